Background: an optimization exercise with open tools, aiming at a short achievable clock period and few clock cycles. Do not read the settings as production practice.
Where RTL was checked, it was by simulation tests only, not by an equivalence proof against the original.
The runs stand in the order in which they began. Some may have run side by side, so a run need not build on the results above it, and the first need not be the original design.
Some runs may be left out. An edit can pass the tests and still lose a function that they never use.
Function not checked in run 2: the RTL went through the layout flow alone.
Power is estimated from default activity; no workload was simulated.

===== config.mk =====
export PLATFORM = sky130hd
export DESIGN_NAME = cmu
export DESIGN_NICKNAME = cmu
export VERILOG_FILES = /design/flow/design.v
export SDC_FILE = /design/flow/constraint.sdc
export NUM_CORES = 4
export LEC_CHECK = 0
export CAP_MARGIN = 20
export CORE_MARGIN = 2
export CORE_UTILIZATION = 40
export PLACE_DENSITY = 0.6
export SETUP_SLACK_MARGIN = 1.0
export SLEW_MARGIN = 20

===== design.v =====
localparam 
    ADDR_BITS = 32,
    WORD_BYTES = 4,
    WORD_BYTES_WIDTH = 2,    
    WORD_BITS = (WORD_BYTES * 8),
    ELEMENT_WORDS = 4,
    ELEMENT_WORDS_WIDTH = 2,    
    BLOCK_WIDTH = (ELEMENT_WORDS_WIDTH + WORD_BYTES_WIDTH),    
    ELEMENT_NUM = 32,
    WAYS = 2,
    ELEMENT_INDEX_WIDTH = 5,    
    SET_INDEX_WIDTH = 4,    
    TAG_BITS = (ADDR_BITS - SET_INDEX_WIDTH - BLOCK_WIDTH);   
module cache (
	input wire clk,   
	input wire rst,   
	input wire [31:0] addr,   
    input wire load,     
	input wire replace,   
	input wire store,   
	input wire invalid,   
    input wire [2:0] u_b_h_w,  
	input wire [31:0] din,   
	output hit,   
	output [31:0] dout,   
	output valid,   
	output dirty,   
	output [23:0] tag   
	);
     localparam 
    ADDR_BITS = 32,
    WORD_BYTES = 4,
    WORD_BYTES_WIDTH = 2,    
    WORD_BITS = (WORD_BYTES * 8),
    ELEMENT_WORDS = 4,
    ELEMENT_WORDS_WIDTH = 2,    
    BLOCK_WIDTH = (ELEMENT_WORDS_WIDTH + WORD_BYTES_WIDTH),    
    ELEMENT_NUM = 32,
    WAYS = 2,
    ELEMENT_INDEX_WIDTH = 5,    
    SET_INDEX_WIDTH = 4,    
    TAG_BITS = (ADDR_BITS - SET_INDEX_WIDTH - BLOCK_WIDTH);   
 	wire [31:0] word1, word2;
    wire [15:0] half_word1, half_word2;
    wire [7:0]  byte1, byte2;
    wire recent1, recent2, valid1, valid2, dirty1, dirty2;
    wire [TAG_BITS-1:0] tag1, tag2;
    wire hit1, hit2;
    reg [ELEMENT_NUM-1:0] inner_recent;
    reg [ELEMENT_NUM-1:0] inner_valid;
    reg [ELEMENT_NUM-1:0] inner_dirty;
    reg [TAG_BITS-1:0] inner_tag [0:ELEMENT_NUM-1];
    reg [31:0] inner_data [0:ELEMENT_NUM*ELEMENT_WORDS-1];
    wire [TAG_BITS-1:0] addr_tag;
    wire [SET_INDEX_WIDTH-1:0] addr_index;      
    wire [ELEMENT_INDEX_WIDTH-1:0] addr_element1; 
    wire [ELEMENT_INDEX_WIDTH-1:0] addr_element2;      
    wire [ELEMENT_INDEX_WIDTH+ELEMENT_WORDS_WIDTH-1:0] addr_word1;
    wire [ELEMENT_INDEX_WIDTH+ELEMENT_WORDS_WIDTH-1:0] addr_word2;  
    assign addr_tag = addr[31:8];   
    assign addr_index = addr[7:4];  
    assign addr_element1 = {addr_index, 1'b0};   
    assign addr_element2 = {addr_index, 1'b1};   
    assign addr_word1 = {addr_element1, addr[ELEMENT_WORDS_WIDTH+WORD_BYTES_WIDTH-1:WORD_BYTES_WIDTH]};
    assign addr_word2 = {addr_element2, addr[ELEMENT_WORDS_WIDTH+WORD_BYTES_WIDTH-1:WORD_BYTES_WIDTH]};            
    assign word1 = inner_data[addr_word1];
    assign word2 = inner_data[addr_word2];                 
    assign half_word1 = addr[1] ? word1[31:16] : word1[15:0];
    assign half_word2 = addr[1] ? word2[31:16] : word2[15:0];  
    assign byte1 = addr[1] ?
                    addr[0] ? word1[31:24] : word1[23:16] :
                    addr[0] ? word1[15:8] :  word1[7:0]   ;
    assign byte2 = addr[1] ?
                    addr[0] ? word2[31:24] : word2[23:16] :
                    addr[0] ? word2[15:8] :  word2[7:0]   ;
    assign recent1 = inner_recent[addr_element1];
    assign recent2 = inner_recent[addr_element2];               
    assign valid1 = inner_valid[addr_element1];
    assign valid2 = inner_valid[addr_element2];                
    assign dirty1 = inner_dirty[addr_element1];
    assign dirty2 = inner_dirty[addr_element2];                
    assign tag1 = inner_tag[addr_element1];
    assign tag2 = inner_tag[addr_element2];                  
    assign hit1 = valid1 & (tag1 == addr_tag);
    assign hit2 = valid2 & (tag2 == addr_tag);                  
    assign valid = hit1 ? valid1 : hit2 ? valid2 : recent1 ? valid2 : recent2 ? valid1 : 0;                   
    assign dirty = hit1 ? dirty1 : hit2 ? dirty2 : recent1 ? dirty2 : recent2 ? dirty1 : 0;                   
    assign hit = valid && (hit1 || hit2);        
    assign tag = hit1 ? tag1 : hit2 ? tag2 : recent1 ? tag2 : tag1;      
    assign dout = (load && hit1) ? 
    (u_b_h_w[1] ? word1 : 
        (u_b_h_w[0] ? 
            {u_b_h_w[2] ? 16'b0 : {16{half_word1[15]}}, half_word1} :
            {u_b_h_w[2] ? 24'b0 : {24{byte1[7]}}, byte1})) :
    (load && hit2) ? 
    (u_b_h_w[1] ? word2 :
        (u_b_h_w[0] ? 
            {u_b_h_w[2] ? 16'b0 : {16{half_word2[15]}}, half_word2} :
            {u_b_h_w[2] ? 24'b0 : {24{byte2[7]}}, byte2})) : 
    (!load) ? inner_data[ recent1 ? addr_word2 : addr_word1 ]
        : 32'b0;
    always @ (posedge clk) begin
        if (rst) begin
            inner_recent <= {ELEMENT_NUM{1'b0}};
            inner_valid <= {ELEMENT_NUM{1'b0}};
            inner_dirty <= {ELEMENT_NUM{1'b0}};
        end
        else if (load) begin
            if (hit1) begin
                inner_recent[addr_element1] <= 1'b1;
                inner_recent[addr_element2] <= 1'b0;
            end
            else if (hit2) begin
                inner_recent[addr_element1] <= 1'b0;
                inner_recent[addr_element2] <= 1'b1;
            end
        end
        else if (store) begin
            if (hit1) begin
                inner_data[addr_word1] <= 
                    u_b_h_w[1] ?         
                        din
                    :
                        u_b_h_w[0] ?     
                            addr[1] ?        
                                {din[15:0], word1[15:0]} 
                            :
                                {word1[31:16], din[15:0]} 
                        :    
                            addr[1] ?
                                addr[0] ?
                                    {din[7:0], word1[23:0]}    
                                :
                                    {word1[31:24], din[7:0], word1[15:0]}  
                            :
                                addr[0] ?
                                    {word1[31:16], din[7:0], word1[7:0]}    
                                :
                                    {word1[31:8], din[7:0]}  
                ;
                inner_dirty[addr_element1] <= 1'b1;
                inner_recent[addr_element1] <= 1'b1;
                inner_recent[addr_element2] <= 1'b0;
            end
            else if (hit2) begin
                inner_data[addr_word2] <=
                    u_b_h_w[1] ?         
                        din
                    :
                        u_b_h_w[0] ?     
                            addr[1] ?        
                                {din[15:0], word2[15:0]} 
                            :
                                {word2[31:16], din[15:0]} 
                        :    
                            addr[1] ?
                                addr[0] ?
                                    {din[7:0], word2[23:0]}    
                                :
                                    {word2[31:24], din[7:0], word2[15:0]}  
                            :
                                addr[0] ?
                                    {word2[31:16], din[7:0], word2[7:0]}    
                                :
                                    {word2[31:8], din[7:0]}  
                ;
                inner_dirty[addr_element2] <= 1'b1;  
                inner_recent[addr_element1] <= 1'b0;
                inner_recent[addr_element2] <= 1'b1;  
            end 
        end
        else if (replace) begin
            if (hit1) begin
                inner_data[addr_word1] <= din;
                inner_valid[addr_element1] <= 1'b1;
                inner_dirty[addr_element1] <= 1'b0;
                inner_tag[addr_element1] <= addr_tag;
                inner_recent[addr_element1] <= 1'b1;
                inner_recent[addr_element2] <= 1'b0;
            end
            else if (hit2) begin
                inner_data[addr_word2] <= din;
                inner_valid[addr_element2] <= 1'b1;
                inner_dirty[addr_element2] <= 1'b0;
                inner_tag[addr_element2] <= addr_tag;
                inner_recent[addr_element1] <= 1'b0;
                inner_recent[addr_element2] <= 1'b1;
            end
            else if (recent1) begin   
                inner_data[addr_word2] <= din;
                inner_valid[addr_element2] <= 1'b1;
                inner_dirty[addr_element2] <= 1'b0;
                inner_tag[addr_element2] <= addr_tag;
                inner_recent[addr_element1] <= 1'b0;
                inner_recent[addr_element2] <= 1'b1;
            end else begin
                inner_data[addr_word1] <= din;
                inner_valid[addr_element1] <= 1'b1;
                inner_dirty[addr_element1] <= 1'b0;
                inner_tag[addr_element1] <= addr_tag;
                inner_recent[addr_element1] <= 1'b1;
                inner_recent[addr_element2] <= 1'b0;
            end
        end
        else if (invalid) begin
            inner_recent[addr_element1] <= 1'b0;
            inner_recent[addr_element2] <= 1'b0;
            inner_valid[addr_element1] <= 1'b0;
            inner_valid[addr_element2] <= 1'b0;
            inner_dirty[addr_element1] <= 1'b0;
            inner_dirty[addr_element2] <= 1'b0;
        end
    end
endmodule
module cmu (
		input clk,
		input rst,
		input [31:0] addr_rw,
		input en_r,
		input en_w,
        input [2:0] u_b_h_w,
		input [31:0] data_w,
		output [31:0] data_r,
		output stall,
		output reg mem_cs_o,
		output reg mem_we_o,
		output reg [31:0] mem_addr_o,
		input [31:0] mem_data_i,
		output [31:0] mem_data_o,
		input mem_ack_i
	);
     localparam 
    ADDR_BITS = 32,
    WORD_BYTES = 4,
    WORD_BYTES_WIDTH = 2,    
    WORD_BITS = (WORD_BYTES * 8),
    ELEMENT_WORDS = 4,
    ELEMENT_WORDS_WIDTH = 2,    
    BLOCK_WIDTH = (ELEMENT_WORDS_WIDTH + WORD_BYTES_WIDTH),    
    ELEMENT_NUM = 32,
    WAYS = 2,
    ELEMENT_INDEX_WIDTH = 5,    
    SET_INDEX_WIDTH = 4,    
    TAG_BITS = (ADDR_BITS - SET_INDEX_WIDTH - BLOCK_WIDTH);   
    reg [ADDR_BITS-1:0] cache_addr;
    reg cache_load;
    reg cache_replace;
    reg cache_store;
    reg [2:0] cache_u_b_h_w;
    reg [WORD_BITS-1:0] cache_din;
    wire cache_hit;
    wire [WORD_BITS-1:0] cache_dout;
    wire cache_valid;
    wire cache_dirty;
    wire [TAG_BITS-1:0] cache_tag;
    cache CACHE (
        .clk(clk),
        .rst(rst),
        .addr(cache_addr),
        .load(cache_load),
        .replace(cache_replace),
        .store(cache_store),
        .invalid(1'b0),
        .u_b_h_w(cache_u_b_h_w),
        .din(cache_din),
        .hit(cache_hit),
        .dout(cache_dout),
        .valid(cache_valid),
        .dirty(cache_dirty),
        .tag(cache_tag)
    );
    localparam
        S_IDLE = 0,
        S_BACK = 2,
        S_FILL = 3,
        S_WAIT = 4;
    reg [2:0]state;
    reg [2:0]next_state;
    reg [ELEMENT_WORDS_WIDTH-1:0]word_count;
    reg [ELEMENT_WORDS_WIDTH-1:0]next_word_count;
    always @ (posedge clk) begin
        if (rst) begin
            state <= S_IDLE;
            word_count <= 2'b00;
        end
        else begin
            state <= next_state;
            word_count <= next_word_count;
        end
    end
    always @ (*) begin
        case (state)
            S_IDLE: begin
                if (en_r || en_w) begin
                    if (cache_hit)
                        next_state = S_IDLE;
                    else if (cache_valid && cache_dirty)
                        next_state = S_BACK;
                    else
                        next_state = S_FILL;
                end
                else begin
                    next_state = S_IDLE;
                end
                next_word_count = 2'b00;
            end
            S_BACK: begin
                if (mem_ack_i && word_count == {ELEMENT_WORDS_WIDTH{1'b1}})     
                    next_state = S_FILL;
                else
                    next_state = S_BACK;
                if (mem_ack_i)
                    next_word_count = word_count + 2'b01;
                else
                    next_word_count = word_count;
            end
            S_FILL: begin
                if (mem_ack_i && word_count == {ELEMENT_WORDS_WIDTH{1'b1}})
                    next_state = S_WAIT;
                else
                    next_state = S_FILL;
                if (mem_ack_i)
                    next_word_count = word_count + 2'b01;
                else
                    next_word_count = word_count;
            end
            S_WAIT: begin
                next_state = S_IDLE;
                next_word_count = 2'b00;
            end
            default: begin
                next_state = S_IDLE;
                next_word_count = 2'b00;
            end
        endcase
    end
    always @ (*) begin
        case(state)
            S_IDLE, S_WAIT: begin
                cache_addr = addr_rw;
                cache_load = en_r;
                cache_store = en_w;
                cache_replace = 1'b0;
                cache_u_b_h_w = u_b_h_w;
                cache_din = data_w;
            end
            S_BACK: begin
                cache_addr = {addr_rw[ADDR_BITS-1:BLOCK_WIDTH], word_count, {ELEMENT_WORDS_WIDTH{1'b0}}};  
                cache_load = 1'b0;
                cache_store = 1'b0;
                cache_replace = 1'b0;
                cache_u_b_h_w = 3'b010;
                cache_din = 32'b0;
            end
            S_FILL: begin
                cache_addr = {addr_rw[ADDR_BITS-1:BLOCK_WIDTH], word_count, {ELEMENT_WORDS_WIDTH{1'b0}}};
                cache_load = 1'b0;
                cache_store = 1'b0;
                cache_replace = mem_ack_i;
                cache_u_b_h_w = 3'b010;
                cache_din = mem_data_i;
            end
            default: begin
                cache_addr = addr_rw;
                cache_load = en_r;
                cache_store = en_w;
                cache_replace = 1'b0;
                cache_u_b_h_w = u_b_h_w;
                cache_din = data_w;
            end
        endcase
    end
    assign data_r = cache_dout;
    always @ (*) begin
        case (state)
            S_IDLE, S_WAIT: begin
                mem_cs_o = 1'b0;
                mem_we_o = 1'b0;
                mem_addr_o = 32'b0;
            end
            S_BACK: begin
                mem_cs_o = 1'b1;
                mem_we_o = 1'b1;
                mem_addr_o = {cache_tag, addr_rw[ADDR_BITS-TAG_BITS-1:BLOCK_WIDTH], word_count, {ELEMENT_WORDS_WIDTH{1'b0}}};  
            end
            S_FILL: begin
                mem_cs_o = 1'b1;
                mem_we_o = 1'b0;
                mem_addr_o = {addr_rw[ADDR_BITS-1:BLOCK_WIDTH], word_count, {ELEMENT_WORDS_WIDTH{1'b0}}};  
            end
            default: begin
                mem_cs_o = 1'b0;
                mem_we_o = 1'b0;
                mem_addr_o = 32'b0;
            end
        endcase
    end
    assign mem_data_o = cache_dout;
    assign stall = (next_state != S_IDLE);
endmodule

===== run.sh =====
#!/bin/bash
# synth_recipe.tcl (not shown) runs the flow's synth.tcl, then flattens the netlist and writes it again
# the make line also repeats each setting of config.mk as NAME=value (left out here)
make -C /OpenROAD-flow-scripts/flow DESIGN_CONFIG=/design/flow/config.mk WORK_HOME=/design/flow/orfs CLKGATE_MAP_FILE= SYNTH_SCRIPT=/design/flow/synth_recipe.tcl finish

===== constraint.sdc =====
create_clock -name core_clock -period 15.0 [get_ports {clk}]
set_input_delay 3.0000 -clock core_clock [delete_from_list [all_inputs] [get_ports {clk}]]
set_output_delay 3.0000 -clock core_clock [all_outputs]
set_load 0.01 [all_outputs]

==> results of run 1 <==
cell usage in the layout (no fill, tap or decap), drive strengths merged, types with 92 or more instances in the layout:
cell type,instances
a22oi,136
a21oi,293
dfxtp,101
mux4,1248
nand2,765
nor2,355
o21ai,170
clkbuf,639
nand3,175
edfxtp,4864
mux2i,736
o22ai,104
clkinv,238
a31oi,92
clkdlybuf4s50,193
buf,570
sequential cells by signal (all words and copies together) (netlist names), named ones only:
register           count
CACHE.inner_data    4096
CACHE.inner_dirty     32
CACHE.inner_tag      768
CACHE.inner_valid     32
state                  3
word_count             2
how the worst max path moves through the flow:
| stage | endpoint | slack (ps) | depth (start not counted) |
|---|---|---|---|
| 5_1_grt | mem_data_o[9] | 1220 | 15 |
| 6_report | data_r[6] | 1300 | 15 |
| 2_1_floorplan | CACHE.inner_data[0][14] | 2060 | 19 |
| 3_5_place_dp | data_r[6] | 1680 | 15 |
| 4_1_cts | data_r[6] | 1660 | 15 |
| 3_3_place_gp | mem_data_o[9] | 1010 | 14 |
stage by stage:
| stage | power, W | area, sq um | hold slack, ps |
|---|---|---|---|
| floorplan | 0.0182 | 204000 | 421 |
| global placement | 0.0202 | 217000 | 430 |
| finish | 0.0330 | 235000 | 449 |
| CTS | 0.0329 | 234000 | 450 |
| detailed placement | 0.0203 | 217000 | 437 |
| global route | 0.0336 | 235000 | 461 |
cell type report:
type / instances / area, sq um / area share [%]
well taps: 6732 / 8420 / 3.59
clock inverters: 299 / 3190 / 1.36
inverters: 45 / 191 / 0.0816
diodes: 44 / 110 / 0.0469
flip-flops and latches: 4965 / 148000 / 63.1
multi-input cells: 4935 / 54100 / 23.1
repair buffers: 765 / 6850 / 2.92
clock buffers: 638 / 13700 / 5.83
worst max-delay path: stages:
cell and delay [ps]:
sky130_fd_sc_hd__clkdlybuf4s50_1 500, sky130_fd_sc_hd__a21oi_4 550, sky130_fd_sc_hd__buf_16 250, sky130_fd_sc_hd__buf_12 220, sky130_fd_sc_hd__buf_4 270, sky130_fd_sc_hd__buf_12 510
sky130_fd_sc_hd__buf_4 490, sky130_fd_sc_hd__mux4_2 680, sky130_fd_sc_hd__mux4_2 670, sky130_fd_sc_hd__o221ai_1 780, sky130_fd_sc_hd__a21oi_1 140, sky130_fd_sc_hd__a221o_1 400
sky130_fd_sc_hd__a21oi_1 1130, sky130_fd_sc_hd__buf_4 290, sky130_fd_sc_hd__clkdlybuf4s50_1 540
layer usage:
metal / vias to the layer above / global-route usage, %
met1: 63900 / 41.3
met4: 38 / 17.1
li1: 45300 / -
met2: 8437 / 45.0
met3: 1455 / 9.21
met5: - / 0
logic make-up (layout without fill, tap and decap cells):
group | Yosys count | in the layout | synth area share, %
flip-flops | 4965 | 4965 | 72.7
AO/OA/AOI/OAI | 1225 | 1225 | 4.04
multiplexers | 2057 | 2057 | 17.8
adder cells (fa/ha/maj) | 7 | 7 | 0.0430
AND/OR/NAND/NOR | 1608 | 1608 | 3.45
buffers and inverters | 766 | 1747 | 1.85
other | 1 | 46 | 0.00184
XOR/XNOR | 36 | 36 | 0.155
report_power, final:
group | switching (W) | internal (W) | leakage [nW] | total, W
Sequential | 0.00000907 | 0.0158 | 44.6 | 0.0158
Combinational | 0.00321 | 0.00120 | 22.6 | 0.00440
Clock | 0.00567 | 0.00713 | 8.14 | 0.0128
Total | 0.00889 | 0.0241 | 75.4 | 0.0330
==> notes.md, run 1 <==
Critical path
The launch instance of the worst register-to-register path is state[1]. The data arrival at the endpoint of the critical path is between 10,000 and 15,000 ps. The worst path required time is 12,000 ps. The minimum setup slack among reg-to-reg paths is 6790 ps. The most critical setup path has its startpoint at addr_rw[2]. Measured in cells, the most critical reg-to-reg path has a length of 14. The largest fanout on the critical path is between 80 and 90.

STA classifies the critical path endpoint as a primary output. The endpoint identified for the worst register-to-register timing path is CACHE.inner_data[127][18]. The startpoint class of the critical path is a primary input. The critical path is of the primary input to primary output type.

Clock network
The number of CTS-inserted buffers is ~530. The CTS sink count is 4,965. Once the clock tree was built, the setup fixing pass inserted 0 buffers. The count of cells resized by post-cts repair is 0.

The number of hold buffers added after CTS was 0. The level count of the clock H-tree is 6. The TritonCTS clock tree is done.

The clock latency of the later-clocked register in the worst-skew pair is 1130 ps. Clock-pin slew was measured on the worst setup and hold paths at 60 ps. The cell sitting at the root of the clock tree is a sky130_fd_sc_hd__clkbuf_16. No sink is reached through more buffers than the 4 on the longest clock path.

Logic synthesis
sky130_fd_sc_hd__edfxtp_1 is the most common cell in the netlist. The synthesized area per cell is 19.1 sq um. The prevailing post-synth register cell is sky130_fd_sc_hd__edfxtp_1.

Of all cell types, the one taking the most synthesized area is sky130_fd_sc_hd__edfxtp_1. The share of the Yosys chip area taken by registers is 72.7%. The synthesized design contains 4,965 register bits. The unique cell type count in the Yosys netlist is 87. The combined area of all synthesized cells is 0.204 sq mm.

By area the synthesized netlist is led by sky130_fd_sc_hd__edfxtp_1, sky130_fd_sc_hd__mux4_2, sky130_fd_sc_hd__mux2i_1. Summed over its instances, the top area cell type makes up 71.7% of the synthesized netlist area. The count of yosys warnings during synthesis is 2. The share of flip-flops with an asynchronous set or reset after synthesis is 0%.

After synthesis, the most frequently instantiated cells are sky130_fd_sc_hd__edfxtp_1, sky130_fd_sc_hd__mux4_2, sky130_fd_sc_hd__nand2_1. Counting flops with a built-in enable in the synthesized netlist gives about 4,900. After technology mapping, the gate count stands at roughly 11,000.

Floorplanning
The count of pins on the block boundary is 203. After floorplanning, the core was divided into 262 placement rows. The starting density of the core is 40.1%. The width of the chip is 718 microns. The overall die height is 718 microns.

The die outline area is 0.515 sq mm. The core region is 0.508 sq mm.

Global routing
The maximum number of pins on one net before global-route repair is 105. The first global-routing pass estimated ~1,100,000 microns of wire. The number of global-route vias before repair is 113,000.

The total track usage is between 30% and 40%. The total global routing overflow is 0. The number of antenna violations at the first check in global routing came to 106.

Drt
The total via count in the routed design is around 120k. The routed design has 810,000 microns of wire. Dividing the detail-routed wire length by the instance count gives 44.0 microns.

The met3 wirelength from detailed routing is 98,400 microns. The count of nets left with antenna violations after detail routing is 0. For this run, the detailed router's first-pass iteration total came to 6. The topmost layer with routed signal wires is met5. In the final routing, the length of wire on met1 measures 305,000 microns. Dividing the detail-routed via count by the number of cells gives 6.46.

The routed wire length on met2 is 352,000 microns. The detailed router's first-iteration violation count is around 20,000. After detailed routing, the number of remaining DRC violations is 0.

Placed design
Input and output buffers added on the ports amount to 200. Prior to clock tree synthesis, the placed netlist has a worst setup slack of roughly 1700 ps. The placed wire-length estimate is 532,000 microns. At the end of routability-driven placement, the weighted congestion stood at 1.05. Once placement completed, the tool counted placed cells totaling 17,400.

Min path
The sink of the worst hold path is CACHE.inner_valid[13]. Counting instances, the worst hold path has a depth of 1. The worst hold path belongs to the class flop to flop. The worst hold path begins at CACHE.inner_valid[13].

STA
Setup repair after global routing left no endpoint under its margin. Setup slack on the critical path of the routed design comes to 1300 ps. The post-route minimum period is 13,700 ps. The sum of negative setup slack is 0 ps. The final count of hold timing violations is 0.

The number of slew-limit violations in the final report is 0. In this run the tightest slew margin relative to its limit is 4.07%. Of the available clock period, the critical path in the final layout requires 91.3%. For the pin with the worst max-slew slack, the measured transition is around 1400 ps. Based on the critical path, the design can be clocked at up to 73.0 MHz. The final setup violation count is 0. The clock arrives with ~100 ps of skew.

Flow run
Max-cap violations in this run came to 0.

Run status
The run finished with no timing, DRC or antenna violations.

Final layout
Compared with the post-synthesis result, the final layout area differs by 15.1%. Of the cells placed in the final design, the portion with a size suffix greater than 1 is 25.3%. The final layout contains 11,400 nets. The count of non-filler cells in the finished layout is 18,400. The count of filler cells inserted in the layout is around 42,000. For this run, the share of the core covered by cells in the final layout is 46.2%.

Power and ir drop
The standby leakage power is 75.4 nW. The peak supply drop is 114 uV. The ratio of total power to cell area is 140 mW/mm^2.
Testbench counts, summed over its fixed seeds: cycles 122,279.
==> run 2, diff against run 1 <==
==> design.v (replaced) <==
localparam 
    ADDR_BITS = 32,
    WORD_BYTES = 4,
    WORD_BYTES_WIDTH = 2,    
    WORD_BITS = (WORD_BYTES * 8),
    ELEMENT_WORDS = 4,
    ELEMENT_WORDS_WIDTH = 2,    
    BLOCK_WIDTH = (ELEMENT_WORDS_WIDTH + WORD_BYTES_WIDTH),    
    ELEMENT_NUM = 32,
    WAYS = 2,
    ELEMENT_INDEX_WIDTH = 5,    
    SET_INDEX_WIDTH = 4,    
    TAG_BITS = (ADDR_BITS - SET_INDEX_WIDTH - BLOCK_WIDTH);   
module mux_tree #(
    parameter W = 32,
    parameter S = 4
) (
    input  wire [W*(1<<S)-1:0] d,
    input  wire [S-1:0]        s,
    output wire [W-1:0]        y
);
    localparam N = 1 << S;
    wire [2*N*W-1:0] t;
    genvar n;
    generate
        for (n = N; n < 2*N; n = n + 1) begin : leaf
            assign t[n*W +: W] = d[(n-N)*W +: W];
        end
        for (n = 1; n < N; n = n + 1) begin : node
            localparam integer D = (n >= 64) ? 6 : (n >= 32) ? 5 : (n >= 16) ? 4 :
                                   (n >= 8) ? 3 : (n >= 4) ? 2 : (n >= 2) ? 1 : 0;
            assign t[n*W +: W] = s[S-1-D] ? t[(2*n+1)*W +: W] : t[2*n*W +: W];
        end
    endgenerate
    assign t[W-1:0] = {W{1'b0}};
    assign y = t[W +: W];
endmodule
module cmu (
        input clk,
        input rst,
        input [31:0] addr_rw,
        input en_r,
        input en_w,
        input [2:0] u_b_h_w,
        input [31:0] data_w,
        output [31:0] data_r,
        output stall,
        output mem_cs_o,
        output mem_we_o,
        output [31:0] mem_addr_o,
        input [31:0] mem_data_i,
        output [31:0] mem_data_o,
        input mem_ack_i
    );
     localparam 
    ADDR_BITS = 32,
    WORD_BYTES = 4,
    WORD_BYTES_WIDTH = 2,    
    WORD_BITS = (WORD_BYTES * 8),
    ELEMENT_WORDS = 4,
    ELEMENT_WORDS_WIDTH = 2,    
    BLOCK_WIDTH = (ELEMENT_WORDS_WIDTH + WORD_BYTES_WIDTH),    
    ELEMENT_NUM = 32,
    WAYS = 2,
    ELEMENT_INDEX_WIDTH = 5,    
    SET_INDEX_WIDTH = 4,    
    TAG_BITS = (ADDR_BITS - SET_INDEX_WIDTH - BLOCK_WIDTH);   
    function [31:0] load_ext(input [31:0] wd, input [1:0] bo, input [2:0] m);
        reg [15:0] h;
        reg [7:0] b;
        begin
            h = bo[1] ? wd[31:16] : wd[15:0];
            b = bo[1] ? (bo[0] ? wd[31:24] : wd[23:16]) : (bo[0] ? wd[15:8] : wd[7:0]);
            if (m[1]) load_ext = wd;
            else if (m[0]) load_ext = {m[2] ? 16'b0 : {16{h[15]}}, h};
            else load_ext = {m[2] ? 24'b0 : {24{b[7]}}, b};
        end
    endfunction
    function [3:0] store_be(input [1:0] bo, input [2:0] m);
        begin
            if (m[1]) store_be = 4'b1111;
            else if (m[0]) store_be = bo[1] ? 4'b1100 : 4'b0011;
            else store_be = 4'b0001 << bo;
        end
    endfunction
    function [31:0] store_lanes(input [31:0] d, input [2:0] m);
        begin
            if (m[1]) store_lanes = d;
            else if (m[0]) store_lanes = {d[15:0], d[15:0]};
            else store_lanes = {4{d[7:0]}};
        end
    endfunction
    reg [4095:0] dat;
    reg [383:0] tag0, tag1;
    reg [15:0] v0, v1, d0, d1;
    reg [15:0] r0;               
    reg s_idle, s_rd, s_wb, s_fill, s_fin;
    reg stall_q;
    reg cs_q, we_q;
    reg [29:0] maddr_q;
    reg [31:0] mdata_q;
    reg [31:0] data_r_q;
    reg [1:0] cnt;
    reg [31:0] addr_q;
    reg [2:0] ubhw_q;
    reg [31:0] din_q;
    reg st_q;                    
    reg way_q;                   
    reg miss_q;
    reg [23:0] vtag_q;           
    reg [27:0] last_line;        
    reg last_way;
    reg last_valid;
    reg [127:0] lb;              
    wire req = en_r | en_w;
    wire [3:0] set_i = addr_rw[7:4];
    wire [23:0] tag_i = addr_rw[31:8];
    wire fast = last_valid & (addr_rw[31:4] == last_line);
    wire [383:0] vt_all;
    wire [511:0] vw0_all;
    wire [15:0] vd_all;
    wire [15:0] m0, m1;
    genvar gs;
    generate
        for (gs = 0; gs < 16; gs = gs + 1) begin : per_set
            assign vt_all[gs*24 +: 24] = r0[gs] ? tag1[gs*24 +: 24] : tag0[gs*24 +: 24];
            assign vw0_all[gs*32 +: 32] = r0[gs] ? dat[(gs*2+1)*128 +: 32] : dat[(gs*2)*128 +: 32];
            assign vd_all[gs] = r0[gs] ? (v1[gs] & d1[gs]) : (v0[gs] & d0[gs]);
            assign m0[gs] = v0[gs] & (tag0[gs*24 +: 24] == tag_i);
            assign m1[gs] = v1[gs] & (tag1[gs*24 +: 24] == tag_i);
        end
    endgenerate
    wire hit0_i = m0[set_i];
    wire hit1_i = m1[set_i];
    wire hit_i = hit0_i | hit1_i;
    wire vic_i = r0[set_i];
    wire vd_i = vd_all[set_i];
    wire [23:0] vt_i;
    wire [31:0] vw0_i;
    mux_tree #(.W(24), .S(4)) MVT (.d(vt_all), .s(set_i), .y(vt_i));
    mux_tree #(.W(32), .S(4)) MVW (.d(vw0_all), .s(set_i), .y(vw0_i));
    wire [31:0] lb_word = lb[addr_rw[3:2]*32 +: 32];
    wire [3:0] set_q = addr_q[7:4];
    wire [23:0] tag_q = addr_q[31:8];
    wire [1:0] word_q = addr_q[3:2];
    wire [255:0] setline;
    mux_tree #(.W(256), .S(4)) MD (.d(dat), .s(set_q), .y(setline));
    wire [127:0] line_w = way_q ? setline[255:128] : setline[127:0];
    wire [1:0] cnt_nx = cnt + 2'd1;
    wire [31:0] wb_next = line_w[cnt_nx*32 +: 32];
    wire [31:0] wb_cur = line_w[cnt*32 +: 32];
    wire [31:0] lbw_q = lb[word_q*32 +: 32];
    wire [1:0] cnt_eff = mem_ack_i ? cnt_nx : cnt;
    wire wb_on = s_wb & ~(mem_ack_i & (cnt == 2'd3));
    wire [3:0] be_q = store_be(addr_q[1:0], ubhw_q);
    wire [31:0] sd_q = store_lanes(din_q, ubhw_q);
    wire fill_end = s_fill & mem_ack_i & (cnt == 2'd3);
    wire start = s_idle & req;
    wire nx_idle = (s_idle & ~req) | s_fin;
    wire nx_rd = start & ~fast & hit_i;
    wire nx_wb = (start & ~fast & ~hit_i & vd_i) | wb_on;
    wire nx_fill = (start & ~fast & ~hit_i & ~vd_i) | (s_wb & ~wb_on) | (s_fill & ~fill_end);
    wire nx_fin = (start & fast) | s_rd | fill_end;
    always @(posedge clk) begin
        if (rst) begin
            s_idle <= 1'b1;
            s_rd <= 1'b0;
            s_wb <= 1'b0;
            s_fill <= 1'b0;
            s_fin <= 1'b0;
            stall_q <= 1'b1;
            cs_q <= 1'b0;
        end else begin
            s_idle <= nx_idle;
            s_rd <= nx_rd;
            s_wb <= nx_wb;
            s_fill <= nx_fill;
            s_fin <= nx_fin;
            stall_q <= ~nx_fin;
            cs_q <= nx_wb | nx_fill;
        end
    end
    always @(posedge clk) begin
        if (rst) begin
            last_valid <= 1'b0;
            v0 <= 16'b0;
            v1 <= 16'b0;
            d0 <= 16'b0;
            d1 <= 16'b0;
            r0 <= 16'b0;
        end else if (s_fin) begin
            last_valid <= 1'b1;
            if (way_q) begin
                v1[set_q] <= 1'b1;
                d1[set_q] <= st_q | (d1[set_q] & ~miss_q);
            end else begin
                v0[set_q] <= 1'b1;
                d0[set_q] <= st_q | (d0[set_q] & ~miss_q);
            end
            r0[set_q] <= ~way_q;
        end
    end
    always @(posedge clk) begin
        if (s_idle) begin
            addr_q <= addr_rw;
            ubhw_q <= u_b_h_w;
            din_q <= data_w;
            st_q <= en_w;
            cnt <= 2'd0;
            miss_q <= ~(fast | hit_i);
            way_q <= fast ? last_way : hit_i ? hit1_i : vic_i;
            vtag_q <= vt_i;
        end
        if (s_rd) begin
            lb <= line_w;
        end
        if (s_wb & mem_ack_i) cnt <= cnt_nx;
        if (s_fill) begin
            lb[cnt*32 +: 32] <= mem_data_i;
            if (mem_ack_i) cnt <= cnt_nx;
        end
        if (s_fin) begin
            last_line <= addr_q[31:4];
            last_way <= way_q;
            if (st_q) begin
                if (be_q[0]) lb[word_q*32 + 0 +: 8] <= sd_q[7:0];
                if (be_q[1]) lb[word_q*32 + 8 +: 8] <= sd_q[15:8];
                if (be_q[2]) lb[word_q*32 + 16 +: 8] <= sd_q[23:16];
                if (be_q[3]) lb[word_q*32 + 24 +: 8] <= sd_q[31:24];
            end
            if (miss_q) begin
                if (way_q) tag1[set_q*24 +: 24] <= tag_q;
                else tag0[set_q*24 +: 24] <= tag_q;
            end
        end
    end
    wire [6:0] row_q = {set_q, way_q, s_fill ? cnt : word_q};
    wire st_we = s_fin & st_q;
    wire [31:0] wdat = s_fill ? mem_data_i : sd_q;
    integer i, b;
    always @(posedge clk) begin
        for (i = 0; i < 128; i = i + 1)
            for (b = 0; b < 4; b = b + 1)
                if ((row_q == i) & (s_fill | (st_we & be_q[b])))
                    dat[i*32 + b*8 +: 8] <= wdat[b*8 +: 8];
    end
    always @(posedge clk) begin
        if (s_idle) begin
            we_q <= vd_i;
            maddr_q <= vd_i ? {vt_i, set_i, 2'd0} : {tag_i, set_i, 2'd0};
            mdata_q <= vw0_i;
            data_r_q <= load_ext(lb_word, addr_rw[1:0], u_b_h_w);
        end else begin
            we_q <= wb_on;
            maddr_q <= {wb_on ? vtag_q : tag_q, set_q, cnt_eff};
            mdata_q <= mem_ack_i ? wb_next : wb_cur;
            if (s_rd)
                data_r_q <= load_ext(line_w[word_q*32 +: 32], addr_q[1:0], ubhw_q);
            else if (cnt == word_q)
                data_r_q <= load_ext(mem_data_i, addr_q[1:0], ubhw_q);
            else
                data_r_q <= load_ext(lbw_q, addr_q[1:0], ubhw_q);
        end
    end
    assign data_r = data_r_q;
    assign stall = stall_q;
    assign mem_cs_o = cs_q;
    assign mem_we_o = we_q;
    assign mem_addr_o = {maddr_q, 2'b00};
    assign mem_data_o = mdata_q;
endmodule
==> flow/run.sh (new file) <==
#!/bin/bash
set -euo pipefail
cd "$(dirname "$0")/.."
MARGIN=$(cat flow/margin.txt)
bash standard.sh "SETUP_SLACK_MARGIN=${MARGIN}" finish > flow_make.log 2>&1
==> flow/margin.txt (new file) <==
10
==> standard.sh (new file) <==
#!/bin/bash
# synth_recipe.tcl (not shown) runs the flow's synth.tcl, then flattens the netlist and writes it again
# the make line also repeats each setting of config.mk as NAME=value (left out here)
make -C /OpenROAD-flow-scripts/flow DESIGN_CONFIG=/design/flow/config.mk WORK_HOME=/design/flow/orfs CLKGATE_MAP_FILE= SYNTH_SCRIPT=/design/flow/synth_recipe.tcl "${@:-finish}"
--- a/config.mk
+++ b/config.mk
@@ -6,8 +6,9 @@
 export NUM_CORES = 4
 export LEC_CHECK = 0
+export ABC_CLOCK_PERIOD_IN_PS = 4000
 export CAP_MARGIN = 20
 export CORE_MARGIN = 2
-export CORE_UTILIZATION = 40
-export PLACE_DENSITY = 0.6
-export SETUP_SLACK_MARGIN = 1.0
+export CORE_UTILIZATION = 50
+export PLACE_DENSITY = 0.65
+export SETUP_SLACK_MARGIN = 5
 export SLEW_MARGIN = 20
removed: run.sh
==> run 2 against run 1 <==
  * Still clean
  * Core utilization increased by 11 points
  * Critical path depth is 1 higher
  * Clock-buffer cell count is 67 higher
  * Die area decreased by 5.0%
  * Clock skew grew 15 ps
  * First-iteration DRC count up 41%
  * Design area up 17%
  * Via count up 33%
  * Combinational power up 16%
  * Sequential share of layout area down 6.4 points
  * Register-to-register slack improved by 3100 ps
  * Critical endpoint is now tag1[173]
  * Largest power group unchanged
==> notes.md, run 2 <==
Logic synthesis
The combined area of all synthesized cells is 0.242 sq mm (was 0.204 sq mm). The most frequent cell after synthesis is sky130_fd_sc_hd__edfxtp_1 (unchanged). The unique cell type count in the Yosys netlist is 92 (was 87). The area fraction of the dominant cell type after synthesis came to 61.9% (was 71.7%).

The synthesized area per cell is 15.9 sq um (was 19.1 sq um). The post-synthesis cell type with the largest combined area is sky130_fd_sc_hd__edfxtp_1 (unchanged). The number of instances in the synthesized netlist is 15,200 (was 10,700).

The prevailing post-synth register cell is sky130_fd_sc_hd__edfxtp_1 (unchanged). Leading post-synthesis cells by cell area: sky130_fd_sc_hd__edfxtp_1, sky130_fd_sc_hd__mux4_2, sky130_fd_sc_hd__mux2i_1 (unchanged). The register bit count reported by yosys was 5,300 (was 4,965). The portion of the post-synthesis area used by sequential elements is 64.5% (was 72.7%).

The share of flip-flops with an asynchronous set or reset after synthesis is 0% (unchanged). The count of flip-flops with a built-in enable after synthesis is 4,987 (was 4,864). Commonest cells in the netlist: sky130_fd_sc_hd__edfxtp_1, sky130_fd_sc_hd__mux4_2, sky130_fd_sc_hd__mux2i_1 (was sky130_fd_sc_hd__edfxtp_1, sky130_fd_sc_hd__mux4_2, sky130_fd_sc_hd__nand2_1). The count of yosys warnings during synthesis is 1 (was 2).

Run status
Outcome: finished clean (unchanged).

Clock network
The CTS sink count is 5,300 (was 4,965). The clock input transition at the sequential cells of the worst setup and hold paths is 70 ps (was 60 ps). The clock latency of the later-clocked register in the worst-skew pair is 1150 ps (was 1130 ps). The number of CTS-inserted buffers is 557 (was 531). The TritonCTS clock tree is done (unchanged). The maximum clock insertion buffer count is 4 (unchanged).

The level count of the clock H-tree is 6 (unchanged). The cell chosen for the clock root is sky130_fd_sc_hd__clkbuf_16 (unchanged).

STA
The final clock period utilization by the worst path is 34.3% (was 91.3%). Setup repair after global routing missed its margin: true (was false). The post-route minimum period is 5150 ps (was 13,700 ps).

The clock skew is 118 ps (was 102 ps). The achievable clock frequency came to 194 MHz (was 73.0 MHz). The normalized max-slew margin was 11.6% (was 4.07%). The sum of negative setup slack was 0 ps (unchanged).

The final count of hold timing violations came to 0 (unchanged). The least setup slack across all paths after layout is 9850 ps (was 1300 ps). The final setup violation count was 0 (unchanged). The pin slew with the least headroom to its limit is 1330 ps (was 1440 ps). The number of slew-limit violations in the final report is 0 (unchanged).

Global routing
The total track usage came to 36.4% (was 30.8%). The number of antenna violations at the first check in global routing is 157 (was 106). The number of global-route vias before repair came to 149,000 (was 113,000).

The global-route wire length before repair is 1,240,000 microns (was 1,060,000 microns). The maximum number of pins on one net before global-route repair is 155 (was 105). The total global routing overflow is 0 (unchanged).

Floorplanning
The starting density of the core is 50.2% (was 40.1%). The placement row count is 255 (was 262). The die outline area was 0.490 sq mm (was 0.515 sq mm). The overall die height is 700 microns (was 718 microns).

The width of the chip is 700 microns (was 718 microns). The area of the placeable core is 0.482 sq mm (was 0.508 sq mm). The count of pins on the block boundary is 203 (unchanged).

Placed design
The number of cells in the design after placement was 21,400 (was 17,400). The placed wire-length estimate came to 606,000 microns (was 532,000 microns). The placer congestion estimate is 1.03 (was 1.05). The count of port buffers added during placement is 200 (unchanged). The post-place setup slack is 7630 ps (was 1680 ps).

Critical path
The cell with the largest stage delay on the worst path is sky130_fd_sc_hd__a22oi_1 (was sky130_fd_sc_hd__a21oi_1). The logic depth of the worst register-to-register path is 16 (was 14). The kind of cell adding the most delay to the critical path is simple AND/OR/NAND/NOR gates (was buffers and inverters). The critical path's most frequent cell is sky130_fd_sc_hd__nor2_1 (was sky130_fd_sc_hd__buf_4). The worst path required time is 15,880 ps (was 12,000 ps). The data arrival at the endpoint of the critical path came to 6030 ps (was 10,700 ps). The startpoint class of the critical path is a flop (was primary input).

The kind of critical path is flop to flop (was primary input to primary output). The delay of the slowest cell on the worst path came to 570 ps (was 1130 ps). The number of stages on the worst setup path is 16 (was 15).

The buffers plus inverters on the worst setup path is 4 (was 8). The minimum setup slack among reg-to-reg paths is 9850 ps (was 6790 ps). The largest fanout on the critical path is 30 (was 87). Ordered list of cells on the worst path: buf_8 > inv_2 > buf_12 > ha_1 > a21o_1 > a21oi_1 > xnor2_2 > nor2_1 > ha_4 > o21bai_2 > buf_4 > nor2_1 > a22oi_1 > nand2b_1 > nor2_1 > a21o_1 (was clkdlybuf4s50_1 > a21oi_4 > buf_16 > buf_12 > buf_4 > buf_12 > buf_4 > mux4_2 > mux4_2 > o221ai_1 > a21oi_1 > a221o_1 > a21oi_1 > buf_4 > clkdlybuf4s50_1). The endpoint type of the worst setup path is a flop (was primary output).

Drt
The detailed-router iteration count before antenna repair is 8 (was 6). The post-detailed-route DRC marker count is 0 (unchanged). The total via count in the routed design is 158,000 (was 119,000).

The count of nets left with antenna violations after detail routing was 0 (unchanged). The average wire per standard cell was 40.4 microns (was 44.0 microns). The via-per-instance ratio came to 7.00 (was 6.46). The final routed wirelength across all metal layers is 914,000 microns (was 810,000 microns). The detailed router's first-iteration violation count is 28,100 (was 20,000).

Min path
The count of cells along the worst hold path came to 2 (was 1). The class of the most critical hold timing path is flop to flop (unchanged).

Final layout
The share of cells above drive strength 1 is 22.5% (was 25.3%). The count of non-filler cells in the finished layout came to 22,600 (was 18,400). The final core area utilization is 57.1% (was 46.2%). Regs by FF count: dat x4096, tag0 x384, tag1 x384 (was CACHE.inner_data x4096, CACHE.inner_tag x768). The final-stage net count is 15,700 (was 11,400). The flip-flop count of the largest register, all copies and words added was 4,096 (unchanged). The most frequent standard cell in the layout excluding fill and tap cells is sky130_fd_sc_hd__edfxtp_1 (unchanged). The register with the most flip-flops is dat (was CACHE.inner_data). Top library cells by usage in the layout, fill and taps aside: sky130_fd_sc_hd__edfxtp_1, sky130_fd_sc_hd__mux4_2, sky130_fd_sc_hd__mux2i_1, sky130_fd_sc_hd__nand2_1, sky130_fd_sc_hd__buf_4 (was sky130_fd_sc_hd__edfxtp_1, sky130_fd_sc_hd__mux4_2, sky130_fd_sc_hd__nand2_1, sky130_fd_sc_hd__mux2i_1, sky130_fd_sc_hd__clkbuf_16).

The post-synthesis to final-layout area growth is 13.8% (was 15.1%).

Power and ir drop
The total power of the final layout is 0.0360 W (was 0.0330 W). The standby leakage power came to 89.2 nW (was 75.4 nW). The peak supply drop came to 103 uV (was 114 uV). The ratio of total power to cell area is 131 mW/mm^2 (was 140 mW/mm^2).

Flow run
The max-cap violation count was 0 (unchanged).
==> run 2: changes by cell type after synthesis, sizes merged, moves of 190 or more <==
cell,delta
nor2,+190
o21ai,+431
xnor2,+385
clkbuf,+416
dfxtp,+212
nand2,+251
a22o,+230
nor3,+579
mux2i,+603
xor2,+387
==> run 2: report_power, final <==
| group | leakage [nW] | switching (W) | internal (W) |
|---|---|---|---|
| combinational | 33.1 | 0.00356 | 0.00154 |
| sequential | 47.6 | 0.000385 | 0.0168 |
| clock | 8.58 | 0.00599 | 0.00768 |
| total | 89.2 | 0.00994 | 0.0260 |
==> run 2: cell type report <==
cell class,instances,area [sq um]
clock inverter,294,2690
tap,6425,8040
inverter,92,374
multi-input combinational,8582,82400
fill,37000,207000
sequential,5300,156000
clock buffer,705,14900
antenna,135,338
timing repair buffer,1072,10400
==> run 2: layer usage <==
metal,share of wire (%),GRT usage [%],vias up
li1,-,-,61700
met1,36,48.7,81200
met2,42,50.9,12700
met3,15,13.7,2600
met4,7.0,21.4,82
met5,0.070,0.0882,-
==> run 2: kinds of logic after synthesis <==
family | synth area share, %
buffers and inverters | 2.64
other | 0.00155
adders and majority gates | 0.137
muxes | 18.6
AOI/OAI and AO/OA | 6.11
xor gates and xnor gates | 2.92
and+or+nand+nor | 5.16
DFF | 64.5
==> run 2: per-stage QoR <==
step / hold slack [ps] / instance area, sq um
global placement: 446 / 254000
finish: 487 / 275000
floorplan: 421 / 242000
detailed placement: 477 / 254000
global route: 511 / 275000
CTS: 487 / 273000
==> run 2: repair_timing <==
item,4_1_cts,5_1_grt
buffers inserted,15,34
gates resized for setup,516,229
pin swaps,9,11
hold buffers,0,0
gates cloned,11,12
endpoints found under the setup margin,2397,2167
==> run 2: path summary, 6_finish.rpt <==
| kind | start | to |
|---|---|---|
| max reg2reg | addr_q[5] | tag1[173] |
| max | addr_q[5] | tag1[173] |
| min | last_valid | last_valid |
| min reg2reg | last_valid | last_valid |
==> run 2: tightest hold or removal path, stage by stage (launching register included) <==
cell	delay (ps)
sky130_fd_sc_hd__dfxtp_1	310
sky130_fd_sc_hd__nor2_1	80
sky130_fd_sc_hd__nor2_1	50
==> run 3, diff against run 2 <==
--- a/design.v
+++ b/design.v
@@ -77,4 +77,14 @@
         end
     endfunction
+    function [31:0] w4(input [127:0] l, input [1:0] k);
+        begin
+            case (k)
+                2'd0: w4 = l[31:0];
+                2'd1: w4 = l[63:32];
+                2'd2: w4 = l[95:64];
+                default: w4 = l[127:96];
+            endcase
+        end
+    endfunction
     function [3:0] store_be(input [1:0] bo, input [2:0] m);
         begin
@@ -113,4 +123,5 @@
     reg last_valid;
     reg [127:0] lb;              
+    integer i, b;
     wire req = en_r | en_w;
     wire [3:0] set_i = addr_rw[7:4];
@@ -140,5 +151,5 @@
     mux_tree #(.W(24), .S(4)) MVT (.d(vt_all), .s(set_i), .y(vt_i));
     mux_tree #(.W(32), .S(4)) MVW (.d(vw0_all), .s(set_i), .y(vw0_i));
-    wire [31:0] lb_word = lb[addr_rw[3:2]*32 +: 32];
+    wire [31:0] lb_word = w4(lb, addr_rw[3:2]);
     wire [3:0] set_q = addr_q[7:4];
     wire [23:0] tag_q = addr_q[31:8];
@@ -148,7 +159,7 @@
     wire [127:0] line_w = way_q ? setline[255:128] : setline[127:0];
     wire [1:0] cnt_nx = cnt + 2'd1;
-    wire [31:0] wb_next = line_w[cnt_nx*32 +: 32];
-    wire [31:0] wb_cur = line_w[cnt*32 +: 32];
-    wire [31:0] lbw_q = lb[word_q*32 +: 32];
+    wire [31:0] wb_next = w4(line_w, cnt_nx);
+    wire [31:0] wb_cur = w4(line_w, cnt);
+    wire [31:0] lbw_q = w4(lb, word_q);
     wire [1:0] cnt_eff = mem_ack_i ? cnt_nx : cnt;
     wire wb_on = s_wb & ~(mem_ack_i & (cnt == 2'd3));
@@ -191,12 +202,16 @@
         end else if (s_fin) begin
             last_valid <= 1'b1;
-            if (way_q) begin
-                v1[set_q] <= 1'b1;
-                d1[set_q] <= st_q | (d1[set_q] & ~miss_q);
-            end else begin
-                v0[set_q] <= 1'b1;
-                d0[set_q] <= st_q | (d0[set_q] & ~miss_q);
+            for (i = 0; i < 16; i = i + 1) begin
+                if (set_q == i) begin
+                    if (way_q) begin
+                        v1[i] <= 1'b1;
+                        d1[i] <= st_q | (d1[i] & ~miss_q);
+                    end else begin
+                        v0[i] <= 1'b1;
+                        d0[i] <= st_q | (d0[i] & ~miss_q);
+                    end
+                    r0[i] <= ~way_q;
+                end
             end
-            r0[set_q] <= ~way_q;
         end
     end
@@ -217,5 +232,6 @@
         if (s_wb & mem_ack_i) cnt <= cnt_nx;
         if (s_fill) begin
-            lb[cnt*32 +: 32] <= mem_data_i;
+            for (i = 0; i < 4; i = i + 1)
+                if (cnt == i) lb[i*32 +: 32] <= mem_data_i;
             if (mem_ack_i) cnt <= cnt_nx;
         end
@@ -223,14 +239,13 @@
             last_line <= addr_q[31:4];
             last_way <= way_q;
-            if (st_q) begin
-                if (be_q[0]) lb[word_q*32 + 0 +: 8] <= sd_q[7:0];
-                if (be_q[1]) lb[word_q*32 + 8 +: 8] <= sd_q[15:8];
-                if (be_q[2]) lb[word_q*32 + 16 +: 8] <= sd_q[23:16];
-                if (be_q[3]) lb[word_q*32 + 24 +: 8] <= sd_q[31:24];
-            end
-            if (miss_q) begin
-                if (way_q) tag1[set_q*24 +: 24] <= tag_q;
-                else tag0[set_q*24 +: 24] <= tag_q;
-            end
+            for (i = 0; i < 4; i = i + 1)
+                for (b = 0; b < 4; b = b + 1)
+                    if (st_q & (word_q == i) & be_q[b])
+                        lb[i*32 + b*8 +: 8] <= sd_q[b*8 +: 8];
+            for (i = 0; i < 16; i = i + 1)
+                if (miss_q & (set_q == i)) begin
+                    if (way_q) tag1[i*24 +: 24] <= tag_q;
+                    else tag0[i*24 +: 24] <= tag_q;
+                end
         end
     end
@@ -238,5 +253,4 @@
     wire st_we = s_fin & st_q;
     wire [31:0] wdat = s_fill ? mem_data_i : sd_q;
-    integer i, b;
     always @(posedge clk) begin
         for (i = 0; i < 128; i = i + 1)
@@ -256,5 +270,5 @@
             mdata_q <= mem_ack_i ? wb_next : wb_cur;
             if (s_rd)
-                data_r_q <= load_ext(line_w[word_q*32 +: 32], addr_q[1:0], ubhw_q);
+                data_r_q <= load_ext(w4(line_w, word_q), addr_q[1:0], ubhw_q);
             else if (cnt == word_q)
                 data_r_q <= load_ext(mem_data_i, addr_q[1:0], ubhw_q);
==> flow/margin.txt (replaced) <==
11.5
==> run 3 against run 2 <==
  * Clock power hardly changed
  * Core utilization is 5.6 points higher
  * Non-clock buffer count is 889 higher
  * Register-to-register slack better by 640 ps
  * Cell count is 2.3% lower
  * Still clean
  * Flip-flop and latch count stayed put
  * Global-route usage is 5.9 points higher
  * First-iteration DRC count is 3.8% higher
  * Die area is 3.1% lower
  * Via count is 1.3% higher
  * Sequential power hardly changed
==> notes.md, run 3 <==
Drt
The count of nets left with antenna violations after detail routing is 0 (unchanged). The average wire per standard cell was 46.9 microns (was 40.4 microns). The via-per-instance ratio is 7.26 (was 7.00).

The detailed router's first-iteration violation count was 29,200 (was 28,100). The total via count in the routed design was 160,000 (was 158,000). The final routed wirelength across all metal layers is 1,030,000 microns (was 914,000 microns).

The post-detailed-route DRC marker count is 0 (unchanged). The detailed-router iteration count before antenna repair is 11 (was 8).

Logic synthesis
The combined area of all synthesized cells is 0.235 sq mm (was 0.242 sq mm). The multiplexer share of the synthesized area is 19.3% (was 18.6%). The count of yosys warnings during synthesis is 1 (unchanged). The most frequent cell after synthesis is sky130_fd_sc_hd__edfxtp_1 (unchanged). The post-synthesis cell type with the largest combined area is sky130_fd_sc_hd__edfxtp_1 (unchanged). The unique cell type count in the Yosys netlist was 91 (was 92). The number of instances in the synthesized netlist is 13,900 (was 15,200). The portion of the post-synthesis area used by sequential elements is 66.5% (was 64.5%).

Leading post-synthesis cells by cell area: sky130_fd_sc_hd__edfxtp_1, sky130_fd_sc_hd__mux4_2, sky130_fd_sc_hd__mux2i_1 (unchanged). The area share of xor/xnor cells in the synthesized design came to 2.98% (was 2.92%). The prevailing post-synth register cell is sky130_fd_sc_hd__edfxtp_1 (unchanged). The adder and majority gate portion of the synthesized area is 0.0373% (was 0.137%). The compound-gate portion of the synthesized area is 4.75% (was 6.11%). The register bit count reported by yosys is 5,300 (unchanged). The post-synthesis simple-gate area fraction was 4.16% (was 5.16%). The count of flip-flops with a built-in enable after synthesis is 4,987 (unchanged). The synthesized area per cell was 16.9 sq um (was 15.9 sq um). The share of flip-flops with an asynchronous set or reset after synthesis is 0% (unchanged). The area fraction of the dominant cell type after synthesis is 63.8% (was 61.9%). The largest family of logic cells by synthesized area is multiplexers (unchanged).

Commonest cells in the netlist: sky130_fd_sc_hd__edfxtp_1, sky130_fd_sc_hd__mux2i_1, sky130_fd_sc_hd__mux4_2 (was sky130_fd_sc_hd__edfxtp_1, sky130_fd_sc_hd__mux4_2, sky130_fd_sc_hd__mux2i_1).

Floorplanning
The die outline area is 0.475 sq mm (was 0.490 sq mm). The overall die height is 689 microns (was 700 microns). The placement row count is 251 (was 255). The count of pins on the block boundary was 203 (unchanged). The width of the chip came to 689 microns (was 700 microns). The starting density of the core is 50.2% (about the same).

The area of the placeable core is 0.467 sq mm (was 0.482 sq mm).

Placed design
The placed wire-length estimate is 606,000 microns (about the same). The post-place setup slack is 7150 ps (was 7630 ps). The placer congestion estimate is 1.07 (was 1.03). The count of port buffers added during placement came to 200 (unchanged).

Clock network
The number of CTS-inserted buffers is 567 (was 557). The TritonCTS clock tree is done (unchanged). The CTS sink count came to 5,300 (unchanged). The clock input transition at the sequential cells of the worst setup and hold paths is 60 ps (was 70 ps).

The level count of the clock H-tree came to 6 (unchanged). The cell chosen for the clock root was sky130_fd_sc_hd__clkbuf_16 (unchanged). The maximum clock insertion buffer count is 4 (unchanged). The number of hold buffers added after cts was 0 (unchanged). The clock latency of the later-clocked register in the worst-skew pair is 1190 ps (was 1150 ps).

Final layout
Top library cells by usage in the layout, fill and taps aside: sky130_fd_sc_hd__edfxtp_1, sky130_fd_sc_hd__mux2i_1, sky130_fd_sc_hd__mux4_2, sky130_fd_sc_hd__buf_4, sky130_fd_sc_hd__clkbuf_16 (was sky130_fd_sc_hd__edfxtp_1, sky130_fd_sc_hd__mux4_2, sky130_fd_sc_hd__mux2i_1, sky130_fd_sc_hd__nand2_1, sky130_fd_sc_hd__buf_4). The most frequent standard cell in the layout excluding fill and tap cells is sky130_fd_sc_hd__edfxtp_1 (unchanged). The final core area utilization is 62.7% (was 57.1%). The register with the most flip-flops is dat (unchanged). The post-synthesis to final-layout area growth came to 25.0% (was 13.8%). The final-stage net count is 15,500 (was 15,700). The share of cells above drive strength 1 is 35.0% (was 22.5%). Regs by FF count: dat x4096, tag0 x384, tag1 x384 (unchanged). The flip-flop count of the largest register, all copies and words added is 4,096 (unchanged).

STA
Setup repair after global routing missed its margin: true (unchanged). The normalized max-slew margin came to 6.15% (was 11.6%). The least setup slack across all paths after layout was 10,110 ps (was 9850 ps). The final clock period utilization by the worst path is 32.6% (was 34.3%).

The post-route minimum period is 4890 ps (was 5150 ps). The pin slew with the least headroom to its limit came to 1410 ps (was 1330 ps). The number of slew-limit violations in the final report is 0 (unchanged). The sum of negative setup slack is 0 ps (unchanged). The final setup violation count was 0 (unchanged). The clock skew is 89.6 ps (was 118 ps).

The final count of hold timing violations came to 0 (unchanged). The achievable clock frequency is 204 MHz (was 194 MHz).

Min path
The class of the most critical hold timing path is flop to flop (unchanged).

Critical path
The buffers plus inverters on the worst setup path is 1 (was 4). The delay of the slowest cell on the worst path was 540 ps (was 570 ps). The startpoint class of the critical path is a flop (unchanged). The endpoint type of the worst setup path is a primary output (was flop). Ordered list of cells on the worst path: buf_6 (was buf_8 > inv_2 > buf_12 > ha_1 > a21o_1 > a21oi_1 > xnor2_2 > nor2_1 > ha_4 > o21bai_2 > buf_4 > nor2_1 > a22oi_1 > nand2b_1 > nor2_1 > a21o_1).

The largest fanout on the critical path is 2 (was 30). The kind of cell adding the most delay to the critical path is flip-flops (was simple AND/OR/NAND/NOR gates). The kind of critical path is flop to primary output (was flop to flop). The cell with the largest stage delay on the worst path is sky130_fd_sc_hd__dfxtp_4 (was sky130_fd_sc_hd__a22oi_1). The worst path required time came to 12,000 ps (was 15,880 ps).

The data arrival at the endpoint of the critical path is 1890 ps (was 6030 ps).

Global routing
The maximum number of pins on one net before global-route repair was 129 (was 155). The number of global-route vias before repair is 151,000 (was 149,000). The number of antenna violations at the first check in global routing is 96 (was 157). The total global routing overflow is 0 (unchanged). The global-route wire length before repair was 1,340,000 microns (was 1,240,000 microns). The total track usage was 42.3% (was 36.4%).

Flow run
The max-cap violation count is 0 (unchanged).

Power and ir drop
The peak supply drop is 134 uV (was 103 uV). The standby leakage power was 97.4 nW (was 89.2 nW). The ratio of total power to cell area is 127 mW/mm^2 (was 131 mW/mm^2). The total power of the final layout is 0.0372 W (was 0.0360 W).

Run status
Outcome: finished clean (unchanged).
==> run 3: cell count changes in the layout (fill, tap and decap cells not counted), moves of 174 or more <==
cell,delta
sky130_fd_sc_hd__a22o_1,-209
sky130_fd_sc_hd__buf_12,+254
sky130_fd_sc_hd__buf_16,+174
sky130_fd_sc_hd__buf_4,+281
sky130_fd_sc_hd__nand2_1,-579
sky130_fd_sc_hd__nor3_1,-255
sky130_fd_sc_hd__nor3_4,+254
sky130_fd_sc_hd__o21ai_0,-367
sky130_fd_sc_hd__xnor2_1,-218
sky130_fd_sc_hd__xor2_1,+177
==> run 3: routing by layer <==
metal,track usage (%),wire [microns],up-vias,share of wire [%]
met5,0.0204,590,-,0.057
met4,24.1,73800,50,7.1
met3,17.1,169000,2972,16
met2,58.4,428000,14900,41
met1,56.8,363000,82900,35
li1,-,-,59500,-
==> run 3: stage by stage <==
step / instance area (sq um) / hold WS [ps] / instances
3_3_place_gp: 248000 / 441 / 19900
4_1_cts: 287000 / 476 / 21700
3_5_place_dp: 248000 / 435 / 19900
2_1_floorplan: 239000 / 424 / 13900
6_report: 293000 / 478 / 22100
5_1_grt: 293000 / 490 / 22000
==> run 3: layout make-up <==
type	instances	area, sq um
multi-input cells	7455	83500
repair buffers	1961	26700
flip-flops and latches	5300	156000
diodes	74	185
inverters	60	463
clock buffers	709	15100
well taps	6198	7750
fillers	32500	174000
clock inverters	322	3110
==> run 3: report_power, final <==
part	leakage, nW	internal (W)	switching (W)	total [W]
sequential	47.6	0.0167	0.000350	0.0171
clock	8.81	0.00786	0.00616	0.0140
combinational	41.0	0.00214	0.00391	0.00605
==> run 3: repair_timing <==
item,in CTS,in global routing
gates resized for setup,2687,454
endpoints found under the setup margin,9353,4889
cloned,217,48
setup buffers,588,247
pin swaps,233,128
==> run 3: worst min-delay path, stage by stage (launching register included) <==
cell,delay (ps)
sky130_fd_sc_hd__dfxtp_1,300
sky130_fd_sc_hd__o21ai_0,60
sky130_fd_sc_hd__a21oi_1,60
==> run 3: path summary, 6_finish.rpt <==
check / endpoint / cells past startpoint / start / slack [ps]
hold reg to reg: d0[11] / 2 / d0[11] / 480
setup reg to reg: data_r_q[12] / 9 / addr_q[2] / 10490
hold / removal: d0[11] / 2 / d0[11] / 480
setup / recovery: mem_data_o[0] / 1 / mdata_q[0] / 10110
==> run 3: cells by family after synthesis <==
kind of cell	count (synthesis)
compound gates	1661
buf+inv	1151
fa+ha+maj	7
simple gates	2057
other cells	1
flops	5300
mux	2876
xor+xnor	799
Testbench counts for the RTL of run 3, summed over its fixed seeds: cycles 142,827.
==> run 4, diff against run 3 <==
--- a/design.v
+++ b/design.v
@@ -161,5 +161,4 @@
     wire [31:0] wb_next = w4(line_w, cnt_nx);
     wire [31:0] wb_cur = w4(line_w, cnt);
-    wire [31:0] lbw_q = w4(lb, word_q);
     wire [1:0] cnt_eff = mem_ack_i ? cnt_nx : cnt;
     wire wb_on = s_wb & ~(mem_ack_i & (cnt == 2'd3));
@@ -169,8 +168,8 @@
     wire start = s_idle & req;
     wire nx_idle = (s_idle & ~req) | s_fin;
-    wire nx_rd = start & ~fast & hit_i;
+    wire nx_rd = start & ~fast & hit_i & ~en_w;
     wire nx_wb = (start & ~fast & ~hit_i & vd_i) | wb_on;
     wire nx_fill = (start & ~fast & ~hit_i & ~vd_i) | (s_wb & ~wb_on) | (s_fill & ~fill_end);
-    wire nx_fin = (start & fast) | s_rd | fill_end;
+    wire nx_fin = (start & (fast | (hit_i & en_w))) | s_rd | fill_end;
     always @(posedge clk) begin
         if (rst) begin
@@ -227,11 +226,6 @@
             vtag_q <= vt_i;
         end
-        if (s_rd) begin
-            lb <= line_w;
-        end
         if (s_wb & mem_ack_i) cnt <= cnt_nx;
         if (s_fill) begin
-            for (i = 0; i < 4; i = i + 1)
-                if (cnt == i) lb[i*32 +: 32] <= mem_data_i;
             if (mem_ack_i) cnt <= cnt_nx;
         end
@@ -241,6 +235,6 @@
             for (i = 0; i < 4; i = i + 1)
                 for (b = 0; b < 4; b = b + 1)
-                    if (st_q & (word_q == i) & be_q[b])
-                        lb[i*32 + b*8 +: 8] <= sd_q[b*8 +: 8];
+                    lb[i*32 + b*8 +: 8] <= (st_q & (word_q == i) & be_q[b]) ?
+                        sd_q[b*8 +: 8] : line_w[i*32 + b*8 +: 8];
             for (i = 0; i < 16; i = i + 1)
                 if (miss_q & (set_q == i)) begin
@@ -269,10 +263,8 @@
             maddr_q <= {wb_on ? vtag_q : tag_q, set_q, cnt_eff};
             mdata_q <= mem_ack_i ? wb_next : wb_cur;
-            if (s_rd)
-                data_r_q <= load_ext(w4(line_w, word_q), addr_q[1:0], ubhw_q);
-            else if (cnt == word_q)
+            if (s_fill & (cnt == word_q))
                 data_r_q <= load_ext(mem_data_i, addr_q[1:0], ubhw_q);
             else
-                data_r_q <= load_ext(lbw_q, addr_q[1:0], ubhw_q);
+                data_r_q <= load_ext(w4(line_w, word_q), addr_q[1:0], ubhw_q);
         end
     end
==> run 4 against run 3 <==
  * Highest routed layer unchanged
  * Cell count decreased by 7.2%
  * Setup slack improved by 72 ps
  * Critical path type is now primary input to flop
  * Synthesized cell count decreased by 8.8%
  * Sequential power about the same
  * Critical path depth increased by 12
==> notes.md, run 4 <==
Min path
The class of the most critical hold timing path was flop to flop (unchanged).

Clock network
The cell chosen for the clock root is sky130_fd_sc_hd__clkbuf_16 (unchanged). The number of CTS-inserted buffers is 563 (was 567). The CTS sink count is 5,300 (unchanged). The TritonCTS clock tree is done (unchanged).

The maximum clock insertion buffer count is 4 (unchanged). The clock latency of the later-clocked register in the worst-skew pair is 1160 ps (was 1190 ps). The clock input transition at the sequential cells of the worst setup and hold paths is 60 ps (about the same). The level count of the clock H-tree came to 6 (unchanged).

Final layout
The sequential cell area is 0.158 sq mm (was 0.156 sq mm). The share of cells above drive strength 1 came to 36.2% (was 35.0%). The register with the most flip-flops was dat (unchanged). The count of filler cells inserted in the layout is 31,400 (was 32,500). The total area of multi-input combinational cells came to 0.0774 sq mm (was 0.0835 sq mm). The flip-flop count of the largest register, all copies and words added came to 4,096 (unchanged). The area of all placed cells without fillers is 0.284 sq mm (was 0.293 sq mm).

The post-synthesis to final-layout area growth was 23.6% (was 25.0%). Top library cells by usage in the layout, fill and taps aside: sky130_fd_sc_hd__edfxtp_1, sky130_fd_sc_hd__mux4_2, sky130_fd_sc_hd__mux2i_1, sky130_fd_sc_hd__buf_4, sky130_fd_sc_hd__clkbuf_16 (was sky130_fd_sc_hd__edfxtp_1, sky130_fd_sc_hd__mux2i_1, sky130_fd_sc_hd__mux4_2, sky130_fd_sc_hd__buf_4, sky130_fd_sc_hd__clkbuf_16). The most frequent standard cell in the layout excluding fill and tap cells is sky130_fd_sc_hd__edfxtp_1 (unchanged). Regs by FF count: dat x4096, tag0 x384, tag1 x384 (unchanged). The final-stage net count is 14,000 (was 15,500).

STA
The achievable clock frequency was 207 MHz (was 204 MHz). The pin slew with the least headroom to its limit is 1330 ps (was 1410 ps). The final count of hold timing violations is 0 (unchanged). The normalized max-slew margin is 11.0% (was 6.15%).

The final setup violation count is 0 (unchanged). The sum of negative setup slack was 0 ps (unchanged). The post-route minimum period is 4820 ps (was 4890 ps).

The clock skew is 118 ps (was 89.6 ps). The number of slew-limit violations in the final report came to 0 (unchanged). The final clock period utilization by the worst path was 32.1% (was 32.6%). Setup repair after global routing missed its margin: true (unchanged).

Logic synthesis
The share of flip-flops with an asynchronous set or reset after synthesis was 0% (unchanged). Leading post-synthesis cells by cell area: sky130_fd_sc_hd__edfxtp_1, sky130_fd_sc_hd__mux4_2, sky130_fd_sc_hd__mux2i_1 (unchanged). The most frequent cell after synthesis is sky130_fd_sc_hd__edfxtp_1 (unchanged).

The unique cell type count in the Yosys netlist is 78 (was 91). The synthesized area per cell is 18.2 sq um (was 16.9 sq um). The count of flip-flops with a built-in enable after synthesis is 5,115 (was 4,987). The count of yosys warnings during synthesis is 1 (unchanged). The number of instances in the synthesized netlist is 12,600 (was 13,900).

The prevailing post-synth register cell is sky130_fd_sc_hd__edfxtp_1 (unchanged). The combined area of all synthesized cells came to 0.230 sq mm (was 0.235 sq mm). Commonest cells in the netlist: sky130_fd_sc_hd__edfxtp_1, sky130_fd_sc_hd__mux4_2, sky130_fd_sc_hd__mux2i_1 (was sky130_fd_sc_hd__edfxtp_1, sky130_fd_sc_hd__mux2i_1, sky130_fd_sc_hd__mux4_2).

The portion of the post-synthesis area used by sequential elements is 68.5% (was 66.5%). The post-synthesis cell type with the largest combined area is sky130_fd_sc_hd__edfxtp_1 (unchanged). The register bit count reported by yosys is 5,300 (unchanged). The area fraction of the dominant cell type after synthesis is 66.9% (was 63.8%).

Floorplanning
The count of pins on the block boundary is 203 (unchanged). The overall die height is 682 microns (was 689 microns). The area of the placeable core is 0.457 sq mm (was 0.467 sq mm). The placement row count was 248 (was 251).

The starting density of the core was 50.3% (was 50.2%). The width of the chip is 682 microns (was 689 microns). The die outline area is 0.465 sq mm (was 0.475 sq mm).

Drt
The total via count in the routed design came to 146,000 (was 160,000). The count of nets left with antenna violations after detail routing came to 0 (unchanged). The detailed router's first-iteration violation count is 26,400 (was 29,200). The met1 wire length is 307,000 microns (was 363,000 microns). The final routed wirelength across all metal layers is 897,000 microns (was 1,030,000 microns). The topmost layer with routed signal wires is met5 (unchanged). The met3 wirelength from detailed routing is 151,000 microns (was 169,000 microns). The average wire per standard cell is 43.7 microns (was 46.9 microns).

The detailed-router iteration count before antenna repair came to 14 (was 11). The routed wire length on met2 is 377,000 microns (was 428,000 microns). The via-per-instance ratio is 7.12 (was 7.26).

The post-detailed-route DRC marker count came to 0 (unchanged).

Critical path
The largest fanout on the critical path is 6 (was 2). The worst path required time is 16,050 ps (was 12,000 ps). The kind of critical path is primary input to flop (was flop to primary output). The startpoint class of the critical path was a primary input (was flop). The endpoint type of the worst setup path is a flop (was primary output). The data arrival at the endpoint of the critical path is 5870 ps (was 1890 ps).

Global routing
The total track usage was 37.5% (was 42.3%). The maximum number of pins on one net before global-route repair is 129 (unchanged). The total global routing overflow was 0 (unchanged). The number of antenna violations at the first check in global routing is 69 (was 96). The number of global-route vias before repair came to 139,000 (was 151,000).

The global-route wire length before repair is 1,190,000 microns (was 1,340,000 microns).

Power and ir drop
The ratio of total power to cell area is 125 mW/mm^2 (was 127 mW/mm^2). The standby leakage power is 92.6 nW (was 97.4 nW). The peak supply drop is 146 uV (was 134 uV).

Placed design
The placed wire-length estimate is 499,000 microns (was 606,000 microns). The post-placement cell area is 0.242 sq mm (was 0.248 sq mm). The count of port buffers added during placement was 200 (unchanged).

The placer congestion estimate is 0.970 (was 1.07).

Flow run
The max-cap violation count is 0 (unchanged).

Run status
Outcome: finished clean (unchanged).
-- run 4: cell types whose count changed in the layout (fill, tap and decap cells not counted), moves of 110 or more --
cell / before / now
sky130_fd_sc_hd__mux2i_1: 1391 / 1139
sky130_fd_sc_hd__buf_4: 993 / 758
sky130_fd_sc_hd__edfxtp_1: 4987 / 5115
sky130_fd_sc_hd__dfxtp_1: 198 / 73
sky130_fd_sc_hd__mux4_2: 1305 / 1421
sky130_fd_sc_hd__a22oi_1: 124 / 14
-- run 4: layout make-up --
cell class / count / share of cell area, %
antenna: 39 / 0.0344
clock buffer: 707 / 5.29
clock inverter: 309 / 1.06
inverter: 51 / 0.141
multi-input combinational: 6359 / 27.3
sequential: 5300 / 55.6
tap: 6125 / 2.70
timing repair buffer: 1606 / 7.91
timing repair inverter: 2 / 0.00617
-- run 4: path summary, 6_finish.rpt --
check                    from          end  slack (ps)  depth (start not counted)
setup / recovery  addr_rw[29]      stall_q       10180                         13
hold / removal          d1[8]        d1[8]         470                          2
setup reg to reg    addr_q[4]  mdata_q[10]       10730                         16
hold reg to reg         d1[8]        d1[8]         470                          2
-- run 4: stage by stage --
stage / worst slack [ps] / instances / util [%] / hold slack [ps] / total power (W)
2_1_floorplan: 9810 / 12600 / - / 428 / 0.0190
3_3_place_gp: 7800 / 18500 / 52.8 / 456 / 0.0205
3_5_place_dp: 7800 / 18500 / 53.0 / 464 / 0.0206
4_1_cts: 10210 / 20200 / 61.0 / 472 / 0.0351
5_1_grt: 10200 / 20500 / 62.1 / 501 / 0.0361
6_report: 10180 / 20500 / 62.1 / 473 / 0.0356
-- run 4: worst max-delay path: stages --
cell and delay [ps]:
sky130_fd_sc_hd__buf_6 130, sky130_fd_sc_hd__buf_12 170, sky130_fd_sc_hd__buf_12 160, sky130_fd_sc_hd__buf_4 140, sky130_fd_sc_hd__xnor2_1 180, sky130_fd_sc_hd__nand4_1 180, sky130_fd_sc_hd__nor4_2 380, sky130_fd_sc_hd__a22oi_2 250
sky130_fd_sc_hd__mux4_2 560, sky130_fd_sc_hd__a31oi_4 210, sky130_fd_sc_hd__buf_12 160, sky130_fd_sc_hd__o211ai_1 110, sky130_fd_sc_hd__a21o_1 220
-- run 4: routing by layer --
metal / GRT usage, % / up-vias
li1: - / 54400
met1: 50.2 / 75500
met2: 52.7 / 13200
met3: 15.2 / 2705
met4: 19.9 / 50
met5: 0.677 / -
-- run 4: logic make-up (layout without fill, tap and decap cells) --
group	after synthesis	in the layout	synth area share [%]
flops	5300	5300	68.5
mux	2708	2732	19.6
simple gates	1776	1801	3.72
buf+inv	1031	2675	2.09
compound gates	1012	1020	2.99
xor+xnor	798	798	3.04
fa+ha+maj	6	6	0.0327
other cells	1	41	0.00163
-- run 4: where the power goes --
group	switching (W)	internal (W)	total, W
logic	0.00311	0.00166	0.00477
registers	0.000179	0.0167	0.0169
clock network	0.00604	0.00787	0.0139
total	0.00933	0.0262	0.0356
-- run 4: timing repair --
action,4_1_cts,5_1_grt
buffers inserted,485,200
gates cloned,220,32
resized for setup,2277,454
pin swaps,254,218
endpoints found under the setup margin,9083,4443
hold buffers,0,0
Testbench counts for the RTL of run 4, summed over its fixed seeds: cycles 140,926.

## re-timing with driven ports
Ports are ideal in the flow. The routed layouts listed here were re-timed in OpenROAD.
Step 1: set_driving_cell puts a clkbuf_16 on clk and a buf_2 on each other input, an assumption about the parent block.
Step 2 moves the port delays by t, midway between the first and last clock arrival at a register: inputs arrive t later, outputs are due t later. That takes back most of the time a late clock gives input paths.
Slacks: ideal / step 1 / step 2; pairs: ideal / step 1.
run	shift t [ns]	setup slack, ns	cell pins on the clock port's net
run 1	1.198	1.299 / 1.234 / 1.234	1
run 2	1.205	9.849 / 9.849 / 8.650	1
run 3	1.243	10.107 / 10.007 / 9.066	1
run 4	1.221	10.179 / 10.087 / 8.936	1
After both steps setup and hold are still met in every run listed. For run 4, which loses most, drivers alone change the setup slack by -0.092 ns; drivers and shift together by -1.243 ns.
